This is an optimization exercise on Yosys and OpenROAD, whose aim is small area, not a production implementation.
Where RTL was checked, it was by simulation tests only, not by an equivalence proof against the original.
Order is by start time. A run may have started before the one above it ended, and the first run may already hold edits.
Some runs may be left out. An edit can pass the tests and still lose a function that they never use.
No functional check of the RTL was part of runs 3 to 6, 9 and 10.
Power is estimated from default activity; no workload was simulated.

[design.v]
module router_fsm(input clock,resetn,pkt_valid,fifo_full,fifo_empty_0,fifo_empty_1,fifo_empty_2,soft_reset_0,soft_reset_1,soft_reset_2,parity_done,low_pkt_valid,input[1:0]data_in, output write_enb_reg,detect_add,ld_state,laf_state,full_state,lfd_state,rst_int_reg,busy);
parameter decode_address    =3'b000,   
	  load_first_data   =3'b001,   
	  load_data         =3'b010,   
	  fifo_full_state   =3'b011,   
	  load_after_full   =3'b100,   
	  load_parity       =3'b101,   
	  check_parity_error=3'b110,   
	  wait_till_empty   =3'b111;   
reg [2:0]ps,ns;
reg[1:0]temp;
always@(posedge clock)
begin
	if(!resetn)
		temp<=0;
	else if(ps==decode_address)
		temp<=data_in;
end
always@(posedge clock)
begin
	if(!resetn)
		ps<=decode_address;
	else if((soft_reset_0 &&(temp==2'b00)) || (soft_reset_1 &&(temp==2'b01)) || (soft_reset_2 &&(temp==2'b10)))
		ps<=decode_address;
	else
		ps<=ns;
end
always@(*)
begin
	ns=ps;
	case(ps)
		decode_address:begin
			if((pkt_valid  && (data_in==2'b00) && fifo_empty_0) || (pkt_valid  && (data_in==2'b01) && fifo_empty_1) || (pkt_valid  && (data_in==2'b10) && fifo_empty_2))
				ns=load_first_data;
			else if((pkt_valid  && (data_in==2'b00) && !fifo_empty_0) || (pkt_valid  && (data_in==2'b01) && !fifo_empty_1) || (pkt_valid  && (data_in==2'b10) && !fifo_empty_2))
				ns=wait_till_empty;
			else
				ns=decode_address;
		end
		load_first_data:begin
			ns=load_data;
		end
		load_data:begin
			if(fifo_full)
				ns=fifo_full_state;
			else
			begin
				if(!fifo_full && !pkt_valid)
					ns=load_parity;
				else
					ns=load_data;
			end
		end
		fifo_full_state:begin
			if(!fifo_full)
				ns=load_after_full;
			else
				ns=fifo_full_state;
		end
		load_after_full:begin
			if(!parity_done && low_pkt_valid)
				ns=load_parity;
			else if(!parity_done && !low_pkt_valid)
				ns=load_data;
			else if(parity_done)
				ns=decode_address;
			else
				ns=load_after_full;
		end
		load_parity:begin
			ns=check_parity_error;
		end
		check_parity_error:begin
			if(fifo_full)
				ns=fifo_full_state;
			else
				ns=decode_address;
		end
		wait_till_empty:begin
			if((fifo_empty_0 && (temp==2'b00)) || (fifo_empty_1 && (temp==2'b01)) || (fifo_empty_2 && (temp==2'b10)))
				ns=load_first_data;
			else
				ns=wait_till_empty;
		end
	endcase
end
assign detect_add = (ps==decode_address) ? 1'b1 : 1'b0;
assign lfd_state  = (ps==load_first_data) ? 1'b1 : 1'b0;
assign ld_state   = (ps==load_data) ? 1'b1 : 1'b0;
assign busy = ((ps==load_first_data) || (ps==load_parity) || (ps==fifo_full_state) || (ps==load_after_full) ||(ps==wait_till_empty) || (ps==check_parity_error)) ? 1'b1 : 1'b0;
assign write_enb_reg = ((ps==load_data) || (ps==load_parity) || (ps==load_after_full)) ? 1'b1 : 1'b0;
assign full_state = (ps==fifo_full_state) ? 1'b1 : 1'b0;
assign laf_state = (ps==load_after_full) ? 1'b1 : 1'b0;
assign rst_int_reg = (ps==check_parity_error) ? 1'b1 : 1'b0;
endmodule
module router_sync(input clock,resetn,detect_add,full_0,full_1,full_2,empty_0,empty_1,empty_2,write_enb_reg,read_enb_0,read_enb_1,read_enb_2,input[1:0]data_in,output reg[2:0]write_enb,output vld_out_0,vld_out_1,vld_out_2,output reg fifo_full,soft_reset_0,soft_reset_1,soft_reset_2);
reg[1:0]temp;
reg[5:0]count_0,count_1,count_2;
always@(posedge clock)
begin
	if(!resetn)
		temp<=0;
	else if(detect_add)
		temp<=data_in;
	else
		temp<=temp;
end
always@(*)
begin
	case(temp)
		2'b00:fifo_full=full_0;
		2'b01:fifo_full=full_1;
		2'b10:fifo_full=full_2;
		default:fifo_full=0;
	endcase
end
assign vld_out_0 = ~empty_0;
assign vld_out_1 = ~empty_1;
assign vld_out_2 = ~empty_2;
always@(*)
begin
	if(write_enb_reg)
	begin
		case(temp)
			2'b00:write_enb=3'b001;
			2'b01:write_enb=3'b010;
			2'b10:write_enb=3'b100;
			default:write_enb=3'b000;
		endcase
	end
	else
		write_enb=0;
end
always@(posedge clock)
begin
	if(!resetn)
	begin
		count_0<=0;
		soft_reset_0<=0;
	end
	else if(vld_out_0)
	begin
		if(read_enb_0)
		begin
			soft_reset_0<=0;
			count_0<=0;
		end
		else if(count_0==6'd29)
		begin
			soft_reset_0<=1;
			count_0<=0;
		end
		else
		begin
			soft_reset_0<=0;
			count_0<=count_0+1'b1;
		end
	end
	else
	begin
		soft_reset_0<=0;
		count_0<=0;
	end
end
always@(posedge clock)
begin
	if(!resetn)
	begin
		count_1<=0;
		soft_reset_1<=0;
	end
	else if(vld_out_1)
	begin
		if(read_enb_1)
		begin
			soft_reset_1<=0;
			count_1<=0;
		end
		else if(count_1==6'd29)
		begin
			soft_reset_1<=1;
			count_1<=0;
		end
		else
		begin
			soft_reset_1<=0;
			count_1<=count_1+1'b1;
		end
	end
	else
	begin
		soft_reset_1<=0;
		count_1<=0;
	end
end
always@(posedge clock)
begin
	if(!resetn)
	begin
		count_2<=0;
		soft_reset_2<=0;
	end
	else if(vld_out_2)
	begin
		if(read_enb_2)
		begin
			soft_reset_2<=0;
			count_2<=0;
		end
		else if(count_2==6'd29)
		begin
			soft_reset_2<=1;
			count_2<=0;
		end
		else
		begin
			soft_reset_2<=0;
			count_2<=count_2+1'b1;
		end
	end
	else
	begin
		soft_reset_2<=0;
		count_2<=0;
	end
end
endmodule
module router_reg(input clock,resetn,pkt_valid,fifo_full,rst_int_reg,detect_add,ld_state,laf_state,full_state,lfd_state,input[7:0]data_in,output reg err,parity_done,low_pkt_valid,output reg[7:0]dout);
reg[7:0]header,fifo_full_state,internal_parity,packet_parity;
always@(posedge clock)
begin
	if(!resetn)
		dout<=0;
	else if(detect_add && pkt_valid && data_in[1:0]!=3)
		dout<=dout;
	else if(lfd_state)
		dout<=header;
	else if(ld_state && !fifo_full)
		dout<=data_in;
	else if(ld_state && fifo_full)
		dout<=dout;
	else if(laf_state)
		dout<=fifo_full_state;
	else
		dout<=dout;
end
always@(posedge clock)
begin
	if(!resetn)
		header<=8'd0;
	else if(detect_add && pkt_valid && data_in[1:0]!=3)
		header<=data_in;
	else
		header<=header;
end
always@(posedge clock)
begin
	if(!resetn)
		internal_parity<=8'd0;
	else if(detect_add)
		internal_parity<=8'd0;
	else if(lfd_state)
		internal_parity<=internal_parity^header;
	else if(pkt_valid && ld_state && ~full_state)
		internal_parity<=internal_parity^data_in;
	else
		internal_parity<=internal_parity;
end
always@(posedge clock)
begin
	if(!resetn)
		packet_parity<=8'd0;
	else if(detect_add)
		packet_parity<=8'd0;
	else if(~pkt_valid && ld_state)
		packet_parity<=data_in;
	else
		packet_parity<=packet_parity;
end
always@(posedge clock)
begin
	if(!resetn)
		fifo_full_state<=8'd0;
	else if(ld_state && fifo_full)
		fifo_full_state<=data_in;
	else
		fifo_full_state<=fifo_full_state;
end
always@(posedge clock)
begin
	if(!resetn)
		low_pkt_valid<=1'b0;
	else if(rst_int_reg)
		low_pkt_valid<=1'b0;
	else if(ld_state && !pkt_valid)
		low_pkt_valid<=1'b1;
end
always@(posedge clock)
begin
	if(!resetn)
		parity_done<=1'b0;
	else if((ld_state && !fifo_full && !pkt_valid) || (laf_state && low_pkt_valid))  
		parity_done<=1'b1;
	else if(detect_add)
		parity_done<=1'b0;
end
always@(posedge clock)
begin
	if(!resetn)
		err<=1'b0;
	else if(parity_done)
	begin
		if(packet_parity !=internal_parity)
			err<=1'b1;
		else
			err<=1'b0;
	end
end
endmodule
module router_fifo(input clock,resetn,soft_reset,write_enb,read_enb,lfd_state,input[7:0]data_in,output full,empty,output reg [7:0]data_out);
reg [3:0]wr_ptr,rd_ptr;
reg lfd;
reg [6:0]count;
integer i;
reg [8:0]mem[15:0];    
always@(posedge clock)
begin
	if(!resetn)
		lfd<=0;
	else if(soft_reset)
		lfd<=0;
	else
		lfd<=lfd_state;
end
always@(posedge clock)
begin
	if(!resetn || soft_reset)
		for(i=0;i<16;i=i+1)
		begin
			{mem[i],wr_ptr}<=0;
		end
		else if(write_enb && !full)
		begin
			mem[wr_ptr]<={lfd,data_in};
			wr_ptr<=wr_ptr+1;
		end
end
always@(posedge clock)
begin
	if(!resetn)  
	begin
		{data_out,rd_ptr}<=0;
	end
	else if(soft_reset)
	begin
		data_out<=8'd0;
		rd_ptr<=0;
	end
	else if(read_enb && !empty)
	begin
		data_out<=mem[rd_ptr];
		rd_ptr<=rd_ptr+1;
	end
end
always@(posedge clock)
begin
	if(!resetn)
		count<=0;
	else if(soft_reset)
		count<=0;
	else if(read_enb && !empty)
	begin
		if(mem[rd_ptr[3:0]][8]==1'b1)
			count<=mem[0][7:2]+1'b1;
		else if(count!=0)
			count<=count-1'b1;
	end
end
assign full=((wr_ptr+4'd1)==rd_ptr) ? 1'b1 : 1'b0;
assign empty=(wr_ptr==rd_ptr) ? 1'b1 : 1'b0;
endmodule
module router_top(input clock,resetn,read_enb_0,read_enb_1,read_enb_2,pkt_valid,input [7:0]data_in, output [7:0]data_out_0,data_out_1,data_out_2, output vld_out_0,vld_out_1,vld_out_2,err,busy);
wire [2:0]write_enb;
wire [7:0]dout;
wire fifo_full,empty_0,empty_1,empty_2,full_0,full_1,full_2,soft_reset_0,soft_reset_1,soft_reset_2;
wire parity_done,low_pkt_valid,write_enb_reg,detect_add,ld_state,laf_state,full_state,lfd_state,rst_int_reg;
router_fsm FSM1 (clock,resetn,pkt_valid,fifo_full,empty_0,empty_1,empty_2,soft_reset_0,soft_reset_1,soft_reset_2,parity_done,low_pkt_valid,data_in[1:0],write_enb_reg,detect_add,ld_state,laf_state,full_state,lfd_state,rst_int_reg,busy);
router_sync SYNC1 (clock,resetn,detect_add,full_0,full_1,full_2,empty_0,empty_1,empty_2,write_enb_reg,read_enb_0,read_enb_1,read_enb_2,data_in[1:0],write_enb,vld_out_0,vld_out_1,vld_out_2,fifo_full,soft_reset_0,soft_reset_1,soft_reset_2);
router_reg REG1 (clock,resetn,pkt_valid,fifo_full,rst_int_reg,detect_add,ld_state,laf_state,full_state,lfd_state,data_in,err,parity_done,low_pkt_valid,dout);
router_fifo FIFO0 (.clock(clock),.resetn(resetn),.soft_reset(soft_reset_0),.write_enb(write_enb[0]),.read_enb(read_enb_0),.lfd_state(lfd_state),.data_in(dout),.full(full_0),.empty(empty_0),.data_out(data_out_0));
router_fifo FIFO1 (.clock(clock),.resetn(resetn),.soft_reset(soft_reset_1),.write_enb(write_enb[1]),.read_enb(read_enb_1),.lfd_state(lfd_state),.data_in(dout),.full(full_1),.empty(empty_1),.data_out(data_out_1));
router_fifo FIFO2 (.clock(clock),.resetn(resetn),.soft_reset(soft_reset_2),.write_enb(write_enb[2]),.read_enb(read_enb_2),.lfd_state(lfd_state),.data_in(dout),.full(full_2),.empty(empty_2),.data_out(data_out_2));
endmodule
[run.sh]
#!/bin/bash
# synth_recipe.tcl (not shown) runs the flow's synth.tcl, then flattens the netlist and writes it again
# the make line also repeats each setting of config.mk as NAME=value (left out here)
make -C /OpenROAD-flow-scripts/flow DESIGN_CONFIG=/design/flow/config.mk WORK_HOME=/design/flow/orfs CLKGATE_MAP_FILE= SYNTH_SCRIPT=/design/flow/synth_recipe.tcl finish
[config.mk]
export PLATFORM = sky130hd
export DESIGN_NAME = router_top
export DESIGN_NICKNAME = router_top
export VERILOG_FILES = /design/flow/design.v
export SDC_FILE = /design/flow/constraint.sdc
export NUM_CORES = 4
export LEC_CHECK = 0
export CAP_MARGIN = 20
export CORE_MARGIN = 2
export CORE_UTILIZATION = 40
export SLEW_MARGIN = 20
[constraint.sdc]
create_clock -name core_clock -period 5.0 [get_ports {clock}]
set_input_delay 1.0000 -clock core_clock [delete_from_list [all_inputs] [get_ports {clock}]]
set_output_delay 1.0000 -clock core_clock [all_outputs]
set_load 0.01 [all_outputs]
==> flow_metrics.env, run 1 <==
export IMPL_grt_total_usage=0.185
export IMPL_cts_tree="done"
export IMPL_required_ps=4000
export IMPL_r2r_cells=8
export IMPL_finalCritPeriodShare=0.726
export IMPL_hold_slack_ps=464
export IMPL_hp_class="flip-flop to flip-flop"
export IMPL_grt_antenna_before_repair=0
export IMPL_maxSlewViolCount=0
export IMPL_routed_wirelength_um=55100
export IMPL_ys_seq_area_frac=0.593
export IMPL_clk_pin_slew_ps=60
export IMPL_firstDrtPassIters=5
export IMPL_post_cts_buffers=0
export IMPL_place_inst=2415
export IMPL_outcome="timing/DRC/antenna clean"
export IMPL_postSynthCellCount=1757
export IMPL_cts_htree_levels=2
export IMPL_cp_arrival_ps=2630
export IMPL_gp_congestion=0.781
export IMPL_drc_errors=0
export IMPL_cpMaxStageDelayCell="dfxtp_1"
export IMPL_tns_ps=0
export IMPL_clkLatencyLatePin_ps=610
export IMPL_hold_viol=0
export IMPL_ys_types=60
export IMPL_finClkSkew_ps=27.7
export IMPL_busiest_layer="met2"
export IMPL_grt_use_met3=0.0287
export IMPL_power_density_mw_per_mm2=421
export IMPL_use_met1=0.264
export IMPL_drive_gt1_frac=0.158
export IMPL_setup_viol=0
export IMPL_floorplan_initialDensity=0.405
export IMPL_rows=88
export IMPL_cap_violations=0
export IMPL_die_y_um=246
export IMPL_vias=13947
export IMPL_grt_max_degree=50
export IMPL_end_kind="output port"
export IMPL_diodes=0
export IMPL_cts_buffers=54
export IMPL_relSlewSlack=0.271
export IMPL_fp_dieW_um=246
export IMPL_timing_reg2reg_setup_slack_ps=1380
export IMPL_route_detailed_wl_per_inst_um=21.9
export IMPL_grt_pass1_wl_um=85300
export IMPL_nets=1741
export IMPL_place_hpwl_um=33400
export IMPL_grt_overflow=0
export IMPL_yosysWarningCount=4
export IMPL_drtIter0Drc=1505
export IMPL_detail_route_vias_per_cell=5.55
export IMPL_peakVddDrop_v=0.000395
export IMPL_synth_edf_count=384
export IMPL_io_buffers=42
export IMPL_critical_path_max_stage_delay_ps=810
export IMPL_worst_pin_slew_ps=1090
export IMPL_grt_pass1_vias=13865
export IMPL_cellLeakagePower_nw=10.5
export IMPL_timing_fmax_mhz=275
export IMPL_syn_nets=1792
export IMPL_r2r_end="FIFO1.mem[7][0]"
export IMPL_critPathLaunchType="flip-flop"
export IMPL_dieArea_sq_mm=0.0604
export IMPL_cts_resized=0
export IMPL_r2r_start="FIFO1.wr_ptr[0]"
export IMPL_period_needed_ps=3630
export IMPL_startpoint="FIFO2.rd_ptr[3]"
export IMPL_ant_nets=0
export IMPL_ys_ff_latch=501
export IMPL_grt_setup_unrepaired="no"
export IMPL_cts_buffer_depth=3
export IMPL_netlist_area_sq_mm=0.0234
export IMPL_cts_root_buf="clkbuf_16"
export IMPL_synthArstFlopShare=0
export IMPL_area_growth_pct=11.2
export IMPL_avgSynthCellArea_sq_um=13.3
export IMPL_fill_cells=5097
export IMPL_path_max_fanout=11
export IMPL_crit_chain="xnor2_1 > nand4_1 > clkdlybuf4s50_1"
export IMPL_ctsHoldBuffers=0
export IMPL_core_area_sq_mm=0.0578
export IMPL_worstSetupPathType="flip-flop to output port"
export IMPL_fin_cells=2513
export IMPL_cts_sink_count=501
export IMPL_worst_slack_ps=1370
export IMPL_crit_path_end="vld_out_2"
export IMPL_dp_slack_ps=1010
export IMPL_io_pins=43
export IMPL_met2_usage=0.296
export IMPL_ys_flop_type="edfxtp_1"
## final cells by class
cell class / count / area (sq um) / area share
Multi-Input combinational cell: 1046 / 8620 / 0.332
Timing Repair Buffer: 79 / 693 / 0.0267
Inverter: 24 / 90.1 / 0.00346
Clock inverter: 17 / 160 / 0.00616
Sequential cell: 501 / 13900 / 0.534
Tap cell: 765 / 957 / 0.0368
Clock buffer: 81 / 1610 / 0.0618
## cells by family (layout without fill, tap and decap cells)
group           after synthesis  after routing  share of synthesized area
simple gates                710            710                      0.173
flops                       501            501                      0.593
buf+inv                     210            201                     0.0385
mux                         143            143                      0.125
compound gates              108            108                     0.0328
xor+xnor                     64             64                     0.0259
fa+ha+maj                    21             21                     0.0112
## metrics by stage
stage                     total power [mW]  utilization  area (sq um)
after floorplan                       6.29            -         23400
after global placement                7.02        0.419         24200
after detailed placement              7.04        0.419         24200
after CTS                             11.0        0.450         26000
after global routing                  11.4        0.450         26000
final                                 10.9        0.450         26000
## sequential cells by signal (all words and copies together), names as in the netlist, 4 cells and up
register and count:
FIFO0.mem 128, SYNC1.count_0 6, REG1.internal_parity 8, FIFO2.mem 128, FIFO2.data_out 8, FIFO0.data_out 8, REG1.fifo_full_state 8, FIFO0.rd_ptr 4
REG1.dout 8, FIFO1.wr_ptr 4, REG1.header 8, FIFO2.rd_ptr 4, FIFO1.rd_ptr 4, FIFO0.wr_ptr 4, FIFO2.wr_ptr 4, FIFO1.mem 128
SYNC1.count_1 6, REG1.packet_parity 8, SYNC1.count_2 6, FIFO1.data_out 8
## worst min path at each step
stage / slack (ps) / from / depth (start not counted) / endpoint
2_1_floorplan: 430 / SYNC1.count_2[0] / 1 / SYNC1.count_2[0]
3_3_place_gp: 450 / SYNC1.count_1[0] / 1 / SYNC1.count_1[0]
3_5_place_dp: 460 / REG1.packet_parity[6] / 2 / REG1.packet_parity[6]
4_1_cts: 470 / REG1.packet_parity[6] / 2 / REG1.packet_parity[6]
5_1_grt: 490 / REG1.packet_parity[0] / 2 / REG1.packet_parity[0]
6_report: 460 / REG1.packet_parity[5] / 2 / REG1.packet_parity[5]
## layout by cell type, fill, tap and decap left out, types with 5 or more instances in the layout
cell / instances
mux2i_1: 23
a22oi_1: 9
nand2b_1: 10
o21ai_0: 16
nor2b_1: 13
clkbuf_16: 58
nor2_1: 91
ha_1: 19
mux4_2: 120
clkinv_2: 8
a31o_2: 8
clkbuf_1: 16
o221a_2: 9
xor2_1: 36
nand2_1: 120
nand3_1: 33
clkbuf_8: 7
xnor2_1: 25
edfxtp_1: 384
clkdlybuf4s50_1: 41
nand4_1: 5
a21o_1: 13
a21oi_1: 31
o211a_1: 10
buf_4: 37
and2_1: 34
inv_1: 24
dfxtp_1: 114
and3_1: 354
## Yosys cell counts (16+ instances only)
cell | count | area (sq um)
and2_1 | 34 | 213
inv_1 | 24 | 90.1
a21oi_1 | 31 | 155
mux4_2 | 120 | 2700
nor2_1 | 91 | 342
buf_2 | 35 | 175
o21ai_0 | 16 | 80.1
edfxtp_1 | 384 | 11500
xnor2_1 | 25 | 219
mux2i_1 | 23 | 230
dfxtp_1 | 117 | 2340
and3_1 | 354 | 2210
ha_1 | 21 | 263
clkbuf_1 | 122 | 458
xor2_1 | 36 | 315
nand3_1 | 33 | 165
nand2_1 | 120 | 450
## where the power goes
part / internal [mW] / switching [mW]
clock network: 2.37 / 1.64
registers: 4.69 / 0.155
logic: 0.764 / 1.32
total: 7.82 / 3.12
## worst max-delay path: cells and delay by family, from the launching register on
| kind | cells | cell delay, ps |
|---|---|---|
| xor+xnor | 1 | 250 |
| simple gates | 1 | 370 |
| buf+inv | 1 | 590 |
| flops | 1 | 810 |
## layer usage
layer,wire length [um],part of all wire
met1,24300,0.44
met3,3290,0.060
met4,1050,0.019
met5,0,0
met2,26400,0.48
==> inputs of run 2 (changes only) <==
==> design.v (replaced) <==
module router_fsm(input clock,resetn,pkt_valid,fifo_full,fifo_empty_0,fifo_empty_1,fifo_empty_2,soft_reset_0,soft_reset_1,soft_reset_2,parity_done,low_pkt_valid,input[1:0]data_in, output write_enb_reg,detect_add,ld_state,laf_state,lfd_state,rst_int_reg,busy,output reg [1:0]temp);
parameter decode_address    =3'b000,
	  load_first_data   =3'b001,
	  load_data         =3'b010,
	  fifo_full_state   =3'b011,
	  load_after_full   =3'b100,
	  load_parity       =3'b101,
	  check_parity_error=3'b110,
	  wait_till_empty   =3'b111;
reg [2:0]ps,ns;
always@(posedge clock)
	if(!resetn)
		temp<=0;
	else if(ps==decode_address)
		temp<=data_in;
wire sel_empty = (data_in==2'b00) ? fifo_empty_0 : (data_in==2'b01) ? fifo_empty_1 : fifo_empty_2;
wire cur_empty = (temp==2'b00) ? fifo_empty_0 : (temp==2'b01) ? fifo_empty_1 : (temp==2'b10) ? fifo_empty_2 : 1'b0;
wire cur_sr    = (temp==2'b00) ? soft_reset_0 : (temp==2'b01) ? soft_reset_1 : (temp==2'b10) ? soft_reset_2 : 1'b0;
always@(posedge clock)
	if(!resetn || cur_sr)
		ps<=decode_address;
	else
		ps<=ns;
always@(*)
begin
	ns=ps;
	case(ps)
		decode_address:
			if(pkt_valid && data_in!=2'b11)
				ns = sel_empty ? load_first_data : wait_till_empty;
		load_first_data:
			ns=load_data;
		load_data:
			if(fifo_full)
				ns=fifo_full_state;
			else if(!pkt_valid)
				ns=load_parity;
		fifo_full_state:
			if(!fifo_full)
				ns=load_after_full;
		load_after_full:
			if(parity_done)
				ns=decode_address;
			else if(low_pkt_valid)
				ns=load_parity;
			else
				ns=load_data;
		load_parity:
			ns=check_parity_error;
		check_parity_error:
			ns = fifo_full ? fifo_full_state : decode_address;
		wait_till_empty:
			if(cur_empty)
				ns=load_first_data;
	endcase
end
assign detect_add = (ps==decode_address);
assign lfd_state  = (ps==load_first_data);
assign ld_state   = (ps==load_data);
assign busy = (ps!=decode_address) && (ps!=load_data);
assign write_enb_reg = (ps==load_data) || (ps==load_parity) || (ps==load_after_full);
assign laf_state = (ps==load_after_full);
assign rst_int_reg = (ps==check_parity_error);
endmodule
module router_sync(input clock,resetn,full_0,full_1,full_2,empty_0,empty_1,empty_2,write_enb_reg,read_enb_0,read_enb_1,read_enb_2,input[1:0]temp,output [2:0]write_enb,output vld_out_0,vld_out_1,vld_out_2,output fifo_full,output soft_reset_0,soft_reset_1,soft_reset_2);
assign fifo_full = (temp==2'b00) ? full_0 : (temp==2'b01) ? full_1 : (temp==2'b10) ? full_2 : 1'b0;
assign write_enb = write_enb_reg ? {temp==2'b10, temp==2'b01, temp==2'b00} : 3'b000;
assign vld_out_0 = ~empty_0;
assign vld_out_1 = ~empty_1;
assign vld_out_2 = ~empty_2;
router_wdog W0 (.clock(clock),.resetn(resetn),.vld(vld_out_0),.read_enb(read_enb_0),.soft_reset(soft_reset_0));
router_wdog W1 (.clock(clock),.resetn(resetn),.vld(vld_out_1),.read_enb(read_enb_1),.soft_reset(soft_reset_1));
router_wdog W2 (.clock(clock),.resetn(resetn),.vld(vld_out_2),.read_enb(read_enb_2),.soft_reset(soft_reset_2));
endmodule
module router_wdog(input clock,resetn,vld,read_enb,output reg soft_reset);
reg [4:0]count;
always@(posedge clock)
	if(!resetn || !vld || read_enb) begin
		count<=0;
		soft_reset<=0;
	end else if(count==5'd29) begin
		count<=0;
		soft_reset<=1;
	end else begin
		count<=count+1'b1;
		soft_reset<=0;
	end
endmodule
module router_reg(input clock,resetn,pkt_valid,fifo_full,rst_int_reg,detect_add,ld_state,laf_state,lfd_state,input[7:0]data_in,output reg err,parity_done,low_pkt_valid,output reg[7:0]dout);
reg[7:0]full_byte,parity_diff;
wire hdr_ld = detect_add && pkt_valid && data_in[1:0]!=2'b11;
always@(posedge clock)
	if(hdr_ld || (ld_state && !fifo_full))
		dout<=data_in;
	else if(laf_state)
		dout<=full_byte;
always@(posedge clock)
	if(ld_state && fifo_full)
		full_byte<=data_in;
always@(posedge clock)
	if(!resetn)
		parity_diff<=8'd0;
	else if(detect_add)
		parity_diff<= hdr_ld ? data_in : 8'd0;
	else if(ld_state)
		parity_diff<=parity_diff^data_in;
always@(posedge clock)
	if(!resetn || rst_int_reg)
		low_pkt_valid<=1'b0;
	else if(ld_state && !pkt_valid)
		low_pkt_valid<=1'b1;
always@(posedge clock)
	if(!resetn)
		parity_done<=1'b0;
	else if((ld_state && !fifo_full && !pkt_valid) || (laf_state && low_pkt_valid))
		parity_done<=1'b1;
	else if(detect_add)
		parity_done<=1'b0;
always@(posedge clock)
	if(!resetn)
		err<=1'b0;
	else if(parity_done)
		err<= |parity_diff;
endmodule
module router_fifo(input clock,resetn,soft_reset,write_enb,read_enb,input[7:0]data_in,output full,empty,output [7:0]data_out);
reg [3:0]wr_ptr,rd_ptr;
reg cleared;
reg [7:0]mem[15:0];
assign full  = (wr_ptr+4'd1)==rd_ptr;
assign empty = wr_ptr==rd_ptr;
always@(posedge clock)
	if(!full)
		mem[wr_ptr]<=data_in;
always@(posedge clock)
	if(!resetn || soft_reset)
		wr_ptr<=0;
	else if(write_enb && !full)
		wr_ptr<=wr_ptr+1'b1;
always@(posedge clock)
	if(!resetn || soft_reset) begin
		rd_ptr<=0;
		cleared<=1'b1;
	end else if(read_enb && !empty) begin
		rd_ptr<=rd_ptr+1'b1;
		cleared<=1'b0;
	end
wire [3:0]last_rd = rd_ptr-4'd1;
assign data_out = cleared ? 8'd0 : mem[last_rd];
endmodule
module router_top(input clock,resetn,read_enb_0,read_enb_1,read_enb_2,pkt_valid,input [7:0]data_in, output [7:0]data_out_0,data_out_1,data_out_2, output vld_out_0,vld_out_1,vld_out_2,err,busy);
wire [2:0]write_enb;
wire [7:0]dout;
wire [1:0]temp;
wire fifo_full,empty_0,empty_1,empty_2,full_0,full_1,full_2,soft_reset_0,soft_reset_1,soft_reset_2;
wire parity_done,low_pkt_valid,write_enb_reg,detect_add,ld_state,laf_state,lfd_state,rst_int_reg;
router_fsm FSM1 (.clock(clock),.resetn(resetn),.pkt_valid(pkt_valid),.fifo_full(fifo_full),
	.fifo_empty_0(empty_0),.fifo_empty_1(empty_1),.fifo_empty_2(empty_2),
	.soft_reset_0(soft_reset_0),.soft_reset_1(soft_reset_1),.soft_reset_2(soft_reset_2),
	.parity_done(parity_done),.low_pkt_valid(low_pkt_valid),.data_in(data_in[1:0]),
	.write_enb_reg(write_enb_reg),.detect_add(detect_add),.ld_state(ld_state),.laf_state(laf_state),
	.lfd_state(lfd_state),.rst_int_reg(rst_int_reg),.busy(busy),.temp(temp));
router_sync SYNC1 (.clock(clock),.resetn(resetn),.temp(temp),.full_0(full_0),.full_1(full_1),.full_2(full_2),
	.empty_0(empty_0),.empty_1(empty_1),.empty_2(empty_2),.write_enb_reg(write_enb_reg),
	.read_enb_0(read_enb_0),.read_enb_1(read_enb_1),.read_enb_2(read_enb_2),.write_enb(write_enb),
	.vld_out_0(vld_out_0),.vld_out_1(vld_out_1),.vld_out_2(vld_out_2),.fifo_full(fifo_full),
	.soft_reset_0(soft_reset_0),.soft_reset_1(soft_reset_1),.soft_reset_2(soft_reset_2));
router_reg REG1 (.clock(clock),.resetn(resetn),.pkt_valid(pkt_valid),.fifo_full(fifo_full),.rst_int_reg(rst_int_reg),
	.detect_add(detect_add),.ld_state(ld_state),.laf_state(laf_state),.lfd_state(lfd_state),.data_in(data_in),
	.err(err),.parity_done(parity_done),.low_pkt_valid(low_pkt_valid),.dout(dout));
router_fifo FIFO0 (.clock(clock),.resetn(resetn),.soft_reset(soft_reset_0),.write_enb(write_enb[0]),.read_enb(read_enb_0),.data_in(dout),.full(full_0),.empty(empty_0),.data_out(data_out_0));
router_fifo FIFO1 (.clock(clock),.resetn(resetn),.soft_reset(soft_reset_1),.write_enb(write_enb[1]),.read_enb(read_enb_1),.data_in(dout),.full(full_1),.empty(empty_1),.data_out(data_out_1));
router_fifo FIFO2 (.clock(clock),.resetn(resetn),.soft_reset(soft_reset_2),.write_enb(write_enb[2]),.read_enb(read_enb_2),.data_in(dout),.full(full_2),.empty(empty_2),.data_out(data_out_2));
endmodule
==> run 2 against run 1 <==
  * Still clean
  * Highest routed layer unchanged
  * Largest cell class unchanged
  * Largest power group unchanged
  * Clock skew decreased by 15 ps
  * Power up 3.5%
  * Synthesized cell count is 36% lower
  * Global-route usage is 2.5 points lower
==> flow_metrics.env, run 2 <==
export IMPL_cp_arrival_ps=3590
export IMPL_vias=9977
export IMPL_avgSynthCellArea_sq_um=17.1
export IMPL_mostFrequentLayoutCells="edfxtp_1, mux4_2, nor2_1"
export IMPL_period_needed_ps=4590
export IMPL_gp_congestion=0.793
export IMPL_diodes=0
export IMPL_synth_edf_count=400
export IMPL_cts_sink_count=461
export IMPL_detail_route_vias_per_cell=5.42
export IMPL_p_switching_mw=3.28
export IMPL_cellLeakagePower_nw=6.87
export IMPL_finalCritPeriodShare=0.918
export IMPL_syn_nets=1155
export IMPL_post_cts_buffers=0
export IMPL_routed_wirelength_um=38900
export IMPL_io_pins=43
export IMPL_ys_seq_area_frac=0.694
export IMPL_route_detailed_wl_per_inst_um=21.1
export IMPL_ys_types=54
export IMPL_rows=80
export IMPL_synthTopCellsByArea="edfxtp_1, mux4_2, dfxtp_1, a211oi_1, mux2i_1"
export IMPL_fp_dieW_um=222
export IMPL_nets=1227
export IMPL_clkLatencyLatePin_ps=580
export IMPL_grt_max_degree=49
export IMPL_internal_power_mw=8.04
export IMPL_area_growth_pct=15.0
export IMPL_grt_setup_unrepaired="no"
export IMPL_grt_overflow=0
export IMPL_fill_cells=4077
export IMPL_grt_antenna_before_repair=0
export IMPL_setup_viol=0
export IMPL_yosysWarningCount=4
export IMPL_power_total_mw=11.3
export IMPL_grt_pass1_vias=10073
export IMPL_hold_viol=0
export IMPL_finClkSkew_ps=12.9
export IMPL_required_ps=4000
export IMPL_synthArstFlopShare=0
export IMPL_path_max_fanout=13
export IMPL_cts_root_buf="clkbuf_16"
export IMPL_synth_top_area_share=0.630
export IMPL_outcome="timing/DRC/antenna clean"
export IMPL_ys_ff_latch=461
export IMPL_ant_nets=0
export IMPL_relSlewSlack=0.327
export IMPL_maxSlewViolCount=0
export IMPL_cts_buffers=48
export IMPL_cts_buffer_depth=3
export IMPL_largest_registers="FIFO0.mem: 128 flops, FIFO1.mem: 128 flops, FIFO2.mem: 128 flops"
export IMPL_cpMaxStageDelayCell="ha_1"
export IMPL_tns_ps=0
export IMPL_hp_class="flip-flop to flip-flop"
export IMPL_final_common_cell="edfxtp_1"
export IMPL_worstSetupPathType="flip-flop to output port"
export IMPL_ctsHoldBuffers=0
export IMPL_core_area_sq_mm=0.0474
export IMPL_crit_chain="inv_1 > ha_1 > buf_4 > mux4_2 > mux2i_1 > a211oi_1 > clkdlybuf4s50_1"
export IMPL_postSynthCellCount=1117
export IMPL_end_kind="output port"
export IMPL_peakVddDrop_v=0.000265
export IMPL_crit_buf_inv=3
export IMPL_swShare=0.290
export IMPL_cap_violations=0
export IMPL_netlist_area_sq_mm=0.0191
export IMPL_ys_flop_type="edfxtp_1"
export IMPL_cts_tree="done"
export IMPL_seq_area_sq_mm=0.0132
export IMPL_critical_path_top_delay_family="buffers and inverters"
export IMPL_synth_most_common_cell="edfxtp_1"
export IMPL_power_density_mw_per_mm2=516
export IMPL_multiInputGateArea_sq_mm=0.00550
export IMPL_critical_path_max_stage_delay_ps=680
export IMPL_dieArea_sq_mm=0.0494
export IMPL_timing_fmax_mhz=218
export IMPL_place_hpwl_um=24200
export IMPL_drtIter0Drc=691
export IMPL_die_y_um=222
export IMPL_power_frac_seq=0.461
export IMPL_grt_pass1_wl_um=60100
export IMPL_yosys_area_top_type="edfxtp_1"
export IMPL_floorplan_initialDensity=0.402
export IMPL_cts_htree_levels=2
export IMPL_io_buffers=42
export IMPL_firstDrtPassIters=5
export IMPL_drc_errors=0
export IMPL_drive_gt1_frac=0.194
export IMPL_clk_pin_slew_ps=60
export IMPL_worst_pin_slew_ps=1010
export IMPL_grt_total_usage=0.160
export IMPL_cts_resized=0
export IMPL_critPathLaunchType="flip-flop"
export IMPL_power_frac_clock=0.314
export IMPL_p_comb_frac=0.224
export IMPL_synth_common_cells="edfxtp_1, mux4_2, nor2_1, dfxtp_1, a211oi_1"
==> run 2: logic make-up after synthesis <==
family	after synthesis	synth area share
XOR/XNOR	54	0.0252
buffers and inverters	89	0.0203
flip-flops	461	0.694
AND/OR/NAND/NOR	239	0.0647
adder cells (fa/ha/maj)	24	0.0157
multiplexers	140	0.137
AO/OA/AOI/OAI	110	0.0431
==> run 2: path summary, 6_finish.rpt <==
| path | cells past startpoint | slack (ps) | from | endpoint |
|---|---|---|---|---|
| worst max register to register | 8 | 1990 | FIFO0.rd_ptr[0] | REG1.dout[0] |
| worst min-delay path | 1 | 470 | SYNC1.W1.count[0] | SYNC1.W1.count[0] |
| worst min register to register | 1 | 470 | SYNC1.W1.count[0] | SYNC1.W1.count[0] |
| worst max-delay path | 7 | 410 | FIFO0.rd_ptr[1] | data_out_0[1] |
==> run 2: layout make-up <==
class	count	share of cell area
multi-input combinational	567	0.251
clock buffer	63	0.0606
timing repair buffer	84	0.0335
sequential	461	0.604
inverter	27	0.00462
clock inverter	25	0.0119
tap	615	0.0351
==> run 2: metrics by stage <==
stage / setup WS, ps / hold slack, ps / cells / util / cell area [sq um]
2_1_floorplan: 1160 / 433 / 1117 / - / 19100
3_3_place_gp: 1030 / 445 / 1754 / 0.429 / 20300
3_5_place_dp: 1000 / 454 / 1754 / 0.429 / 20300
4_1_cts: 357 / 469 / 1842 / 0.462 / 21900
5_1_grt: 263 / 492 / 1842 / 0.462 / 21900
6_report: 410 / 469 / 1842 / 0.462 / 21900
==> run 2: power groups by stage <==
stage | sequential, mW | combinational (mW) | clock (mW)
floorplan | 5.33 | 1.55 | 0
CTS | 5.23 | 2.59 | 3.65
finish | 5.22 | 2.54 | 3.56
global placement | 5.29 | 2.54 | 0
detailed placement | 5.31 | 2.58 | 0
global route | 5.26 | 2.77 | 3.80
==> run 2: layer usage <==
layer / global-route usage / share of wire / routed length [um]
met2: 0.261 / 0.48 / 18900
met4: 0.0459 / 0.023 / 904
met1: 0.216 / 0.44 / 17100
met5: 0 / 0 / 0
met3: 0.0352 / 0.052 / 2030
==> inputs of run 3 (changes only) <==
--- a/design.v
+++ b/design.v
@@ -146,4 +146,11 @@
 	end
-wire [3:0]last_rd = rd_ptr-4'd1;
-assign data_out = cleared ? 8'd0 : mem[last_rd];
+reg [7:0]rdata;
+integer j;
+always@(*) begin
+	rdata = 8'd0;
+	for(j=0;j<16;j=j+1)
+		if(rd_ptr==((j+1)&15) && !(j==15 && cleared))
+			rdata = rdata | mem[j];
+end
+assign data_out = rdata;
 endmodule
--- a/config.mk
+++ b/config.mk
@@ -7,2 +7,3 @@
 export LEC_CHECK = 0
+export ABC_AREA = 1
 export CAP_MARGIN = 20
==> run 3 against run 2 <==
  * Wire length grew 16%
  * Die area shrank 3.1%
  * Final cell count rose by 21%
  * Global-route usage rose by 3.2 points
  * Clock power shrank 7.0%
  * Non-clock buffer count shrank 34
  * Design area decreased by 4.0%
  * Highest routed layer unchanged
==> flow_metrics.env, run 3 <==
export IMPL_ys_ff_latch=461
export IMPL_synthArstFlopShare=0
export IMPL_cts_tree="done"
export IMPL_grt_antenna_before_repair=0
export IMPL_worst_pin_slew_ps=1030
export IMPL_r2r_start="FIFO2.wr_ptr[0]"
export IMPL_syn_nets=1538
export IMPL_min_to="SYNC1.W1.count[0]"
export IMPL_largest_registers="FIFO0.mem: 128 flops, FIFO1.mem: 128 flops, FIFO2.mem: 128 flops"
export IMPL_period_needed_ps=4120
export IMPL_synth_xor_area_share=0.00522
export IMPL_swShare=0.324
export IMPL_hp_class="flip-flop to flip-flop"
export IMPL_route_detailed_wl_per_inst_um=20.3
export IMPL_cp_arrival_ps=3120
export IMPL_worstSetupPathType="flip-flop to output port"
export IMPL_synth_common_cells="edfxtp_1, nand2_1, nor2_1, inv_1, nand3_1"
export IMPL_timing_fmax_mhz=243
export IMPL_timing_reg2reg_setup_slack_ps=2140
export IMPL_finClkSkew_ps=20.0
export IMPL_place_inst=2135
export IMPL_clkLatencyLatePin_ps=590
export IMPL_mostFrequentLayoutCells="edfxtp_1, nand2_1, nor2_1"
export IMPL_synthAdderAreaFrac=0.0203
export IMPL_fin_cells=2223
export IMPL_place_area_sq_mm=0.0196
export IMPL_end_kind="output port"
export IMPL_power_frac_seq=0.466
export IMPL_p_switching_mw=3.73
export IMPL_outcome="timing/DRC/antenna clean"
export IMPL_synth_compound_gate_area_share=0.0835
export IMPL_synthTopCellsByArea="edfxtp_1, dfxtp_1, nand2_1, nor2_1, inv_1"
export IMPL_die_y_um=219
export IMPL_core_area_sq_mm=0.0455
export IMPL_postSynthCellCount=1494
export IMPL_detail_route_vias_per_cell=5.33
export IMPL_ys_seq_area_frac=0.717
export IMPL_grt_pass1_wl_um=69300
export IMPL_setup_viol=0
export IMPL_synth_edf_count=400
export IMPL_p_comb_frac=0.246
export IMPL_grt_overflow=0
export IMPL_area_growth_pct=14.1
export IMPL_drc_errors=0
export IMPL_fill_cells=4166
export IMPL_min_path_cells=1
export IMPL_synth_top_area_share=0.650
export IMPL_clk_pin_slew_ps=60
export IMPL_firstDrtPassIters=5
export IMPL_internal_power_mw=7.76
export IMPL_critPathLaunchType="flip-flop"
export IMPL_yosysWarningCount=4
export IMPL_drtIter0Drc=1121
export IMPL_synth_most_common_cell="edfxtp_1"
export IMPL_floorplan_initialDensity=0.406
export IMPL_hp_start="SYNC1.W1.count[0]"
export IMPL_avgSynthCellArea_sq_um=12.4
export IMPL_r2r_end="REG1.dout[3]"
export IMPL_nets=1629
export IMPL_cts_resized=0
export IMPL_grt_pass1_vias=11678
export IMPL_diodes=0
export IMPL_gp_congestion=0.915
export IMPL_fp_dieW_um=219
export IMPL_maxSlewViolCount=0
export IMPL_cts_buffers=48
export IMPL_path_max_fanout=7
export IMPL_final_area_sq_mm=0.0211
export IMPL_synth_top_family_by_area="simple AND/OR/NAND/NOR gates"
export IMPL_cts_htree_levels=2
export IMPL_cts_root_buf="clkbuf_16"
export IMPL_cap_violations=0
export IMPL_final_common_cell="edfxtp_1"
export IMPL_finalCritPeriodShare=0.825
export IMPL_ctsHoldBuffers=0
export IMPL_ys_types=43
export IMPL_rows=78
export IMPL_power_frac_clock=0.288
export IMPL_io_pins=43
export IMPL_yosys_area_top_type="edfxtp_1"
export IMPL_ys_flop_type="edfxtp_1"
export IMPL_hold_viol=0
export IMPL_synth_mux_area_frac=0
export IMPL_grt_total_usage=0.192
export IMPL_power_density_mw_per_mm2=546
export IMPL_drive_gt1_frac=0.0641
export IMPL_dieArea_sq_mm=0.0479
export IMPL_cts_sink_count=461
export IMPL_post_cts_buffers=0
export IMPL_vias=11848
export IMPL_required_ps=4000
export IMPL_place_hpwl_um=29000
export IMPL_r2r_cells=12
export IMPL_io_buffers=42
export IMPL_peakVddDrop_v=0.000279
export IMPL_cellLeakagePower_nw=7.47
export IMPL_grt_setup_unrepaired="no"
export IMPL_synthSimpleGateAreaFrac=0.142
export IMPL_cts_buffer_depth=3
export IMPL_relSlewSlack=0.310
export IMPL_tns_ps=0
export IMPL_ant_nets=0
export IMPL_netlist_area_sq_mm=0.0185
export IMPL_routed_wirelength_um=45000
export IMPL_grt_max_degree=49
-- run 3: cell count changes after synthesis, sizes merged, moves of 48 or more --
cell / before / now
nor2: 76 / 164
nand3: 21 / 87
mux4: 96 / 0
nand2: 36 / 325
inv: 27 / 139
a221oi: 0 / 48
-- run 3: final cells by class --
class / count / area (sq um) / area share
clock buffer: 64 / 1270 / 0.0604
clock inverter: 24 / 153 / 0.00725
inverter: 142 / 534 / 0.0254
multi-input combinational: 882 / 4640 / 0.220
sequential: 461 / 13200 / 0.628
tap: 600 / 751 / 0.0356
timing repair buffer: 50 / 480 / 0.0228
-- run 3: power by group through the flow --
stage                     clock network [mW]  registers, mW  logic, mW
final                                   3.31           5.35       2.83
after global placement                     0           5.42       2.79
after global routing                    3.51           5.40       3.13
after floorplan                            0           5.60       1.35
after detailed placement                   0           5.43       2.83
after CTS                               3.35           5.35       2.84
-- run 3: metal layers --
layer,share of wire,track usage,wire length (um)
met3,0.062,0.0333,2810
met5,0,0,0
met2,0.47,0.313,21200
met1,0.44,0.261,19800
met4,0.026,0.0628,1190
-- run 3: worst max-delay path by stage --
| stage | startpoint | to | slack [ps] | cells past startpoint |
|---|---|---|---|---|
| 2_1_floorplan | FIFO1.rd_ptr[1] | data_out_1[7] | 2430 | 8 |
| 3_3_place_gp | FIFO0.rd_ptr[1] | data_out_0[0] | 1470 | 11 |
| 3_5_place_dp | FIFO0.rd_ptr[1] | data_out_0[0] | 1460 | 11 |
| 4_1_cts | FIFO0.rd_ptr[1] | data_out_0[0] | 820 | 11 |
| 5_1_grt | FIFO2.rd_ptr[1] | data_out_2[4] | 660 | 9 |
| 6_report | FIFO2.rd_ptr[0] | data_out_2[2] | 880 | 7 |
-- run 3: logic make-up after synthesis --
group,count (synthesis)
adders and majority gates,30
buffers and inverters,151
AOI/OAI and AO/OA,217
and+or+nand+nor,624
xor gates and xnor gates,11
DFF,461
-- run 3: metrics by stage --
| step | util | hold WS [ps] | power [mW] | setup slack, ps |
|---|---|---|---|---|
| global placement | 0.432 | 437 | 8.21 | 1470 |
| global route | 0.463 | 497 | 12.0 | 658 |
| detailed placement | 0.432 | 460 | 8.26 | 1460 |
| floorplan | - | 420 | 6.95 | 2430 |
| finish | 0.463 | 466 | 11.5 | 876 |
| CTS | 0.463 | 471 | 11.5 | 819 |
-- run 3: worst max-delay path: stages (launching register included) --
cell and delay [ps]:
dfxtp_1 400, inv_1 110, ha_1 280, nand2_1 140
inv_1 180, a221oi_1 640, nand4_1 260, clkdlybuf4s50_1 540
==> inputs of run 4 (changes only) <==
--- a/design.v
+++ b/design.v
@@ -76,13 +76,10 @@
 reg [4:0]count;
+wire last = count[4] & ~count[2] & ~count[1] & ~count[0];
 always@(posedge clock)
-	if(!resetn || !vld || read_enb) begin
+	if(!resetn || !vld || read_enb || last)
 		count<=0;
-		soft_reset<=0;
-	end else if(count==5'd29) begin
-		count<=0;
-		soft_reset<=1;
-	end else begin
-		count<=count+1'b1;
-		soft_reset<=0;
-	end
+	else
+		count<={count[3:0], ~(count[4]^count[2])};
+always@(posedge clock)
+	soft_reset <= resetn && vld && !read_enb && last;
 endmodule
--- a/config.mk
+++ b/config.mk
@@ -10,3 +10,5 @@
 export CORE_MARGIN = 2
-export CORE_UTILIZATION = 40
+export CORE_UTILIZATION = 60
+export CTS_CLUSTER_DIAMETER = 80
+export CTS_CLUSTER_SIZE = 30
 export SLEW_MARGIN = 20
==> run 4 against run 3 <==
  * Still clean
  * Clock-buffer cell count is 35 lower
  * Die area is 33% lower
  * Utilization increased by 19 points
  * Worst setup slack got worse by 240 ps
  * Largest cell class unchanged
  * Largest power group unchanged
  * Non-clock buffer count increased by 1
  * First-iteration DRC count increased by 8.8%
  * Synthesized cell count down 0.40%
  * Power shrank 12%
  * Sequential share of layout area grew 3.8 points
==> flow_metrics.env, run 4 <==
export IMPL_place_inst=1929
export IMPL_use_met1=0.387
export IMPL_firstDrtPassIters=6
export IMPL_diodes=0
export IMPL_syn_nets=1529
export IMPL_fin_cells=1962
export IMPL_area_growth_pct=8.20
export IMPL_timing_fmax_mhz=229
export IMPL_grt_pass1_wl_um=61800
export IMPL_met2_usage=0.407
export IMPL_largest_registers="FIFO0.mem: 128 flops, FIFO1.mem: 128 flops, FIFO2.mem: 128 flops"
export IMPL_cts_tree="done"
export IMPL_detail_route_vias_per_cell=5.77
export IMPL_post_cts_buffers=0
export IMPL_period_needed_ps=4360
export IMPL_cellLeakagePower_nw=6.99
export IMPL_cap_violations=0
export IMPL_io_buffers=42
export IMPL_outcome="timing/DRC/antenna clean"
export IMPL_cts_htree_levels=1
export IMPL_dieArea_sq_mm=0.0320
export IMPL_die_y_um=179
export IMPL_grt_total_usage=0.257
export IMPL_busiest_layer="met2"
export IMPL_yosys_area_top_type="edfxtp_1"
export IMPL_rows=64
export IMPL_grt_overflow=0
export IMPL_peakVddDrop_v=0.000390
export IMPL_drc_errors=0
export IMPL_hp_class="flip-flop to flip-flop"
export IMPL_netlist_area_sq_mm=0.0184
export IMPL_floorplan_initialDensity=0.605
export IMPL_tns_ps=0
export IMPL_grt_antenna_before_repair=0
export IMPL_hp_start="SYNC1.W0.count[3]"
export IMPL_place_hpwl_um=26900
export IMPL_min_to="SYNC1.W0.count[4]"
export IMPL_ant_nets=0
export IMPL_ys_ff_latch=461
export IMPL_cts_resized=0
export IMPL_grt_setup_unrepaired="no"
export IMPL_synth_top_area_share=0.655
export IMPL_synth_most_common_cell="edfxtp_1"
export IMPL_place_area_sq_mm=0.0193
export IMPL_ys_seq_area_frac=0.721
export IMPL_final_area_sq_mm=0.0199
export IMPL_grt_max_degree=49
export IMPL_final_common_cell="edfxtp_1"
export IMPL_finalCritPeriodShare=0.872
export IMPL_route_detailed_wl_per_inst_um=20.8
export IMPL_startpoint="FIFO1.rd_ptr[1]"
export IMPL_ys_flop_type="edfxtp_1"
export IMPL_maxSlewViolCount=0
export IMPL_grt_use_met3=0.0297
export IMPL_clkLatencyLatePin_ps=530
export IMPL_cp_arrival_ps=3360
export IMPL_min_path_cells=2
export IMPL_vias=11312
export IMPL_dp_slack_ps=1330
export IMPL_power_total_mw=10.1
export IMPL_avgSynthCellArea_sq_um=12.3
export IMPL_synth_common_cells="edfxtp_1, nand2_1, nor2_1, inv_1, a221oi_1"
export IMPL_drtIter0Drc=1220
export IMPL_finClkSkew_ps=18.0
export IMPL_power_density_mw_per_mm2=510
export IMPL_worst_pin_slew_ps=1030
export IMPL_mostFrequentLayoutCells="edfxtp_1, nand2_1, nor2_1"
export IMPL_r2r_end="FIFO1.mem[5][4]"
export IMPL_ctsHoldBuffers=0
export IMPL_hold_slack_ps=417
export IMPL_cts_buffers=19
export IMPL_io_pins=43
export IMPL_final_util=0.654
export IMPL_ys_types=40
export IMPL_critPathLaunchType="flip-flop"
export IMPL_cts_buffer_depth=3
export IMPL_timing_reg2reg_setup_slack_ps=2300
export IMPL_end_kind="output port"
export IMPL_core_area_sq_mm=0.0303
export IMPL_synthArstFlopShare=0
export IMPL_drive_gt1_frac=0.0568
export IMPL_worst_slack_ps=641
export IMPL_relSlewSlack=0.295
export IMPL_synthTopCellsByArea="edfxtp_1, nand2_1, dfxtp_1, nor2_1, a221oi_1"
export IMPL_worstSetupPathType="flip-flop to output port"
export IMPL_routed_wirelength_um=40900
export IMPL_yosysWarningCount=4
export IMPL_gp_congestion=0.895
export IMPL_postSynthCellCount=1488
export IMPL_clk_pin_slew_ps=110
export IMPL_grt_pass1_vias=10816
export IMPL_setup_viol=0
export IMPL_path_max_fanout=8
export IMPL_r2r_cells=8
export IMPL_cts_root_buf="clkbuf_16"
export IMPL_cts_sink_count=461
export IMPL_fp_dieW_um=179
export IMPL_r2r_start="FIFO1.wr_ptr[0]"
export IMPL_hold_viol=0
export IMPL_synth_edf_count=400
export IMPL_required_ps=4000
export IMPL_nets=1595
==> run 4: cell count changes after synthesis, sizes merged, moves of 6 or more <==
cell	previous run	this run
nor3	6	12
nand2	325	372
a22o	34	22
a211oi	22	5
nand3	87	63
nor3b	0	8
a221oi	48	62
o21ai	54	46
==> run 4: how the worst max path moves through the flow <==
stage,to,slack [ps],depth (start not counted)
CTS,data_out_1[0],720,9
detailed placement,data_out_1[0],1330,9
global route,data_out_1[0],560,9
global placement,data_out_1[0],1440,9
floorplan,data_out_2[1],2470,9
finish,data_out_1[0],640,9
==> run 4: worst max-delay path: stages, from the launching register on <==
cell	delay [ps]
dfxtp_1	470
inv_1	140
ha_1	220
inv_1	100
nor2_1	150
nand2_1	90
nand3_1	90
a2111oi_0	880
nand3_1	140
clkdlybuf4s50_1	530
==> run 4: layer usage <==
metal  wire length (um)  vias to the layer above
met2              18900                      373
met4                919                        0
met5                  0                        -
met1              18500                     5459
met3               2540                       55
li1                   -                     5425
==> run 4: kinds of logic after synthesis <==
family | share of synthesized area
compound gates | 0.0747
xor+xnor | 0.00239
fa+ha+maj | 0.0184
buf+inv | 0.0314
flops | 0.721
simple gates | 0.152
==> run 4: final cells by class <==
class | instances | area (sq um)
Sequential cell | 461 | 13200
Fill cell | 2352 | 10500
Multi-Input combinational cell | 879 | 4540
Inverter | 142 | 536
Clock buffer | 29 | 513
Tap cell | 396 | 495
Timing Repair Buffer | 51 | 488
Clock inverter | 4 | 48.8
==> run 4: power breakdown <==
| group | leakage (nW) | switching (mW) | internal [mW] |
|---|---|---|---|
| combinational | 2.58 | 2.06 | 0.831 |
| sequential | 4.13 | 0.183 | 5.15 |
| clock | 0.272 | 1.12 | 0.782 |
| total | 6.99 | 3.36 | 6.76 |
==> inputs of run 5 (changes only) <==
--- a/config.mk
+++ b/config.mk
@@ -11,4 +11,5 @@
 export CORE_UTILIZATION = 60
-export CTS_CLUSTER_DIAMETER = 80
-export CTS_CLUSTER_SIZE = 30
+export CTS_BUF_LIST = sky130_fd_sc_hd__clkbuf_8
+export CTS_CLUSTER_DIAMETER = 60
+export CTS_CLUSTER_SIZE = 20
 export SLEW_MARGIN = 20
==> run 5 against run 4 <==
  * Clock-buffer cell count is 6 higher
  * Wire length about the same
  * Still clean on timing, DRC and antenna
  * Utilization rose by 0.56 points
  * Critical path type unchanged
  * Synthesized cell count unchanged
  * Hold slack gained 2.5 ps
  * Non-clock buffer count unchanged
  * Global-route usage rose by 0.19 points
  * Worst setup slack lost 120 ps
  * Critical endpoint unchanged
  * Design area up 0.85%
  * Register-to-register slack gained 20 ps
  * Die area did not move
==> flow_metrics.env, run 5 <==
export IMPL_power_density_mw_per_mm2=515
export IMPL_hold_slack_ps=420
export IMPL_cts_resized=0
export IMPL_ys_types=40
export IMPL_worst_pin_slew_ps=1120
export IMPL_gp_congestion=0.895
export IMPL_routed_wl_met2_um=18900
export IMPL_synth_mux_area_frac=0
export IMPL_floorplan_initialDensity=0.605
export IMPL_largest_registers="FIFO0.mem: 128 flops, FIFO1.mem: 128 flops, FIFO2.mem: 128 flops"
export IMPL_peakVddDrop_v=0.000482
export IMPL_hp_class="flip-flop to flip-flop"
export IMPL_worst_slack_ps=518
export IMPL_final_common_cell="edfxtp_1"
export IMPL_dr_max_layer_used="met4"
export IMPL_wl_met1_um=18300
export IMPL_cts_buffers=35
export IMPL_relSlewSlack=0.233
export IMPL_setup_viol=0
export IMPL_place_area_sq_mm=0.0193
export IMPL_yosys_area_top_type="edfxtp_1"
export IMPL_dieArea_sq_mm=0.0320
export IMPL_die_y_um=179
export IMPL_synth_most_common_cell="edfxtp_1"
export IMPL_fill_cells=2341
export IMPL_ys_ff_latch=461
export IMPL_ys_flop_type="edfxtp_1"
export IMPL_swShare=0.340
export IMPL_avgSynthCellArea_sq_um=12.3
export IMPL_ant_nets=0
export IMPL_fp_dieW_um=179
export IMPL_required_ps=4000
export IMPL_cellLeakagePower_nw=7.09
export IMPL_worstSetupPathType="flip-flop to output port"
export IMPL_ys_seq_area_frac=0.721
export IMPL_period_needed_ps=4480
export IMPL_grt_setup_unrepaired="no"
export IMPL_cts_tree="done"
export IMPL_ctsHoldBuffers=0
export IMPL_synth_compound_gate_area_share=0.0747
export IMPL_clk_pin_slew_ps=110
export IMPL_io_buffers=42
export IMPL_synth_top_area_share=0.655
export IMPL_yosysWarningCount=4
export IMPL_grt_overflow=0
export IMPL_synthSimpleGateAreaFrac=0.152
export IMPL_route_detailed_wl_per_inst_um=20.5
export IMPL_power_total_mw=10.3
export IMPL_synthAdderAreaFrac=0.0184
export IMPL_synth_top_family_by_area="simple AND/OR/NAND/NOR gates"
export IMPL_synth_xor_area_share=0.00239
export IMPL_drc_errors=0
export IMPL_firstDrtPassIters=5
export IMPL_cts_htree_levels=2
export IMPL_cp_arrival_ps=3480
export IMPL_clkLatencyLatePin_ps=560
export IMPL_outcome="timing/DRC/antenna clean"
export IMPL_maxSlewViolCount=0
export IMPL_cts_root_buf="clkbuf_8"
export IMPL_place_hpwl_um=26900
export IMPL_fin_cells=1991
export IMPL_p_switching_mw=3.51
export IMPL_wl_met3_um=2790
export IMPL_syn_nets=1529
export IMPL_power_frac_clock=0.203
export IMPL_grt_max_degree=49
export IMPL_grt_pass1_vias=11002
export IMPL_dp_slack_ps=1330
export IMPL_core_area_sq_mm=0.0303
export IMPL_end_kind="output port"
export IMPL_power_frac_seq=0.517
export IMPL_post_cts_buffers=0
export IMPL_netlist_area_sq_mm=0.0184
export IMPL_cts_buffer_depth=3
export IMPL_drive_gt1_frac=0.0759
export IMPL_p_comb_frac=0.280
export IMPL_cts_sink_count=461
export IMPL_internal_power_mw=6.80
export IMPL_grt_antenna_before_repair=0
export IMPL_diodes=0
export IMPL_place_inst=1929
export IMPL_cap_violations=0
export IMPL_area_growth_pct=9.12
export IMPL_vias=11456
export IMPL_timing_fmax_mhz=223
export IMPL_finalCritPeriodShare=0.896
export IMPL_synth_edf_count=400
export IMPL_grt_total_usage=0.259
export IMPL_final_util=0.660
export IMPL_critPathLaunchType="flip-flop"
export IMPL_final_area_sq_mm=0.0200
export IMPL_drtIter0Drc=1321
export IMPL_mostFrequentLayoutCells="edfxtp_1, nand2_1, nor2_1"
export IMPL_hold_viol=0
export IMPL_detail_route_vias_per_cell=5.75
export IMPL_postSynthCellCount=1488
export IMPL_finClkSkew_ps=22.9
export IMPL_routed_wirelength_um=40900
export IMPL_synthTopCellsByArea="edfxtp_1, nand2_1, dfxtp_1, nor2_1, a221oi_1"
export IMPL_nets=1611
export IMPL_grt_pass1_wl_um=62100
export IMPL_synthArstFlopShare=0
export IMPL_io_pins=43
export IMPL_tns_ps=0
export IMPL_rows=64
export IMPL_synth_common_cells="edfxtp_1, nand2_1, nor2_1, inv_1, a221oi_1"
export IMPL_path_max_fanout=8
## run 5: worst paths after layout
check,from,end,slack [ps],depth (start not counted)
hold reg to reg,SYNC1.W0.count[3],SYNC1.W0.count[4],420,2
setup / recovery,FIFO1.rd_ptr[1],data_out_1[0],520,9
setup reg to reg,FIFO1.wr_ptr[0],FIFO1.mem[5][2],2320,8
hold / removal,SYNC1.W0.count[3],SYNC1.W0.count[4],420,2
## run 5: power groups by stage
stage	sequential, mW	clock, mW	combinational [mW]
finish	5.33	2.09	2.88
global route	5.38	2.25	3.18
CTS	5.33	2.12	2.90
detailed placement	5.42	0	2.89
global placement	5.41	0	2.86
floorplan	5.61	0	1.44
## run 5: cells by family (layout without fill, tap and decap cells)
| kind of cell | Yosys count | in the layout |
|---|---|---|
| AOI/OAI and AO/OA | 191 | 191 |
| xor gates and xnor gates | 5 | 5 |
| adders and majority gates | 27 | 27 |
| buffers and inverters | 148 | 255 |
| DFF | 461 | 461 |
| and+or+nand+nor | 656 | 656 |
## run 5: routing by layer
| layer | up-vias | GRT usage |
|---|---|---|
| met4 | 0 | 0.0694 |
| met5 | - | 0 |
| met2 | 404 | 0.408 |
| met3 | 67 | 0.0344 |
| met1 | 5511 | 0.385 |
| li1 | 5474 | - |
## run 5: critical path, stage by stage, from the launching register on
cell and delay, ps:
dfxtp_1 460, inv_1 140, ha_1 220, inv_1 100
nor2_1 160, nand2_1 90, nand3_1 110, a2111oi_0 960
nand3_1 140, clkdlybuf4s50_1 530
## run 5: cell type report
cell class / instances / area, sq um / area share
sequential: 461 / 13200 / 0.661
multi-input combinational: 879 / 4540 / 0.227
inverter: 142 / 536 / 0.0267
tap: 396 / 495 / 0.0247
timing repair buffer: 51 / 488 / 0.0244
clock buffer: 35 / 482 / 0.0241
clock inverter: 27 / 249 / 0.0124
==> inputs of run 6 (changes only) <==
--- a/design.v
+++ b/design.v
@@ -122,32 +122,40 @@
 module router_fifo(input clock,resetn,soft_reset,write_enb,read_enb,input[7:0]data_in,output full,empty,output [7:0]data_out);
-reg [3:0]wr_ptr,rd_ptr;
+reg [3:0]count;
 reg cleared;
 reg [7:0]mem[15:0];
-assign full  = (wr_ptr+4'd1)==rd_ptr;
-assign empty = wr_ptr==rd_ptr;
+integer i;
+assign full  = count==4'd15;
+assign empty = count==4'd0;
+wire wr = write_enb && !full;
+wire rd = read_enb && !empty;
 always@(posedge clock)
-	if(!full)
-		mem[wr_ptr]<=data_in;
+	if(wr) begin
+		mem[0]<=data_in;
+		for(i=1;i<16;i=i+1)
+			mem[i]<=mem[i-1];
+	end
 always@(posedge clock)
 	if(!resetn || soft_reset)
-		wr_ptr<=0;
-	else if(write_enb && !full)
-		wr_ptr<=wr_ptr+1'b1;
+		count<=0;
+	else if(wr && !rd)
+		count<=count+1'b1;
+	else if(rd && !wr)
+		count<=count-1'b1;
 always@(posedge clock)
-	if(!resetn || soft_reset) begin
-		rd_ptr<=0;
+	if(!resetn || soft_reset)
 		cleared<=1'b1;
-	end else if(read_enb && !empty) begin
-		rd_ptr<=rd_ptr+1'b1;
+	else if(rd)
 		cleared<=1'b0;
+wire [3:0]sa = 4'b1 << count[1:0];
+wire [3:0]sb = (4'b1 << count[3:2]) & {4{~cleared}};
+reg [7:0]r,t; integer j,k;
+always@(*) begin
+	r=0;
+	for(k=0;k<4;k=k+1) begin
+		t=0;
+		for(j=0;j<4;j=j+1) t = t | ({8{sa[j]}} & mem[4*k+j]);
+		r = r | ({8{sb[k]}} & t);
 	end
-reg [7:0]rdata;
-integer j;
-always@(*) begin
-	rdata = 8'd0;
-	for(j=0;j<16;j=j+1)
-		if(rd_ptr==((j+1)&15) && !(j==15 && cleared))
-			rdata = rdata | mem[j];
 end
-assign data_out = rdata;
+assign data_out = r;
 endmodule
--- a/config.mk
+++ b/config.mk
@@ -7,3 +7,2 @@
 export LEC_CHECK = 0
-export ABC_AREA = 1
 export CAP_MARGIN = 20
@@ -11,5 +10,4 @@
 export CORE_UTILIZATION = 60
-export CTS_BUF_LIST = sky130_fd_sc_hd__clkbuf_8
-export CTS_CLUSTER_DIAMETER = 60
-export CTS_CLUSTER_SIZE = 20
+export CTS_CLUSTER_DIAMETER = 80
+export CTS_CLUSTER_SIZE = 30
 export SLEW_MARGIN = 20
==> run 6 against run 5 <==
  * Still clean
  * Sequential cell count is 12 lower
  * Wire length is 28% lower
  * Clock skew is 12 ps lower
  * Final cell count is 35% lower
  * Utilization is 0.41 points higher
  * Power is 3.9% higher
  * Via count is 29% lower
  * Sequential power is 14% higher
  * Combinational power is 3% lower
  * Largest power group unchanged
==> flow_metrics.env, run 6 <==
export IMPL_outcome="timing/DRC/antenna clean"
export IMPL_core_area_sq_mm=0.0289
export IMPL_ys_seq_area_frac=0.734
export IMPL_synthTopCellsByArea="edfxtp_1, mux4_2, dfxtp_1, nor2b_1, ha_1"
export IMPL_hold_viol=0
export IMPL_busiest_layer="met2"
export IMPL_cellLeakagePower_nw=5.93
export IMPL_firstDrtPassIters=5
export IMPL_fill_cells=1926
export IMPL_fp_dieW_um=176
export IMPL_critPathLaunchType="flip-flop"
export IMPL_diodes=0
export IMPL_synth_edf_count=400
export IMPL_worstSetupPathType="flip-flop to output port"
export IMPL_min_to="FIFO1.mem[5][7]"
export IMPL_place_hpwl_um=18300
export IMPL_dp_slack_ps=1180
export IMPL_grt_max_degree=88
export IMPL_largest_registers="FIFO0.mem: 128 flops, FIFO1.mem: 128 flops, FIFO2.mem: 128 flops"
export IMPL_peakVddDrop_v=0.000319
export IMPL_ant_nets=0
export IMPL_ys_ff_latch=449
export IMPL_required_ps=4000
export IMPL_hold_slack_ps=449
export IMPL_period_needed_ps=4330
export IMPL_synth_mux_area_frac=0.162
export IMPL_met2_usage=0.311
export IMPL_hp_class="flip-flop to flip-flop"
export IMPL_route_detailed_wl_per_inst_um=22.7
export IMPL_synthSimpleGateAreaFrac=0.0441
export IMPL_mostFrequentLayoutCells="edfxtp_1, mux4_2, dfxtp_1"
export IMPL_min_path_cells=0
export IMPL_power_density_mw_per_mm2=559
export IMPL_r2r_end="FIFO0.count[3]"
export IMPL_drtIter0Drc=895
export IMPL_dieArea_sq_mm=0.0309
export IMPL_avgSynthCellArea_sq_um=20.4
export IMPL_r2r_cells=12
export IMPL_grt_total_usage=0.197
export IMPL_cts_buffer_depth=3
export IMPL_grt_antenna_before_repair=2
export IMPL_post_cts_buffers=0
export IMPL_clk_pin_slew_ps=110
export IMPL_cts_resized=0
export IMPL_die_y_um=176
export IMPL_vias=8106
export IMPL_synthAdderAreaFrac=0.0119
export IMPL_setup_viol=0
export IMPL_relSlewSlack=0.296
export IMPL_cts_tree="done"
export IMPL_path_max_fanout=22
export IMPL_grt_pass1_vias=8233
export IMPL_hp_start="FIFO1.mem[4][7]"
export IMPL_synth_top_area_share=0.679
export IMPL_nets=935
export IMPL_crit_chain="buf_4 > mux4_1 > mux4_2 > nor2b_1 > clkdlybuf4s50_1"
export IMPL_io_buffers=42
export IMPL_end_kind="output port"
export IMPL_multiInputGateArea_sq_mm=0.00450
export IMPL_finClkSkew_ps=11.2
export IMPL_synth_xor_area_share=0.00445
export IMPL_postSynthCellCount=868
export IMPL_timing_reg2reg_setup_slack_ps=1420
export IMPL_cts_root_buf="clkbuf_16"
export IMPL_ctsHoldBuffers=0
export IMPL_clkLatencyLatePin_ps=520
export IMPL_maxSlewViolCount=0
export IMPL_timing_fmax_mhz=231
export IMPL_place_inst=1269
export IMPL_critical_path_max_stage_delay_ps=840
export IMPL_r2r_start="FSM1.ps[1]"
export IMPL_synth_most_common_cell="edfxtp_1"
export IMPL_area_growth_pct=8.22
export IMPL_ys_flop_type="edfxtp_1"
export IMPL_worst_slack_ps=669
export IMPL_ys_types=56
export IMPL_floorplan_initialDensity=0.613
export IMPL_cts_buffers=19
export IMPL_synth_top_family_by_area="multiplexers"
export IMPL_grt_use_met3=0.0234
export IMPL_netlist_area_sq_mm=0.0177
export IMPL_synth_common_cells="edfxtp_1, mux4_2, dfxtp_1, nor2_1, nor2b_1"
export IMPL_yosys_area_top_type="edfxtp_1"
export IMPL_cts_htree_levels=1
export IMPL_cts_sink_count=449
export IMPL_syn_nets=897
export IMPL_rows=62
export IMPL_grt_overflow=0
export IMPL_routed_wirelength_um=29600
export IMPL_io_pins=43
export IMPL_cpMaxStageDelayCell="dfxtp_2"
export IMPL_yosysWarningCount=5
export IMPL_grt_setup_unrepaired="no"
export IMPL_synthArstFlopShare=0
export IMPL_gp_congestion=0.805
export IMPL_worst_pin_slew_ps=1060
export IMPL_cap_violations=0
export IMPL_detail_route_vias_per_cell=6.24
export IMPL_drc_errors=0
export IMPL_drive_gt1_frac=0.212
export IMPL_cp_arrival_ps=3330
export IMPL_seq_area_sq_mm=0.0130
export IMPL_final_common_cell="edfxtp_1"
export IMPL_finalCritPeriodShare=0.866
export IMPL_use_met1=0.305
export IMPL_synth_compound_gate_area_share=0.0274
export IMPL_grt_pass1_wl_um=47300
export IMPL_fin_cells=1300
## run 6: critical path, delay by kind of cell (launching register included)
| kind | cells | cell delay [ps] |
|---|---|---|
| multiplexers | 2 | 1010 |
| flip-flops | 1 | 840 |
| buffers and inverters | 2 | 830 |
| AND/OR/NAND/NOR | 1 | 140 |
## run 6: kinds of logic after synthesis
family | Yosys count
AO/OA/AOI/OAI | 72
XOR/XNOR | 9
adder cells (fa/ha/maj) | 15
buffers and inverters | 54
flip-flops | 449
multiplexers | 135
AND/OR/NAND/NOR | 134
## run 6: area by class of cell
class | count | share of cell area
Clock inverter | 4 | 0.00294
Inverter | 12 | 0.00235
Tap cell | 384 | 0.0251
Clock buffer | 27 | 0.0264
Timing Repair Buffer | 59 | 0.0299
Multi-Input combinational cell | 365 | 0.235
Sequential cell | 449 | 0.678
## run 6: worst max-delay path by stage
stage | cells past startpoint | to | start
finish | 5 | data_out_1[7] | FIFO1.count[0]
global route | 5 | data_out_1[7] | FIFO1.count[0]
CTS | 5 | data_out_1[7] | FIFO1.count[0]
detailed placement | 5 | data_out_1[7] | FIFO1.count[0]
global placement | 5 | data_out_1[7] | FIFO1.count[0]
floorplan | 13 | FIFO0.count[3] | FSM1.ps[0]
## run 6: where the power goes
| group | internal, mW | switching [mW] |
|---|---|---|
| combinational | 1.56 | 1.24 |
| sequential | 5.27 | 0.779 |
| clock | 0.781 | 1.07 |
## run 6: layer usage
layer	share of wire	routed length, um	vias up
met1	0.46	13600	4242
met2	0.48	14100	227
met5	0	0	-
li1	-	-	3594
met4	0.019	573	0
met3	0.043	1280	43
## run 6: through the flow
| step | TNS, ps | util | area [sq um] | power [mW] |
|---|---|---|---|---|
| final | 0 | 0.664 | 19200 | 10.7 |
| after global routing | 0 | 0.664 | 19200 | 11.3 |
| after CTS | 0 | 0.664 | 19200 | 10.8 |
| after detailed placement | 0 | 0.644 | 18600 | 8.96 |
| after global placement | 0 | 0.644 | 18600 | 8.81 |
| after floorplan | -62800 | - | 17800 | 8.05 |
==> inputs of run 7 (changes only) <==
--- a/design.v
+++ b/design.v
@@ -148,14 +148,8 @@
 		cleared<=1'b0;
-wire [3:0]sa = 4'b1 << count[1:0];
-wire [3:0]sb = (4'b1 << count[3:2]) & {4{~cleared}};
-reg [7:0]r,t; integer j,k;
-always@(*) begin
-	r=0;
-	for(k=0;k<4;k=k+1) begin
-		t=0;
-		for(j=0;j<4;j=j+1) t = t | ({8{sa[j]}} & mem[4*k+j]);
-		r = r | ({8{sb[k]}} & t);
-	end
-end
-assign data_out = r;
+wire [7:0]q0 = count[1] ? (count[0]?mem[3]:mem[2]) : (count[0]?mem[1]:mem[0]);
+wire [7:0]q1 = count[1] ? (count[0]?mem[7]:mem[6]) : (count[0]?mem[5]:mem[4]);
+wire [7:0]q2 = count[1] ? (count[0]?mem[11]:mem[10]) : (count[0]?mem[9]:mem[8]);
+wire [7:0]q3 = count[1] ? (count[0]?mem[15]:mem[14]) : (count[0]?mem[13]:mem[12]);
+wire [7:0]r = count[3] ? (count[2]?q3:q2) : (count[2]?q1:q0);
+assign data_out = cleared ? 8'd0 : r;
 endmodule
==> run 7 against run 6 <==
  * Hold slack lost 1.0 ps
  * First-iteration DRC count shrank 7.4%
  * Clock power increased by 2%
  * Register-to-register slack better by 70 ps
  * Synthesized area down 0.11%
  * Critical path type unchanged
  * Still clean on timing, DRC and antenna
  * Sequential share of layout area about the same
  * Critical path depth increased by 1
  * Clock skew rose by 13 ps
==> flow_metrics.env, run 7 <==
export IMPL_rows=62
export IMPL_fp_dieW_um=176
export IMPL_synth_top_area_share=0.679
export IMPL_ys_seq_area_frac=0.735
export IMPL_dieArea_sq_mm=0.0309
export IMPL_p_comb_frac=0.265
export IMPL_clk_pin_slew_ps=110
export IMPL_synthTopCellsByArea="edfxtp_1, mux4_2, dfxtp_1, nor2b_1, ha_1"
export IMPL_cts_tree="done"
export IMPL_grt_setup_unrepaired="no"
export IMPL_grt_antenna_before_repair=1
export IMPL_timing_fmax_mhz=227
export IMPL_firstDrtPassIters=5
export IMPL_critPathLaunchType="flip-flop"
export IMPL_gp_congestion=0.809
export IMPL_final_common_cell="edfxtp_1"
export IMPL_grt_max_degree=73
export IMPL_finalCritPeriodShare=0.881
export IMPL_route_detailed_wl_per_inst_um=22.4
export IMPL_grt_overflow=0
export IMPL_cp_arrival_ps=3400
export IMPL_io_buffers=42
export IMPL_final_util=0.664
export IMPL_synth_edf_count=400
export IMPL_peakVddDrop_v=0.000276
export IMPL_ys_ff_latch=449
export IMPL_post_cts_buffers=0
export IMPL_cts_buffers=19
export IMPL_avgSynthCellArea_sq_um=20.0
export IMPL_synth_compound_gate_area_share=0.0342
export IMPL_relSlewSlack=0.306
export IMPL_drive_gt1_frac=0.201
export IMPL_fill_cells=1900
export IMPL_ys_flop_type="edfxtp_1"
export IMPL_synth_mux_area_frac=0.156
export IMPL_drtIter0Drc=829
export IMPL_finClkSkew_ps=24.4
export IMPL_synth_xor_area_share=0.00446
export IMPL_synth_top_family_by_area="multiplexers"
export IMPL_synthArstFlopShare=0
export IMPL_postSynthCellCount=886
export IMPL_netlist_area_sq_mm=0.0177
export IMPL_vias=8176
export IMPL_period_needed_ps=4400
export IMPL_io_pins=43
export IMPL_worst_slack_ps=596
export IMPL_cellLeakagePower_nw=5.88
export IMPL_internal_power_mw=7.30
export IMPL_cts_resized=0
export IMPL_place_hpwl_um=18400
export IMPL_cts_htree_levels=1
export IMPL_ys_types=54
export IMPL_yosys_area_top_type="edfxtp_1"
export IMPL_diodes=0
export IMPL_hold_slack_ps=448
export IMPL_end_kind="output port"
export IMPL_die_y_um=176
export IMPL_worst_pin_slew_ps=1040
export IMPL_nets=948
export IMPL_routed_wirelength_um=29500
export IMPL_place_inst=1282
export IMPL_fin_cells=1316
export IMPL_yosysWarningCount=5
export IMPL_synth_most_common_cell="edfxtp_1"
export IMPL_synthSimpleGateAreaFrac=0.0422
export IMPL_swShare=0.295
export IMPL_drc_errors=0
export IMPL_synthAdderAreaFrac=0.0119
export IMPL_largest_registers="FIFO0.mem: 128 flops, FIFO1.mem: 128 flops, FIFO2.mem: 128 flops"
export IMPL_clkLatencyLatePin_ps=540
export IMPL_power_density_mw_per_mm2=541
export IMPL_grt_total_usage=0.198
export IMPL_cts_root_buf="clkbuf_16"
export IMPL_grt_pass1_vias=8433
export IMPL_hp_class="flip-flop to flip-flop"
export IMPL_required_ps=4000
export IMPL_detail_route_vias_per_cell=6.21
export IMPL_maxSlewViolCount=0
export IMPL_syn_nets=915
export IMPL_mostFrequentLayoutCells="edfxtp_1, mux4_2, dfxtp_1"
export IMPL_ctsHoldBuffers=0
export IMPL_dp_slack_ps=1090
export IMPL_ant_nets=0
export IMPL_cts_sink_count=449
export IMPL_cts_buffer_depth=3
export IMPL_synth_common_cells="edfxtp_1, mux4_2, dfxtp_1, nor2_1, nor2b_1"
export IMPL_grt_pass1_wl_um=47800
export IMPL_p_switching_mw=3.06
export IMPL_path_max_fanout=26
export IMPL_floorplan_initialDensity=0.613
export IMPL_hold_viol=0
export IMPL_outcome="timing/DRC/antenna clean"
export IMPL_cap_violations=0
export IMPL_core_area_sq_mm=0.0289
export IMPL_power_frac_seq=0.553
export IMPL_setup_viol=0
export IMPL_worstSetupPathType="flip-flop to output port"
export IMPL_power_frac_clock=0.182
export IMPL_area_growth_pct=8.30
export IMPL_tns_ps=0
-- run 7: power by group through the flow --
stage | sequential (mW) | clock, mW | combinational (mW)
finish | 5.73 | 1.89 | 2.74
global route | 5.86 | 2.08 | 2.99
CTS | 5.76 | 1.94 | 2.77
detailed placement | 5.84 | 0 | 2.77
global placement | 5.78 | 0 | 2.65
floorplan | 5.39 | 0 | 2.39
-- run 7: final cells by class --
cell class	count	area (sq um)	area share
sequential	449	13000	0.679
inverter	13	48.8	0.00255
multi-input combinational	379	4490	0.234
timing repair buffer	57	546	0.0285
tap	384	480	0.0251
clock inverter	5	68.8	0.00359
clock buffer	29	523	0.0273
-- run 7: metrics by stage --
step / total power [mW] / instance area (sq um)
after floorplan: 7.77 / 17800
after global placement: 8.43 / 18600
after detailed placement: 8.60 / 18600
after CTS: 10.5 / 19100
after global routing: 10.9 / 19100
final: 10.4 / 19100
-- run 7: logic make-up (layout without fill, tap and decap cells) --
| family | Yosys count | after routing |
|---|---|---|
| AO/OA/AOI/OAI | 89 | 89 |
| XOR/XNOR | 9 | 9 |
| adder cells (fa/ha/maj) | 15 | 15 |
| buffers and inverters | 58 | 104 |
| flip-flops | 449 | 449 |
| multiplexers | 133 | 133 |
| AND/OR/NAND/NOR | 133 | 133 |
-- run 7: per-layer routing --
layer  GRT usage  routed length [um]  up-vias  share of wire
li1            -                   -     3645              -
met1       0.309               13600     4310           0.46
met2       0.309               14100      186           0.48
met3      0.0255                1240       33          0.042
met4      0.0368                 525        2          0.018
met5           0                  13        -        0.00044
-- run 7: worst paths after layout --
kind / depth (start not counted) / from / slack, ps / to
max reg2reg: 5 / FSM1.ps[1] / 1490 / FIFO1.mem[4][1]
max: 6 / FIFO0.count[0] / 600 / data_out_0[4]
min: 1 / SYNC1.W2.count[3] / 450 / SYNC1.W2.count[4]
min reg2reg: 1 / SYNC1.W2.count[3] / 450 / SYNC1.W2.count[4]
-- run 7: critical path, stage by stage (launching register included) --
cell	delay [ps]
dfxtp_2	920
buf_4	390
mux4_2	520
nor2b_1	140
a211oi_1	260
a211oi_1	100
clkdlybuf4s50_1	540
==> inputs of run 8 (changes only) <==
==> flow/run.sh (new file) <==
#!/bin/bash
set -euo pipefail
export BUFFER_PORTS_ARGS="-buffer_cell sky130_fd_sc_hd__buf_1"
export CTS_ARGS="-sink_clustering_enable -repair_clock_nets -sink_clustering_size 30 -sink_clustering_max_diameter 80 -dont_use_dummy_load"
bash standard.sh > run_standard.log 2>&1
==> standard.sh (new file) <==
#!/bin/bash
# synth_recipe.tcl (not shown) runs the flow's synth.tcl, then flattens the netlist and writes it again
# the make line also repeats each setting of config.mk as NAME=value (left out here)
make -C /OpenROAD-flow-scripts/flow DESIGN_CONFIG=/design/flow/config.mk WORK_HOME=/design/flow/orfs CLKGATE_MAP_FILE= SYNTH_SCRIPT=/design/flow/synth_recipe.tcl "${@:-finish}"
removed: run.sh
==> run 8 against run 7 <==
  * Global-route usage is 0.40 points lower
  * Fmax is 6.6% higher
  * Clock power is 9.5% lower
  * Combinational power is 4% lower
  * Register-to-register slack better by 80 ps
  * Final cell count is 1.2% lower
  * Clock skew is 27 ps higher
  * Utilization is 1.3 points lower
  * Wire length is 1.1% lower
  * Design area is 2.0% lower
  * Sequential share of layout area is 1.4 points higher
  * Worst setup slack better by 270 ps
  * Highest routed layer is now met4
==> flow_metrics.env, run 8 <==
export IMPL_die_y_um=176
export IMPL_yosys_area_top_type="edfxtp_1"
export IMPL_final_common_cell="edfxtp_1"
export IMPL_synthArstFlopShare=0
export IMPL_hold_viol=0
export IMPL_critical_path_max_stage_delay_ps=900
export IMPL_ys_flop_type="edfxtp_1"
export IMPL_final_area_sq_mm=0.0188
export IMPL_yosysWarningCount=5
export IMPL_maxSlewViolCount=0
export IMPL_postSynthCellCount=886
export IMPL_clkLatencyLatePin_ps=530
export IMPL_ctsHoldBuffers=0
export IMPL_crit_chain="buf_4 > mux4_2 > mux4_2 > nor2b_1 > buf_1"
export IMPL_synth_top_area_share=0.679
export IMPL_ys_types=54
export IMPL_peakVddDrop_v=0.000356
export IMPL_clk_pin_slew_ps=110
export IMPL_cts_buffer_depth=3
export IMPL_avgSynthCellArea_sq_um=20.0
export IMPL_grt_setup_unrepaired="no"
export IMPL_cpMaxStageDelayCell="dfxtp_2"
export IMPL_route_detailed_wl_per_inst_um=22.4
export IMPL_grt_pass1_wl_um=46500
export IMPL_ys_seq_area_frac=0.735
export IMPL_hp_class="flip-flop to flip-flop"
export IMPL_finalCritPeriodShare=0.827
export IMPL_synth_edf_count=400
export IMPL_cp_arrival_ps=3130
export IMPL_required_ps=4000
export IMPL_cellLeakagePower_nw=5.72
export IMPL_hold_slack_ps=427
export IMPL_grt_pass1_vias=8241
export IMPL_synth_common_cells="edfxtp_1, mux4_2, dfxtp_1, nor2_1, nor2b_1"
export IMPL_io_pins=43
export IMPL_grt_overflow=0
export IMPL_drtIter0Drc=835
export IMPL_path_max_fanout=26
export IMPL_core_area_sq_mm=0.0289
export IMPL_cts_buffers=19
export IMPL_firstDrtPassIters=5
export IMPL_cts_sink_count=449
export IMPL_worst_slack_ps=867
export IMPL_setup_viol=0
export IMPL_cpMostUsedCell="mux4_2"
export IMPL_post_cts_buffers=0
export IMPL_end_kind="output port"
export IMPL_grt_total_usage=0.194
export IMPL_relSlewSlack=0.306
export IMPL_place_inst=1281
export IMPL_gp_congestion=0.790
export IMPL_rows=62
export IMPL_netlist_area_sq_mm=0.0177
export IMPL_mostFrequentLayoutCells="edfxtp_1, mux4_2, dfxtp_1"
export IMPL_cts_root_buf="clkbuf_16"
export IMPL_fp_dieW_um=176
export IMPL_drive_gt1_frac=0.195
export IMPL_area_growth_pct=6.15
export IMPL_place_hpwl_um=18100
export IMPL_fin_cells=1300
export IMPL_detail_route_vias_per_cell=6.20
export IMPL_timing_fmax_mhz=242
export IMPL_cap_violations=0
export IMPL_cts_htree_levels=1
export IMPL_nets=947
export IMPL_worst_pin_slew_ps=1040
export IMPL_grt_antenna_before_repair=1
export IMPL_place_area_sq_mm=0.0183
export IMPL_worstSetupPathType="flip-flop to output port"
export IMPL_synthTopCellsByArea="edfxtp_1, mux4_2, dfxtp_1, nor2b_1, ha_1"
export IMPL_synth_most_common_cell="edfxtp_1"
export IMPL_io_buffers=42
export IMPL_critPathLaunchType="flip-flop"
export IMPL_diodes=0
export IMPL_dieArea_sq_mm=0.0309
export IMPL_power_density_mw_per_mm2=535
export IMPL_vias=8063
export IMPL_dp_slack_ps=1360
export IMPL_cts_resized=0
export IMPL_period_needed_ps=4130
export IMPL_floorplan_initialDensity=0.613
export IMPL_routed_wirelength_um=29200
export IMPL_outcome="timing/DRC/antenna clean"
export IMPL_syn_nets=915
export IMPL_ys_ff_latch=449
export IMPL_drc_errors=0
export IMPL_finClkSkew_ps=51.1
export IMPL_cts_tree="done"
export IMPL_grt_max_degree=97
export IMPL_ant_nets=0
export IMPL_largest_registers="FIFO0.mem: 128 flops, FIFO1.mem: 128 flops, FIFO2.mem: 128 flops"
[run 8: changes by cell type in the layout (fill, tap and decap cells not counted), sizes merged]
cell / before / now
clkinv: 2 / 0
buf: 15 / 56
bufinv: 1 / 0
inv: 15 / 13
clkdlybuf4s50: 42 / 0
clkbuf: 29 / 19
[run 8: kinds of logic (layout without fill, tap and decap cells)]
| group | Yosys count | in the layout | synth area share |
|---|---|---|---|
| multiplexers | 133 | 133 | 0.156 |
| adder cells (fa/ha/maj) | 15 | 15 | 0.0119 |
| buffers and inverters | 58 | 88 | 0.0166 |
| flip-flops | 449 | 449 | 0.735 |
| XOR/XNOR | 9 | 9 | 0.00446 |
| AO/OA/AOI/OAI | 89 | 89 | 0.0342 |
| AND/OR/NAND/NOR | 133 | 133 | 0.0422 |
[run 8: final cells by class]
type                            instances  area, sq um
Sequential cell                       449        13000
Multi-Input combinational cell        379         4490
Clock buffer                           19          475
Fill cell                            1972        10100
Inverter                               13         48.8
Timing Repair Buffer                   56          283
Tap cell                              384          480
[run 8: critical path, delay by kind of cell (launching register included)]
kind | cells | cell delay (ps)
simple gates | 1 | 150
buf+inv | 2 | 540
mux | 2 | 1010
flops | 1 | 900
[run 8: per-layer routing]
layer	global-route usage	part of all wire	up-vias	wire (um)
met5	0	0	-	0
met4	0.0410	0.022	0	628
met3	0.0258	0.033	36	955
met2	0.304	0.48	139	13900
met1	0.299	0.47	4253	13700
li1	-	-	3635	-
[run 8: path summary, 6_finish.rpt]
path              startpoint          endpoint  slack [ps]  cells after the start
max reg2reg       FSM1.ps[1]  FIFO1.mem[12][3]        1570                      5
min reg2reg  FIFO1.mem[3][7]   FIFO1.mem[4][7]         430                      0
max           FIFO1.count[0]     data_out_1[2]         870                      5
min          FIFO1.mem[3][7]   FIFO1.mem[4][7]         430                      0
[run 8: report_power, final]
part / switching (mW) / internal, mW
Combinational: 1.28 / 1.33
Sequential: 0.678 / 5.04
Clock: 1.02 / 0.688
[run 8: metrics by stage]
stage	total power, mW	TNS (ps)	utilization
floorplan	7.77	-133780	-
global placement	8.32	0	0.634
detailed placement	8.46	0	0.634
CTS	10.2	0	0.650
global route	10.6	0	0.650
finish	10.0	0	0.650
==> inputs of run 9 (changes only) <==
--- a/design.v
+++ b/design.v
@@ -11,5 +11,3 @@
 always@(posedge clock)
-	if(!resetn)
-		temp<=0;
-	else if(ps==decode_address)
+	if(ps==decode_address)
 		temp<=data_in;
@@ -74,12 +72,10 @@
 endmodule
-module router_wdog(input clock,resetn,vld,read_enb,output reg soft_reset);
+module router_wdog(input clock,resetn,vld,read_enb,output soft_reset);
 reg [4:0]count;
-wire last = count[4] & ~count[2] & ~count[1] & ~count[0];
+assign soft_reset = count==5'b10000;
 always@(posedge clock)
-	if(!resetn || !vld || read_enb || last)
+	if(!resetn || !vld || read_enb)
 		count<=0;
 	else
-		count<={count[3:0], ~(count[4]^count[2])};
-always@(posedge clock)
-	soft_reset <= resetn && vld && !read_enb && last;
+		count<={count[3:0], ~(count[4]^count[2]) | soft_reset};
 endmodule
@@ -97,5 +93,3 @@
 always@(posedge clock)
-	if(!resetn)
-		parity_diff<=8'd0;
-	else if(detect_add)
+	if(detect_add)
 		parity_diff<= hdr_ld ? data_in : 8'd0;
@@ -148,8 +142,8 @@
 		cleared<=1'b0;
-wire [7:0]q0 = count[1] ? (count[0]?mem[3]:mem[2]) : (count[0]?mem[1]:mem[0]);
-wire [7:0]q1 = count[1] ? (count[0]?mem[7]:mem[6]) : (count[0]?mem[5]:mem[4]);
-wire [7:0]q2 = count[1] ? (count[0]?mem[11]:mem[10]) : (count[0]?mem[9]:mem[8]);
-wire [7:0]q3 = count[1] ? (count[0]?mem[15]:mem[14]) : (count[0]?mem[13]:mem[12]);
-wire [7:0]r = count[3] ? (count[2]?q3:q2) : (count[2]?q1:q0);
-assign data_out = cleared ? 8'd0 : r;
+reg [7:0]r; integer j;
+always@(*) begin
+	r=0;
+	for(j=0;j<16;j=j+1) if(count==j && !cleared) r = r | mem[j];
+end
+assign data_out = r;
 endmodule
==> flow/run.sh (replaced) <==
#!/bin/bash
set -euo pipefail
export BUFFER_PORTS_ARGS="-buffer_cell sky130_fd_sc_hd__buf_1"
export CTS_ARGS="-sink_clustering_enable -repair_clock_nets -sink_clustering_size 30 -sink_clustering_max_diameter 80 -dont_use_dummy_load -root_buf sky130_fd_sc_hd__clkbuf_8 -tree_buf sky130_fd_sc_hd__clkbuf_8"
bash standard.sh > run_standard.log 2>&1
--- a/config.mk
+++ b/config.mk
@@ -7,7 +7,6 @@
 export LEC_CHECK = 0
+export ABC_AREA = 1
 export CAP_MARGIN = 20
 export CORE_MARGIN = 2
-export CORE_UTILIZATION = 60
-export CTS_CLUSTER_DIAMETER = 80
-export CTS_CLUSTER_SIZE = 30
+export CORE_UTILIZATION = 70
 export SLEW_MARGIN = 20
==> run 9 against run 8 <==
  * Global-route usage increased by 8.5 points
  * Non-clock buffer count fell by 10
  * Synthesized cell count up 48%
  * Clock power decreased by 5%
  * Register-to-register slack got worse by 20 ps
  * Clock skew decreased by 23 ps
  * First-iteration DRC count increased by 54%
  * Critical path type unchanged
==> flow_metrics.env, run 9 <==
export IMPL_io_buffers=42
export IMPL_worstSetupPathType="flip-flop to output port"
export IMPL_cellLeakagePower_nw=6.24
export IMPL_yosys_area_top_type="edfxtp_1"
export IMPL_synth_most_common_cell="edfxtp_1"
export IMPL_hold_slack_ps=440
export IMPL_detail_route_vias_per_cell=6.22
export IMPL_drc_errors=0
export IMPL_swShare=0.316
export IMPL_cts_root_buf="clkbuf_8"
export IMPL_r2r_cells=12
export IMPL_clkLatencyLatePin_ps=600
export IMPL_synthTopCellsByArea="edfxtp_1, nand2_1, dfxtp_1, nor2_1, nand3_1"
export IMPL_grt_setup_unrepaired="no"
export IMPL_core_area_sq_mm=0.0242
export IMPL_grt_pass1_vias=10045
export IMPL_power_total_mw=9.14
export IMPL_rows=57
export IMPL_p_comb_frac=0.205
export IMPL_critPathLaunchType="flip-flop"
export IMPL_place_hpwl_um=22700
export IMPL_cp_arrival_ps=2850
export IMPL_worst_pin_slew_ps=1000
export IMPL_ys_types=33
export IMPL_grt_max_degree=94
export IMPL_die_y_um=161
export IMPL_place_inst=1677
export IMPL_synth_edf_count=410
export IMPL_timing_reg2reg_setup_slack_ps=1550
export IMPL_syn_nets=1343
export IMPL_mostFrequentLayoutCells="edfxtp_1, nand2_1, nor2_1"
export IMPL_cts_resized=0
export IMPL_ys_ff_latch=446
export IMPL_internal_power_mw=6.25
export IMPL_yosysWarningCount=5
export IMPL_setup_viol=0
export IMPL_post_cts_buffers=0
export IMPL_cts_htree_levels=1
export IMPL_crit_buf_inv=2
export IMPL_path_max_fanout=8
export IMPL_drive_gt1_frac=0.0299
export IMPL_cpMostUsedCell="nand2_1"
export IMPL_min_to="SYNC1.W2.count[1]"
export IMPL_final_common_cell="edfxtp_1"
export IMPL_routed_wirelength_um=35300
export IMPL_critical_path_top_delay_family="simple AND/OR/NAND/NOR gates"
export IMPL_power_density_mw_per_mm2=503
export IMPL_fp_dieW_um=161
export IMPL_synthArstFlopShare=0
export IMPL_floorplan_initialDensity=0.711
export IMPL_firstDrtPassIters=7
export IMPL_crit_chain="inv_1 > ha_1 > nand2_1 > nor2_1 > nand2_1 > nand4_1 > a211oi_1 > nand2_1 > buf_1"
export IMPL_ys_flop_type="edfxtp_1"
export IMPL_cts_buffer_depth=3
export IMPL_grt_overflow=0
export IMPL_ys_seq_area_frac=0.759
export IMPL_largest_registers="FIFO0.mem: 128 flops, FIFO1.mem: 128 flops, FIFO2.mem: 128 flops"
export IMPL_finalCritPeriodShare=0.770
export IMPL_nets=1405
export IMPL_grt_antenna_before_repair=0
export IMPL_r2r_end="FIFO0.count[3]"
export IMPL_power_frac_seq=0.618
export IMPL_fin_cells=1695
export IMPL_vias=10538
export IMPL_tns_ps=0
export IMPL_cts_tree="done"
export IMPL_cap_violations=0
export IMPL_period_needed_ps=3850
export IMPL_area_growth_pct=5.80
export IMPL_hp_start="SYNC1.W2.count[0]"
export IMPL_clk_pin_slew_ps=110
export IMPL_synth_common_cells="edfxtp_1, nand2_1, nor2_1, nand3_1, inv_1"
export IMPL_cts_buffers=18
export IMPL_ctsHoldBuffers=0
export IMPL_avgSynthCellArea_sq_um=13.1
export IMPL_synth_top_area_share=0.717
export IMPL_p_switching_mw=2.89
export IMPL_grt_pass1_wl_um=55100
export IMPL_hp_class="flip-flop to flip-flop"
export IMPL_critical_path_max_stage_delay_ps=730
export IMPL_postSynthCellCount=1311
export IMPL_drtIter0Drc=1282
export IMPL_maxSlewViolCount=0
export IMPL_dieArea_sq_mm=0.0258
export IMPL_cpMaxStageDelayCell="nor2_1"
export IMPL_required_ps=4000
export IMPL_timing_fmax_mhz=260
export IMPL_r2r_start="FSM1.ps[1]"
export IMPL_cts_sink_count=446
export IMPL_relSlewSlack=0.330
export IMPL_ant_nets=0
export IMPL_grt_total_usage=0.278
export IMPL_gp_congestion=0.890
export IMPL_finClkSkew_ps=27.6
export IMPL_route_detailed_wl_per_inst_um=20.8
export IMPL_power_frac_clock=0.177
export IMPL_netlist_area_sq_mm=0.0172
export IMPL_hold_viol=0
export IMPL_diodes=0
export IMPL_peakVddDrop_v=0.000394
export IMPL_end_kind="output port"
export IMPL_min_path_cells=2
export IMPL_io_pins=43
export IMPL_outcome="timing/DRC/antenna clean"
[run 9: kinds of logic (layout without fill, tap and decap cells)]
kind of cell | Yosys count | in the layout | share of synthesized area
xor gates and xnor gates | 3 | 3 | 0.00153
buffers and inverters | 78 | 138 | 0.0178
and+or+nand+nor | 644 | 644 | 0.157
AOI/OAI and AO/OA | 122 | 122 | 0.0516
DFF | 446 | 446 | 0.759
adders and majority gates | 18 | 18 | 0.0131
[run 9: cell type report]
cell class | instances | area [sq um]
Sequential cell | 446 | 13000
Fill cell | 1563 | 6000
Multi-Input combinational cell | 787 | 3840
Clock buffer | 18 | 417
Tap cell | 324 | 405
Inverter | 74 | 289
Timing Repair Buffer | 46 | 191
[run 9: how the worst max path moves through the flow]
stage / start / endpoint / slack, ps / depth (start not counted)
after floorplan: FSM1.ps[0] / FIFO2.count[3] / 190 / 11
after global placement: FSM1.ps[0] / FIFO0.count[3] / 1740 / 12
after detailed placement: FSM1.ps[1] / FIFO0.count[3] / 1620 / 12
after CTS: FIFO1.count[0] / data_out_1[5] / 1210 / 9
after global routing: FIFO1.count[0] / data_out_1[1] / 1060 / 9
final: FIFO1.count[0] / data_out_1[5] / 1150 / 9
[run 9: per-layer routing]
layer / share of wire / GRT usage / vias to the layer above
met5: 0 / 0 / -
met4: 0.032 / 0.0958 / 0
met3: 0.081 / 0.0405 / 78
met2: 0.45 / 0.421 / 532
met1: 0.43 / 0.427 / 5084
li1: - / - / 4844
[run 9: power groups by stage]
| stage | sequential [mW] | combinational (mW) | clock (mW) |
|---|---|---|---|
| 2_1_floorplan | 5.58 | 1.34 | 0 |
| 3_3_place_gp | 5.70 | 1.80 | 0 |
| 3_5_place_dp | 5.73 | 1.85 | 0 |
| 4_1_cts | 5.65 | 1.86 | 1.63 |
| 5_1_grt | 5.74 | 2.08 | 1.74 |
| 6_report | 5.65 | 1.87 | 1.62 |
[run 9: through the flow]
step	area (sq um)	setup WS [ps]	utilization
after floorplan	17200	185	-
after global placement	17800	1740	0.734
after detailed placement	17800	1620	0.734
after CTS	18200	1210	0.752
after global routing	18200	1060	0.752
final	18200	1150	0.752
[run 9: worst reg2reg max path, stage by stage, from the launching register on]
cell        delay, ps
dfxtp_1           390
inv_1             170
nand3_1           200
o211ai_1          240
nand3_1           190
clkinvlp_4        690
ha_1              650
inv_1             110
nand2_1            80
o22ai_1           130
o21ai_0           120
or2_2             290
a21oi_1           120
==> inputs of run 10 (changes only) <==
--- a/config.mk
+++ b/config.mk
@@ -10,3 +10,3 @@
 export CORE_MARGIN = 2
-export CORE_UTILIZATION = 70
+export CORE_UTILIZATION = 60
 export SLEW_MARGIN = 20
==> run 10 against run 9 <==
  * Via count decreased by 2.5%
  * Final cell count rose by 3.4%
  * First-iteration DRC count decreased by 10%
  * Clock power up 3%
  * Highest routed layer unchanged
==> flow_metrics.env, run 10 <==
export IMPL_drive_gt1_frac=0.0313
export IMPL_cap_violations=0
export IMPL_drtIter0Drc=1154
export IMPL_critical_path_max_stage_delay_ps=870
export IMPL_swShare=0.316
export IMPL_dieArea_sq_mm=0.0300
export IMPL_firstDrtPassIters=7
export IMPL_core_area_sq_mm=0.0280
export IMPL_grt_pass1_vias=9458
export IMPL_nets=1407
export IMPL_cts_resized=0
export IMPL_route_detailed_wl_per_inst_um=20.2
export IMPL_netlist_area_sq_mm=0.0172
export IMPL_yosys_area_top_type="edfxtp_1"
export IMPL_worst_pin_slew_ps=1130
export IMPL_crit_buf_inv=2
export IMPL_p_comb_frac=0.203
export IMPL_synthArstFlopShare=0
export IMPL_grt_setup_unrepaired="no"
export IMPL_critical_path_top_delay_family="simple AND/OR/NAND/NOR gates"
export IMPL_synthSimpleGateAreaFrac=0.157
export IMPL_relSlewSlack=0.246
export IMPL_required_ps=4000
export IMPL_ctsHoldBuffers=0
export IMPL_final_common_cell="edfxtp_1"
export IMPL_cts_buffer_depth=3
export IMPL_cts_buffers=19
export IMPL_cellLeakagePower_nw=6.26
export IMPL_cp_arrival_ps=2940
export IMPL_cts_root_buf="clkbuf_8"
export IMPL_synthTopCellsByArea="edfxtp_1, nand2_1, dfxtp_1, nor2_1, nand3_1"
export IMPL_floorplan_initialDensity=0.613
export IMPL_grt_overflow=0
export IMPL_grt_max_degree=68
export IMPL_postSynthCellCount=1311
export IMPL_ant_nets=0
export IMPL_crit_chain="inv_1 > ha_1 > nand2_1 > nor2_1 > nand2_1 > nand3_1 > a211oi_1 > nand2_1 > buf_1"
export IMPL_io_pins=43
export IMPL_vias=10274
export IMPL_cts_sink_count=446
export IMPL_mostFrequentLayoutCells="edfxtp_1, nand2_1, nor2_1"
export IMPL_finalCritPeriodShare=0.788
export IMPL_tns_ps=0
export IMPL_internal_power_mw=6.29
export IMPL_synth_compound_gate_area_share=0.0516
export IMPL_largest_registers="FIFO0.mem: 128 flops, FIFO1.mem: 128 flops, FIFO2.mem: 128 flops"
export IMPL_synthAdderAreaFrac=0.0131
export IMPL_post_cts_buffers=0
export IMPL_rows=61
export IMPL_peakVddDrop_v=0.000365
export IMPL_io_buffers=42
export IMPL_grt_antenna_before_repair=0
export IMPL_ys_types=33
export IMPL_cpMaxStageDelayCell="nor2_1"
export IMPL_synth_top_family_by_area="simple AND/OR/NAND/NOR gates"
export IMPL_area_growth_pct=6.38
export IMPL_fp_dieW_um=173
export IMPL_cts_tree="done"
export IMPL_outcome="timing/DRC/antenna clean"
export IMPL_ys_ff_latch=446
export IMPL_critPathLaunchType="flip-flop"
export IMPL_clkLatencyLatePin_ps=610
export IMPL_synth_xor_area_share=0.00153
export IMPL_worstSetupPathType="flip-flop to output port"
export IMPL_synth_mux_area_frac=0
export IMPL_cts_htree_levels=1
export IMPL_synth_edf_count=410
export IMPL_hold_viol=0
export IMPL_place_inst=1732
export IMPL_routed_wirelength_um=35400
export IMPL_power_density_mw_per_mm2=503
export IMPL_power_frac_seq=0.615
export IMPL_gp_congestion=0.876
export IMPL_worst_slack_ps=1060
export IMPL_finClkSkew_ps=34.4
export IMPL_synth_top_area_share=0.717
export IMPL_period_needed_ps=3940
export IMPL_dp_slack_ps=1580
export IMPL_drc_errors=0
export IMPL_fin_cells=1752
export IMPL_detail_route_vias_per_cell=5.86
export IMPL_p_switching_mw=2.90
export IMPL_end_kind="output port"
export IMPL_grt_pass1_wl_um=54500
export IMPL_power_frac_clock=0.181
export IMPL_clk_pin_slew_ps=100
export IMPL_ys_seq_area_frac=0.759
export IMPL_synth_most_common_cell="edfxtp_1"
export IMPL_maxSlewViolCount=0
export IMPL_timing_fmax_mhz=254
export IMPL_avgSynthCellArea_sq_um=13.1
export IMPL_synth_common_cells="edfxtp_1, nand2_1, nor2_1, nand3_1, inv_1"
export IMPL_cpMostUsedCell="nand2_1"
export IMPL_yosysWarningCount=5
export IMPL_ys_flop_type="edfxtp_1"
export IMPL_die_y_um=173
export IMPL_setup_viol=0
export IMPL_path_max_fanout=8
export IMPL_fill_cells=2153
export IMPL_syn_nets=1343
export IMPL_grt_total_usage=0.235
export IMPL_place_hpwl_um=23100
export IMPL_hp_class="flip-flop to flip-flop"
==> run 10: cell counts after synthesis <==
Identical to the previous run, type by type.
==> run 10: kinds of logic after synthesis <==
family	Yosys count
XOR/XNOR	3
buffers and inverters	78
AND/OR/NAND/NOR	644
AO/OA/AOI/OAI	122
adder cells (fa/ha/maj)	18
flip-flops	446
==> run 10: final cells by class <==
| type | count | area, sq um | area share |
|---|---|---|---|
| multi-input cells | 787 | 3840 | 0.210 |
| clock buffers | 19 | 442 | 0.0242 |
| diodes | 1 | 2.50 | 0.000137 |
| inverters | 74 | 289 | 0.0158 |
| well taps | 378 | 473 | 0.0259 |
| flip-flops and latches | 446 | 13000 | 0.713 |
| repair buffers | 47 | 195 | 0.0107 |
==> run 10: worst paths after layout <==
path | startpoint | endpoint | slack [ps] | cells past startpoint
max | FIFO1.count[0] | data_out_1[0] | 1060 | 9
min reg2reg | FIFO0.mem[0][0] | FIFO0.mem[1][0] | 430 | 0
min | FIFO0.mem[0][0] | FIFO0.mem[1][0] | 430 | 0
max reg2reg | FSM1.ps[1] | FIFO0.count[3] | 1630 | 12
==> run 10: layer usage <==
layer,vias to the layer above,track usage,wire length [um]
met3,57,0.0309,2400
met4,0,0.0604,792
met5,-,0,0
met2,344,0.346,15800
li1,4849,-,-
met1,5024,0.377,16400
==> run 10: power by group through the flow <==
stage / combinational (mW) / sequential (mW) / clock [mW]
2_1_floorplan: 1.34 / 5.58 / 0
3_3_place_gp: 1.82 / 5.71 / 0
3_5_place_dp: 1.86 / 5.73 / 0
4_1_cts: 1.87 / 5.66 / 1.72
5_1_grt: 2.07 / 5.75 / 1.83
6_report: 1.87 / 5.65 / 1.67
==> run 10: through the flow <==
| stage | utilization | hold WS (ps) | power (mW) | instance area (sq um) |
|---|---|---|---|---|
| detailed placement | 0.637 | 420 | 7.59 | 17800 |
| finish | 0.652 | 428 | 9.19 | 18300 |
| CTS | 0.652 | 422 | 9.24 | 18300 |
| floorplan | - | 408 | 6.91 | 17200 |
| global route | 0.652 | 439 | 9.65 | 18300 |
| global placement | 0.637 | 417 | 7.54 | 17800 |
==> inputs of run 11 (changes only) <==
--- a/design.v
+++ b/design.v
@@ -79,3 +79,3 @@
 	else
-		count<={count[3:0], ~(count[4]^count[2]) | soft_reset};
+		count<={count[3:0], ~(count[4]^count[2])};
 endmodule
==> run 11 against run 10 <==
  * Clock power barely moved
  * Clock skew rose by 20 ps
  * Sequential cell count did not move
  * Largest power group unchanged
  * Synthesized area fell by 0.18%
  * Largest cell class unchanged
  * Register-to-register slack improved by 210 ps
==> flow_metrics.env, run 11 <==
export IMPL_outcome="timing/DRC/antenna clean"
export IMPL_synth_top_family_by_area="simple AND/OR/NAND/NOR gates"
export IMPL_power_density_mw_per_mm2=502
export IMPL_use_met1=0.368
export IMPL_finClkSkew_ps=54.6
export IMPL_cts_buffers=19
export IMPL_ys_flop_type="edfxtp_1"
export IMPL_grt_pass1_vias=9762
export IMPL_r2r_start="FSM1.ps[0]"
export IMPL_crit_chain="inv_1 > ha_1 > nand2_1 > nor2_1 > nand2_1 > nand4_1 > nor2_1 > nand3_1 > buf_1"
export IMPL_synth_top_area_share=0.718
export IMPL_seq_area_sq_mm=0.0130
export IMPL_syn_nets=1343
export IMPL_tns_ps=0
export IMPL_vias=10428
export IMPL_clk_pin_slew_ps=110
export IMPL_route_detailed_wl_per_inst_um=20.9
export IMPL_peakVddDrop_v=0.000427
export IMPL_swShare=0.317
export IMPL_detail_route_vias_per_cell=5.94
export IMPL_cts_resized=0
export IMPL_cp_arrival_ps=2870
export IMPL_finalCritPeriodShare=0.774
export IMPL_relSlewSlack=0.256
export IMPL_firstDrtPassIters=6
export IMPL_synth_most_common_cell="edfxtp_1"
export IMPL_synthAdderAreaFrac=0.0131
export IMPL_synth_compound_gate_area_share=0.0486
export IMPL_ys_ff_latch=446
export IMPL_r2r_cells=6
export IMPL_met2_usage=0.354
export IMPL_cts_buffer_depth=3
export IMPL_cts_root_buf="clkbuf_8"
export IMPL_avgSynthCellArea_sq_um=13.1
export IMPL_hp_start="SYNC1.W1.count[0]"
export IMPL_synthSimpleGateAreaFrac=0.161
export IMPL_io_pins=43
export IMPL_timing_fmax_mhz=258
export IMPL_min_to="SYNC1.W1.count[1]"
export IMPL_fp_dieW_um=173
export IMPL_cts_htree_levels=1
export IMPL_worstSetupPathType="flip-flop to output port"
export IMPL_multiInputGateArea_sq_mm=0.00383
export IMPL_postSynthCellCount=1311
export IMPL_hold_viol=0
export IMPL_busiest_layer="met1"
export IMPL_cellLeakagePower_nw=6.26
export IMPL_ys_seq_area_frac=0.760
export IMPL_grt_overflow=0
export IMPL_grt_pass1_wl_um=56000
export IMPL_die_y_um=173
export IMPL_yosys_area_top_type="edfxtp_1"
export IMPL_p_switching_mw=2.90
export IMPL_p_comb_frac=0.201
export IMPL_r2r_end="FIFO2.mem[8][1]"
export IMPL_gp_congestion=0.824
export IMPL_mostFrequentLayoutCells="edfxtp_1, nand2_1, nor2_1"
export IMPL_final_util=0.653
export IMPL_drc_errors=0
export IMPL_required_ps=4000
export IMPL_synthTopCellsByArea="edfxtp_1, nand2_1, dfxtp_1, nor2_1, nand4_1"
export IMPL_worst_pin_slew_ps=1110
export IMPL_cpMaxStageDelayCell="nor2_1"
export IMPL_rows=61
export IMPL_timing_reg2reg_setup_slack_ps=1840
export IMPL_power_frac_seq=0.616
export IMPL_maxSlewViolCount=0
export IMPL_cts_sink_count=446
export IMPL_netlist_area_sq_mm=0.0171
export IMPL_drive_gt1_frac=0.0378
export IMPL_synth_xor_area_share=0
export IMPL_post_cts_buffers=0
export IMPL_ant_nets=0
export IMPL_nets=1408
export IMPL_floorplan_initialDensity=0.614
export IMPL_dp_slack_ps=1830
export IMPL_min_path_cells=2
export IMPL_synth_edf_count=410
export IMPL_largest_registers="FIFO0.mem: 128 flops, FIFO1.mem: 128 flops, FIFO2.mem: 128 flops"
export IMPL_clkLatencyLatePin_ps=600
export IMPL_fill_cells=2106
export IMPL_synth_common_cells="edfxtp_1, nand2_1, nor2_1, inv_1, nand4_1"
export IMPL_area_growth_pct=6.40
export IMPL_routed_wirelength_um=36700
export IMPL_grt_use_met3=0.0528
export IMPL_synthArstFlopShare=0
export IMPL_cts_tree="done"
export IMPL_ctsHoldBuffers=0
export IMPL_power_frac_clock=0.183
export IMPL_grt_max_degree=69
export IMPL_yosysWarningCount=5
export IMPL_hp_class="flip-flop to flip-flop"
export IMPL_critical_path_max_stage_delay_ps=840
export IMPL_period_needed_ps=3870
export IMPL_grt_setup_unrepaired="no"
export IMPL_power_total_mw=9.17
export IMPL_critPathLaunchType="flip-flop"
export IMPL_synth_mux_area_frac=0
export IMPL_path_max_fanout=8
export IMPL_core_area_sq_mm=0.0279
export IMPL_final_common_cell="edfxtp_1"
export IMPL_place_hpwl_um=23400
export IMPL_io_buffers=42
export IMPL_end_kind="output port"
export IMPL_cap_violations=0
export IMPL_drtIter0Drc=1299
export IMPL_ys_types=31
export IMPL_setup_viol=0
export IMPL_worst_slack_ps=1130
export IMPL_grt_antenna_before_repair=0
export IMPL_grt_total_usage=0.242
export IMPL_internal_power_mw=6.26
export IMPL_dieArea_sq_mm=0.0299
## run 11: worst max-delay path by stage
stage	from	end	slack, ps	depth (start not counted)
final	FIFO1.count[0]	data_out_1[0]	1130	9
after global routing	FIFO1.count[1]	data_out_1[5]	980	9
after CTS	FIFO1.count[0]	data_out_1[7]	1150	9
after detailed placement	FSM1.ps[0]	FIFO2.mem[4][6]	1830	6
after global placement	FIFO1.count[0]	data_out_1[7]	1860	9
after floorplan	FSM1.ps[0]	FIFO0.count[3]	180	12
## run 11: power by group through the flow
stage | clock network (mW) | logic (mW) | registers [mW]
after floorplan | 0 | 1.33 | 5.57
after global placement | 0 | 1.80 | 5.71
after detailed placement | 0 | 1.83 | 5.72
after CTS | 1.72 | 1.83 | 5.65
after global routing | 1.83 | 2.05 | 5.74
final | 1.68 | 1.84 | 5.65
## run 11: cell type report
class / instances / area share
flip-flops and latches: 446 / 0.714
clock buffers: 19 / 0.0242
multi-input cells: 792 / 0.210
repair buffers: 47 / 0.0107
inverters: 70 / 0.0148
diodes: 3 / 0.000411
well taps: 378 / 0.0259
## run 11: through the flow
step	instance area [sq um]	cells	hold slack, ps
floorplan	17100	1311	408
global placement	17800	1733	415
detailed placement	17800	1733	424
CTS	18200	1752	437
global route	18200	1752	455
finish	18200	1755	435
## run 11: cells by family (layout without fill, tap and decap cells)
kind of cell	Yosys count	in the layout
AOI/OAI and AO/OA	115	115
adders and majority gates	18	18
buffers and inverters	73	136
DFF	446	446
other	0	3
and+or+nand+nor	659	659
## run 11: routing by layer
metal  vias to the layer above  share of wire
met5                         -              0
met4                         0          0.030
met3                        76          0.086
met2                       459           0.44
met1                      5058           0.44
li1                       4835              -
## run 11: worst max-delay path: cells and delay by family, from the launching register on
family / cells / cell delay (ps)
adder cells (fa/ha/maj): 1 / 170
buffers and inverters: 2 / 330
flip-flops: 1 / 360
AND/OR/NAND/NOR: 6 / 1400
==> inputs of run 12 (changes only) <==
--- a/config.mk
+++ b/config.mk
@@ -11,2 +11,3 @@
 export CORE_UTILIZATION = 60
+export PLACE_DENSITY = 0.85
 export SLEW_MARGIN = 20
==> run 12 against run 11 <==
  * Via count is 2.2% higher
  * Non-clock buffer count is 2 lower
  * Clock-buffer cell count stayed put
  * Wire length is 3.8% lower
  * Sequential share of layout area is 0.088 points higher
  * Clock skew is 23 ps higher
  * Design area is 0.12% lower
  * Die area stayed put
  * Clock power hardly changed
  * Final cell count is 0.28% lower
  * Critical path depth stayed put
  * Utilization is 0.081 points lower
  * Critical endpoint is now data_out_2[0]
==> flow_metrics.env, run 12 <==
export IMPL_peakVddDrop_v=0.000467
export IMPL_dieArea_sq_mm=0.0299
export IMPL_grt_use_met3=0.0350
export IMPL_place_hpwl_um=23000
export IMPL_grt_setup_unrepaired="no"
export IMPL_final_common_cell="edfxtp_1"
export IMPL_power_total_mw=9.15
export IMPL_synth_top_area_share=0.718
export IMPL_met2_usage=0.363
export IMPL_yosysWarningCount=5
export IMPL_busiest_layer="met2"
export IMPL_cts_sink_count=446
export IMPL_synth_mux_area_frac=0
export IMPL_core_area_sq_mm=0.0279
export IMPL_maxSlewViolCount=0
export IMPL_ys_flop_type="edfxtp_1"
export IMPL_cpMaxStageDelayCell="nor2_1"
export IMPL_cts_buffer_depth=3
export IMPL_finClkSkew_ps=77.4
export IMPL_drtIter0Drc=1592
export IMPL_cts_resized=0
export IMPL_crit_buf_inv=2
export IMPL_ctsHoldBuffers=0
export IMPL_fp_dieW_um=173
export IMPL_use_met1=0.348
export IMPL_nets=1406
export IMPL_gp_congestion=0.852
export IMPL_area_growth_pct=6.27
export IMPL_synthTopCellsByArea="edfxtp_1, nand2_1, dfxtp_1, nor2_1, nand4_1"
export IMPL_grt_total_usage=0.235
export IMPL_io_pins=43
export IMPL_path_max_fanout=8
export IMPL_relSlewSlack=0.354
export IMPL_finalCritPeriodShare=0.772
export IMPL_crit_chain="inv_1 > ha_1 > nand2_1 > nor2_1 > nand2_1 > nand4_1 > nor2_1 > nand2_1 > buf_1"
export IMPL_synth_xor_area_share=0
export IMPL_tns_ps=0
export IMPL_synthAdderAreaFrac=0.0131
export IMPL_grt_overflow=0
export IMPL_multiInputGateArea_sq_mm=0.00383
export IMPL_required_ps=4000
export IMPL_ys_types=31
export IMPL_seq_area_sq_mm=0.0130
export IMPL_firstDrtPassIters=5
export IMPL_avgSynthCellArea_sq_um=13.1
export IMPL_postSynthCellCount=1311
export IMPL_final_area_sq_mm=0.0182
export IMPL_synthSimpleGateAreaFrac=0.161
export IMPL_place_area_sq_mm=0.0178
export IMPL_die_y_um=173
export IMPL_ys_seq_area_frac=0.760
export IMPL_diodes=0
export IMPL_synthArstFlopShare=0
export IMPL_critical_path_max_stage_delay_ps=730
export IMPL_synth_common_cells="edfxtp_1, nand2_1, nor2_1, inv_1, nand4_1"
export IMPL_hold_viol=0
export IMPL_critPathLaunchType="flip-flop"
export IMPL_cts_root_buf="clkbuf_8"
export IMPL_synth_top_family_by_area="simple AND/OR/NAND/NOR gates"
export IMPL_grt_antenna_before_repair=0
export IMPL_vias=10654
export IMPL_cp_arrival_ps=2860
export IMPL_ant_nets=0
export IMPL_mostFrequentLayoutCells="edfxtp_1, nand2_1, nor2_1"
export IMPL_grt_pass1_wl_um=55600
export IMPL_grt_pass1_vias=10394
export IMPL_critical_path_top_delay_family="simple AND/OR/NAND/NOR gates"
export IMPL_period_needed_ps=3860
export IMPL_cpMostUsedCell="nand2_1"
export IMPL_rows=61
export IMPL_timing_fmax_mhz=259
export IMPL_yosys_area_top_type="edfxtp_1"
export IMPL_floorplan_initialDensity=0.614
export IMPL_drive_gt1_frac=0.0364
export IMPL_drc_errors=0
export IMPL_routed_wirelength_um=35400
export IMPL_cts_htree_levels=1
export IMPL_route_detailed_wl_per_inst_um=20.2
export IMPL_clk_pin_slew_ps=110
export IMPL_io_buffers=42
export IMPL_cellLeakagePower_nw=6.25
export IMPL_cap_violations=0
export IMPL_worstSetupPathType="flip-flop to output port"
export IMPL_syn_nets=1343
export IMPL_setup_viol=0
export IMPL_cts_buffers=19
export IMPL_clkLatencyLatePin_ps=640
export IMPL_fill_cells=1926
export IMPL_outcome="timing/DRC/antenna clean"
export IMPL_cts_tree="done"
export IMPL_worst_pin_slew_ps=965
export IMPL_largest_registers="FIFO0.mem: 128 flops, FIFO1.mem: 128 flops, FIFO2.mem: 128 flops"
export IMPL_final_util=0.652
export IMPL_post_cts_buffers=0
export IMPL_power_density_mw_per_mm2=502
export IMPL_netlist_area_sq_mm=0.0171
export IMPL_synth_compound_gate_area_share=0.0486
export IMPL_synth_edf_count=410
export IMPL_hp_class="flip-flop to flip-flop"
export IMPL_grt_max_degree=79
export IMPL_ys_ff_latch=446
export IMPL_end_kind="output port"
export IMPL_detail_route_vias_per_cell=6.09
export IMPL_synth_most_common_cell="edfxtp_1"
[run 12: cell counts after synthesis]
Identical to the previous run, type by type.
[run 12: power breakdown]
group / switching, mW / total, mW / internal [mW] / leakage, nW
sequential: 0.458 / 5.63 / 5.17 / 4.03
clock: 1.03 / 1.65 / 0.628 / 0.219
combinational: 1.40 / 1.87 / 0.469 / 2.00
[run 12: worst paths after layout]
path	start	end	slack, ps	depth (start not counted)
worst max-delay path	FIFO2.count[0]	data_out_2[0]	1140	9
worst max register to register	FSM1.ps[0]	FIFO0.mem[15][4]	1790	6
worst min register to register	FIFO0.mem[5][6]	FIFO0.mem[6][6]	410	0
worst min-delay path	FIFO0.mem[5][6]	FIFO0.mem[6][6]	410	0
[run 12: cells by family (layout without fill, tap and decap cells)]
logic type / Yosys count / after routing
adders and majority gates: 18 / 18
and+or+nand+nor: 659 / 659
DFF: 446 / 446
buffers and inverters: 73 / 134
AOI/OAI and AO/OA: 115 / 115
[run 12: final cells by class]
cell class / count / area share
multi-input cells: 792 / 0.210
clock buffers: 19 / 0.0242
inverters: 70 / 0.0148
well taps: 378 / 0.0260
repair buffers: 45 / 0.00989
flip-flops and latches: 446 / 0.715
[run 12: per-layer routing]
metal,wire length (um),part of all wire,up-vias
li1,-,-,4826
met3,3570,0.10,105
met4,1270,0.036,0
met5,0,0,-
met1,14400,0.41,5048
met2,16100,0.46,675
[run 12: metrics by stage]
stage / std cells / hold slack (ps) / setup WS, ps
2_1_floorplan: 1311 / 408 / 185
3_3_place_gp: 1731 / 415 / 1960
3_5_place_dp: 1731 / 422 / 1810
4_1_cts: 1750 / 420 / 1210
5_1_grt: 1750 / 427 / 1010
6_report: 1750 / 412 / 1140
==> inputs of run 13 (changes only) <==
--- a/config.mk
+++ b/config.mk
@@ -10,4 +10,3 @@
 export CORE_MARGIN = 2
-export CORE_UTILIZATION = 60
-export PLACE_DENSITY = 0.85
+export CORE_UTILIZATION = 65
 export SLEW_MARGIN = 20
==> run 13 against run 12 <==
  * Via count decreased by 3.1%
  * Register-to-register slack about the same
  * Utilization up 4.7 points
  * Die area shrank 7.5%
  * First-iteration DRC count shrank 24%
  * Clock power barely moved
  * Worst setup slack worse by 32 ps
==> flow_metrics.env, run 13 <==
export IMPL_multiInputGateArea_sq_mm=0.00383
export IMPL_peakVddDrop_v=0.000411
export IMPL_power_density_mw_per_mm2=502
export IMPL_drive_gt1_frac=0.0364
export IMPL_hp_class="flip-flop to flip-flop"
export IMPL_dieArea_sq_mm=0.0277
export IMPL_grt_setup_unrepaired="no"
export IMPL_ys_seq_area_frac=0.760
export IMPL_tns_ps=0
export IMPL_synth_top_area_share=0.718
export IMPL_dr_max_layer_used="met4"
export IMPL_fill_cells=1810
export IMPL_cts_buffer_depth=3
export IMPL_clk_pin_slew_ps=110
export IMPL_ant_nets=0
export IMPL_rows=59
export IMPL_wl_met3_um=2590
export IMPL_firstDrtPassIters=5
export IMPL_route_detailed_wl_per_inst_um=20.7
export IMPL_synth_mux_area_frac=0
export IMPL_final_common_cell="edfxtp_1"
export IMPL_cts_htree_levels=1
export IMPL_detail_route_vias_per_cell=6.05
export IMPL_cts_root_buf="clkbuf_8"
export IMPL_cts_resized=0
export IMPL_synth_compound_gate_area_share=0.0486
export IMPL_worst_pin_slew_ps=1100
export IMPL_maxSlewViolCount=0
export IMPL_required_ps=4000
export IMPL_yosysWarningCount=5
export IMPL_clkLatencyLatePin_ps=630
export IMPL_path_max_fanout=8
export IMPL_hold_viol=0
export IMPL_routed_wl_met2_um=16300
export IMPL_ctsHoldBuffers=0
export IMPL_gp_congestion=0.829
export IMPL_diodes=0
export IMPL_cts_buffers=19
export IMPL_synth_edf_count=410
export IMPL_finClkSkew_ps=72.9
export IMPL_postSynthCellCount=1311
export IMPL_period_needed_ps=3890
export IMPL_grt_max_degree=76
export IMPL_grt_pass1_wl_um=54600
export IMPL_grt_pass1_vias=9772
export IMPL_ys_types=31
export IMPL_fp_dieW_um=166
export IMPL_synth_top_family_by_area="simple AND/OR/NAND/NOR gates"
export IMPL_final_area_sq_mm=0.0182
export IMPL_synthSimpleGateAreaFrac=0.161
export IMPL_cap_violations=0
export IMPL_area_growth_pct=5.95
export IMPL_place_hpwl_um=22500
export IMPL_synthArstFlopShare=0
export IMPL_synthAdderAreaFrac=0.0131
export IMPL_largest_registers="FIFO0.mem: 128 flops, FIFO1.mem: 128 flops, FIFO2.mem: 128 flops"
export IMPL_end_kind="output port"
export IMPL_ys_ff_latch=446
export IMPL_worstSetupPathType="flip-flop to output port"
export IMPL_grt_total_usage=0.254
export IMPL_timing_fmax_mhz=257
export IMPL_synth_most_common_cell="edfxtp_1"
export IMPL_avgSynthCellArea_sq_um=13.1
export IMPL_cts_tree="done"
export IMPL_core_area_sq_mm=0.0260
export IMPL_yosys_area_top_type="edfxtp_1"
export IMPL_timing_reg2reg_setup_slack_ps=1780
export IMPL_cp_arrival_ps=2890
export IMPL_floorplan_initialDensity=0.660
export IMPL_drc_errors=0
export IMPL_grt_antenna_before_repair=0
export IMPL_cts_sink_count=446
export IMPL_netlist_area_sq_mm=0.0171
export IMPL_nets=1406
export IMPL_post_cts_buffers=0
export IMPL_grt_overflow=0
export IMPL_io_buffers=42
export IMPL_relSlewSlack=0.261
export IMPL_die_y_um=166
export IMPL_ys_flop_type="edfxtp_1"
export IMPL_place_area_sq_mm=0.0177
export IMPL_synthTopCellsByArea="edfxtp_1, nand2_1, dfxtp_1, nor2_1, nand4_1"
export IMPL_finalCritPeriodShare=0.779
export IMPL_synth_xor_area_share=0
export IMPL_cellLeakagePower_nw=6.25
export IMPL_wl_met1_um=15700
export IMPL_critPathLaunchType="flip-flop"
export IMPL_vias=10329
export IMPL_mostFrequentLayoutCells="edfxtp_1, nand2_1, nor2_1"
export IMPL_seq_area_sq_mm=0.0130
export IMPL_routed_wirelength_um=35400
export IMPL_io_pins=43
export IMPL_synth_common_cells="edfxtp_1, nand2_1, nor2_1, inv_1, nand4_1"
export IMPL_drtIter0Drc=1203
export IMPL_syn_nets=1343
export IMPL_outcome="timing/DRC/antenna clean"
export IMPL_setup_viol=0
==> run 13: stage by stage <==
stage | instances | utilization | worst slack [ps] | total power, mW | hold WS, ps
3_3_place_gp | 1688 | 0.682 | 1840 | 7.48 | 414
3_5_place_dp | 1688 | 0.682 | 1750 | 7.54 | 417
2_1_floorplan | 1311 | - | 185 | 6.90 | 408
5_1_grt | 1707 | 0.699 | 1060 | 9.55 | 407
6_report | 1707 | 0.699 | 1110 | 9.13 | 404
4_1_cts | 1707 | 0.699 | 1210 | 9.14 | 407
==> run 13: cell type report <==
cell class	instances	area share
Sequential cell	446	0.717
Multi-Input combinational cell	792	0.211
Clock buffer	19	0.0243
Tap cell	335	0.0231
Inverter	70	0.0149
Timing Repair Buffer	45	0.00992
==> run 13: routing by layer <==
metal,vias to the layer above,global-route usage
met1,5044,0.389
met5,-,0
met3,49,0.0283
met4,0,0.0637
li1,4830,-
met2,406,0.401
==> run 13: where the power goes <==
group,internal [mW],leakage (nW),switching (mW)
Combinational,0.466,2.00,1.37
Sequential,5.17,4.03,0.459
Clock,0.629,0.219,1.03
==> run 13: cells by family (layout without fill, tap and decap cells) <==
| logic type | count (synthesis) | in the layout |
|---|---|---|
| buf+inv | 73 | 134 |
| simple gates | 659 | 659 |
| fa+ha+maj | 18 | 18 |
| compound gates | 115 | 115 |
| flops | 446 | 446 |
==> run 13: path summary, 6_finish.rpt <==
| check | endpoint | cells past startpoint | startpoint |
|---|---|---|---|
| worst max-delay path | data_out_1[3] | 9 | FIFO1.count[0] |
| worst min-delay path | FIFO0.mem[14][3] | 0 | FIFO0.mem[13][3] |
| worst max register to register | FIFO1.mem[15][3] | 6 | FSM1.ps[0] |
| worst min register to register | FIFO0.mem[14][3] | 0 | FIFO0.mem[13][3] |
==> run 13: critical path: stages (launching register included) <==
cell	delay, ps
dfxtp_1	370
inv_1	160
ha_1	190
nand2_1	120
nor2_1	830
nand2_1	200
nand2_1	130
a221oi_1	50
nand3_1	130
buf_1	160
==> inputs of run 14 (changes only) <==
--- a/config.mk
+++ b/config.mk
@@ -8,5 +8,5 @@
 export ABC_AREA = 1
-export CAP_MARGIN = 20
+export CAP_MARGIN = 0
 export CORE_MARGIN = 2
 export CORE_UTILIZATION = 65
-export SLEW_MARGIN = 20
+export SLEW_MARGIN = 0
==> run 14 against run 13 <==
  * Clock power barely moved
  * Fmax did not move
  * Design area stayed put
  * Largest power group unchanged
==> flow_metrics.env, run 14 <==
export IMPL_outcome="timing/DRC/antenna clean"
export IMPL_area_growth_pct=5.95
export IMPL_avgSynthCellArea_sq_um=13.1
export IMPL_firstDrtPassIters=5
export IMPL_ys_types=31
export IMPL_clkLatencyLatePin_ps=630
export IMPL_dieArea_sq_mm=0.0277
export IMPL_floorplan_initialDensity=0.660
export IMPL_cts_tree="done"
export IMPL_critical_path_max_stage_delay_ps=830
export IMPL_setup_viol=0
export IMPL_vias=10329
export IMPL_yosysWarningCount=5
export IMPL_ys_seq_area_frac=0.760
export IMPL_drc_errors=0
export IMPL_ctsHoldBuffers=0
export IMPL_hp_class="flip-flop to flip-flop"
export IMPL_grt_total_usage=0.254
export IMPL_synthArstFlopShare=0
export IMPL_mostFrequentLayoutCells="edfxtp_1, nand2_1, nor2_1"
export IMPL_routed_wirelength_um=35400
export IMPL_yosys_area_top_type="edfxtp_1"
export IMPL_crit_chain="inv_1 > ha_1 > nand2_1 > nor2_1 > nand2_1 > nand2_1 > a221oi_1 > nand3_1 > buf_1"
export IMPL_critPathLaunchType="flip-flop"
export IMPL_grt_pass1_wl_um=54600
export IMPL_r2r_cells=6
export IMPL_cap_violations=0
export IMPL_p_switching_mw=2.86
export IMPL_detail_route_vias_per_cell=6.05
export IMPL_netlist_area_sq_mm=0.0171
export IMPL_peakVddDrop_v=0.000411
export IMPL_cts_htree_levels=1
export IMPL_grt_setup_unrepaired="no"
export IMPL_worst_pin_slew_ps=1100
export IMPL_cellLeakagePower_nw=6.25
export IMPL_multiInputGateArea_sq_mm=0.00383
export IMPL_largest_registers="FIFO0.mem: 128 flops, FIFO1.mem: 128 flops, FIFO2.mem: 128 flops"
export IMPL_cts_root_buf="clkbuf_8"
export IMPL_drtIter0Drc=1203
export IMPL_grt_max_degree=76
export IMPL_ys_ff_latch=446
export IMPL_cts_resized=0
export IMPL_hold_slack_ps=404
export IMPL_nets=1406
export IMPL_grt_overflow=0
export IMPL_power_frac_seq=0.617
export IMPL_finClkSkew_ps=72.9
export IMPL_end_kind="output port"
export IMPL_ant_nets=0
export IMPL_internal_power_mw=6.26
export IMPL_drive_gt1_frac=0.0364
export IMPL_period_needed_ps=3890
export IMPL_p_comb_frac=0.202
export IMPL_place_hpwl_um=22500
export IMPL_cp_arrival_ps=2890
export IMPL_worstSetupPathType="flip-flop to output port"
export IMPL_cpMaxStageDelayCell="nor2_1"
export IMPL_post_cts_buffers=0
export IMPL_synth_edf_count=410
export IMPL_path_max_fanout=8
export IMPL_power_frac_clock=0.182
export IMPL_io_buffers=42
export IMPL_gp_congestion=0.829
export IMPL_finalCritPeriodShare=0.779
export IMPL_cts_buffers=19
export IMPL_clk_pin_slew_ps=110
export IMPL_diodes=0
export IMPL_required_ps=4000
export IMPL_postSynthCellCount=1311
export IMPL_io_pins=43
export IMPL_cts_buffer_depth=3
export IMPL_rows=59
export IMPL_die_y_um=166
export IMPL_timing_fmax_mhz=257
export IMPL_seq_area_sq_mm=0.0130
export IMPL_tns_ps=0
export IMPL_synthTopCellsByArea="edfxtp_1, nand2_1, dfxtp_1, nor2_1, nand4_1"
export IMPL_cpMostUsedCell="nand2_1"
export IMPL_syn_nets=1343
export IMPL_relSlewSlack=0.261
export IMPL_synth_common_cells="edfxtp_1, nand2_1, nor2_1, inv_1, nand4_1"
export IMPL_power_density_mw_per_mm2=502
export IMPL_maxSlewViolCount=0
export IMPL_core_area_sq_mm=0.0260
export IMPL_hold_viol=0
export IMPL_route_detailed_wl_per_inst_um=20.7
export IMPL_grt_pass1_vias=9772
export IMPL_ys_flop_type="edfxtp_1"
export IMPL_cts_sink_count=446
export IMPL_grt_antenna_before_repair=0
export IMPL_synth_most_common_cell="edfxtp_1"
export IMPL_fill_cells=1810
export IMPL_fp_dieW_um=166
export IMPL_synth_top_area_share=0.718
export IMPL_min_path_cells=0
export IMPL_swShare=0.314
export IMPL_final_common_cell="edfxtp_1"
-- run 14: cell counts after synthesis --
No cell type changed its count.
-- run 14: layer usage --
| layer | track usage | wire length (um) | up-vias |
|---|---|---|---|
| met5 | 0 | 0 | - |
| met4 | 0.0637 | 789 | 0 |
| met3 | 0.0283 | 2590 | 49 |
| met2 | 0.401 | 16300 | 406 |
| met1 | 0.389 | 15700 | 5044 |
| li1 | - | - | 4830 |
-- run 14: path summary, 6_finish.rpt --
check | start | endpoint | slack, ps
max reg2reg | FSM1.ps[0] | FIFO1.mem[15][3] | 1780
min reg2reg | FIFO0.mem[13][3] | FIFO0.mem[14][3] | 400
max | FIFO1.count[0] | data_out_1[3] | 1110
min | FIFO0.mem[13][3] | FIFO0.mem[14][3] | 400
-- run 14: cells by family after synthesis --
family | synth area share
and+or+nand+nor | 0.161
DFF | 0.760
AOI/OAI and AO/OA | 0.0486
buffers and inverters | 0.0169
adders and majority gates | 0.0131
-- run 14: power by group through the flow --
stage / clock (mW) / combinational (mW) / sequential [mW]
global route: 1.79 / 2.05 / 5.72
CTS: 1.67 / 1.83 / 5.63
floorplan: 0 / 1.33 / 5.57
finish: 1.66 / 1.84 / 5.63
detailed placement: 0 / 1.83 / 5.71
global placement: 0 / 1.79 / 5.69
-- run 14: cell type report --
cell class                      count  share of cell area
Sequential cell                   446               0.717
Multi-Input combinational cell    792               0.211
Clock buffer                       19              0.0243
Tap cell                          335              0.0231
Inverter                           70              0.0149
Timing Repair Buffer               45             0.00992
-- run 14: critical path, delay by kind of cell (launching register included) --
family | cells | cell delay [ps]
simple gates | 5 | 1410
compound gates | 1 | 50
flops | 1 | 370
fa+ha+maj | 1 | 190
buf+inv | 2 | 320
-- run 14: per-stage QoR --
| stage | area [sq um] | total power, mW | utilization | setup WS, ps | cells |
|---|---|---|---|---|---|
| after floorplan | 17100 | 6.90 | - | 185 | 1311 |
| after global placement | 17700 | 7.48 | 0.682 | 1840 | 1688 |
| after detailed placement | 17700 | 7.54 | 0.682 | 1750 | 1688 |
| after CTS | 18200 | 9.14 | 0.699 | 1210 | 1707 |
| after global routing | 18200 | 9.55 | 0.699 | 1060 | 1707 |
| final | 18200 | 9.13 | 0.699 | 1110 | 1707 |

[separate check: timing with driven ports]
In the flow no input, the clock included, has a driving cell. The finished layouts below were timed again as built, in two steps.
Step 1 (the two cells are an assumption about what drives the block):
set clk [get_ports {clock}]
set_driving_cell -lib_cell sky130_fd_sc_hd__clkbuf_16 $clk
set_driving_cell -lib_cell sky130_fd_sc_hd__buf_2 [delete_from_list [all_inputs] $clk]
Step 2 moves the port delays by t, midway between the first and last clock arrival at a register: inputs arrive t later, outputs are due t later. That takes back most of the time a late clock gives input paths.
Three values: ideal, step 1, step 2; two values: the first two.
| run | t (ns) | slack for setup (ns) | hold WS [ns] | cell pins on the clock port's net |
|---|---|---|---|---|
| run 1 | 0.651 | 1.370 / 1.312 / 0.955 | 0.464 / 0.464 / 0.464 | 1 |
| run 2 | 0.629 | 0.410 / 0.354 / 0.982 | 0.469 / 0.469 / 0.469 | 1 |
| run 3 | 0.637 | 0.876 / 0.821 / 1.459 | 0.466 / 0.466 / 0.466 | 1 |
| run 4 | 0.573 | 0.641 / 0.593 / 1.166 | 0.417 / 0.417 / 0.417 | 1 |
| run 5 | 0.601 | 0.518 / 0.473 / 1.075 | 0.420 / 0.420 / 0.420 | 1 |
| run 6 | 0.568 | 0.669 / 0.617 / 1.185 | 0.449 / 0.449 / 0.449 | 1 |
| run 7 | 0.576 | 0.596 / 0.548 / 1.124 | 0.448 / 0.448 / 0.448 | 1 |
| run 8 | 0.557 | 0.867 / 0.818 / 1.375 | 0.427 / 0.427 / 0.427 | 1 |
| run 9 | 0.639 | 1.152 / 1.103 / 1.545 | 0.440 / 0.440 / 0.440 | 1 |
| run 10 | 0.643 | 1.061 / 1.014 / 1.627 | 0.428 / 0.428 / 0.428 | 1 |
| run 11 | 0.625 | 1.128 / 1.081 / 1.707 | 0.435 / 0.435 / 0.435 | 1 |
| run 12 | 0.640 | 1.138 / 1.096 / 1.736 | 0.412 / 0.412 / 0.412 | 1 |
| run 13 | 0.640 | 1.106 / 1.059 / 1.699 | 0.404 / 0.404 / 0.404 | 1 |
| run 14 | 0.640 | 1.106 / 1.059 / 1.699 | 0.404 / 0.404 / 0.404 | 1 |
After both steps setup and hold are still met in every run listed. For run 1, which loses most, drivers alone change the setup slack by -0.058 ns; drivers and shift together by -0.415 ns.
